From an optimization exercise on the open Yosys and OpenROAD flow, aimed at small area, a short achievable clock period and few clock cycles; shortcuts taken in it are not production practice.
RTL that was checked went through simulation tests only; none was proved equivalent to the original.
Runs are listed by start time; runs that overlapped did not see each other's results, and the first one shown may already differ from the original design.
Some runs may be left out. An edit can pass the tests and still lose a function that they never use.
The RTL of run 1 was laid out without a check of its function.
Power figures rest on the tool's default switching activity, not on a simulated workload.

## config.mk

```make
export PLATFORM = sky130hd
export DESIGN_NAME = mips_cpu
export DESIGN_NICKNAME = mips_cpu
export VERILOG_FILES = /design/flow/design.v
export SDC_FILE = /design/flow/constraint.sdc
export NUM_CORES = 4
export LEC_CHECK = 0
export CAP_MARGIN = 20
export CELL_PAD_IN_SITES_DETAIL_PLACEMENT = 1
export CELL_PAD_IN_SITES_GLOBAL_PLACEMENT = 2
export CORE_MARGIN = 2
export CORE_UTILIZATION = 35
export PLACE_DENSITY = 0.55
export SLEW_MARGIN = 20
```

## design.v

```verilog
module Adder
  (
    input [31:0] PC_in,
    output [31:0] PC_out
  );
  assign PC_out = PC_in + 4;
endmodule
module Adder32
  (
    input [31:0] inp1,inp2,
    output [31:0] result
  );
	wire[31:0] shifted_inp2;
	assign shifted_inp2 = inp2 << 2;
  assign result = inp1 + shifted_inp2;
endmodule  
module Alu (
            input [31:0] first,
            input [31:0] second,
            input [3:0] control,
            output reg [31:0] out
            );
        always @ (*) begin
          case (control)
            4'b0000 : out <= first + second ;
            4'b0010 : out <= first - second ;
            4'b0100 : out <= first & second ;
            4'b0101 : out <= first | second ;
            4'b0110 : out <= ~(first | second) ;
            4'b0111 : out <= first ^ second ;
            4'b1000 : out <= first << second ;
            4'b1001 : out <= $signed($signed(first) >>> second) ;
            4'b1010 : out <= first >> second ;
				default : out <= 32'b0;
          endcase
        end
endmodule  
module Address_Mapping
  (
    input[31: 0] in,
    output[31:0] out
  );
  assign out = in - 32'b00000000000000000000010000000000;
endmodule
module Condition_Check
  (
    input[1:0] Branch_Type,
    input[31:0] Val1,
    input[31:0] Val2,
    output reg Br_taken
  );
  always @(*) begin
    case (Branch_Type)
      2'b01: Br_taken = (Val1 == Val2) ? 1'b1 : 1'b0;
      2'b10: Br_taken = (Val1 != Val2) ? 1'b1 : 1'b0;
      2'b11: Br_taken = 1'b1;
      default: Br_taken = 1'b0;
    endcase
  end
endmodule
module Control_Unit(
    input[5:0] Op_Code,
    output [3:0] Alu_Command, output mem_read,mem_write,
    output [1:0] branch_type,
    output wb_enable,is_immediate,
    output is_two_source
  );
  assign Alu_Command = (Op_Code == 6'b000000) ?  4'b0000 : 
                       (Op_Code == 6'b000001) ?  4'b0000 : 
                       (Op_Code == 6'b000011) ?  4'b0010 : 
                       (Op_Code == 6'b000101) ?  4'b0100 : 
                       (Op_Code == 6'b000110) ?  4'b0101 : 
                       (Op_Code == 6'b000111) ?  4'b0110 : 
                       (Op_Code == 6'b001000) ?  4'b0111 : 
                       (Op_Code == 6'b001001) ?  4'b1000 : 
                       (Op_Code == 6'b001010) ?  4'b1000 : 
                       (Op_Code == 6'b001011) ?  4'b1001 : 
                       (Op_Code == 6'b001100) ?  4'b1010 : 
                       (Op_Code == 6'b100000) ?  4'b0000 : 
                       (Op_Code == 6'b100001) ?  4'b0010 : 
                       (Op_Code == 6'b100100) ?  4'b0000 : 
                       (Op_Code == 6'b100101) ?  4'b0000 : 
                       (Op_Code == 6'b101000) ?  4'b0000 : 
                       (Op_Code == 6'b101001) ?  4'b0000 : 
                       (Op_Code == 6'b101010) ?  4'b0000 : 
                       4'b0000;
  assign wb_enable =   (Op_Code == 6'b000000) ?  1'b1 : 
                       (Op_Code == 6'b000001) ?  1'b1 : 
                       (Op_Code == 6'b000011) ?  1'b1 : 
                       (Op_Code == 6'b000101) ?  1'b1 : 
                       (Op_Code == 6'b000110) ?  1'b1 : 
                       (Op_Code == 6'b000111) ?  1'b1 : 
                       (Op_Code == 6'b001000) ?  1'b1 : 
                       (Op_Code == 6'b001001) ?  1'b1 : 
                       (Op_Code == 6'b001010) ?  1'b1 : 
                       (Op_Code == 6'b001011) ?  1'b1 : 
                       (Op_Code == 6'b001100) ?  1'b1 : 
                       (Op_Code == 6'b100000) ?  1'b1 : 
                       (Op_Code == 6'b100001) ?  1'b1 : 
                       (Op_Code == 6'b100100) ?  1'b1 : 
                       1'b0;
  assign is_immediate =  (Op_Code == 6'b100000) ?  1'b1 : 
                         (Op_Code == 6'b100001) ?  1'b1 : 
                         (Op_Code == 6'b100100) ?  1'b1 : 
                         (Op_Code == 6'b100101) ?  1'b1 : 
                         (Op_Code == 6'b101000) ?  1'b1 : 
                         (Op_Code == 6'b101001) ?  1'b1 : 
                         (Op_Code == 6'b101010) ?  1'b1 : 
                         1'b0;
  assign mem_read = (Op_Code == 6'b100100) ? 1'b1: 1'b0; 
  assign mem_write = (Op_Code == 6'b100101) ? 1'b1: 1'b0; 
  assign branch_type = (Op_Code == 6'b101000) ?  2'b01 : 
                       (Op_Code == 6'b101001) ?  2'b10 : 
                       (Op_Code == 6'b101010) ?  2'b11 : 
                       2'b00;
  assign is_two_source = (Op_Code == 6'b100101) ? 1'b1 :
                         (Op_Code == 6'b101001) ? 1'b1 :
                         (Op_Code == 6'b000001) ?  1'b1 : 
                         (Op_Code == 6'b000011) ?  1'b1 : 
                         (Op_Code == 6'b000101) ?  1'b1 : 
                         (Op_Code == 6'b000110) ?  1'b1 : 
                         (Op_Code == 6'b000111) ?  1'b1 : 
                         (Op_Code == 6'b001000) ?  1'b1 : 
                         (Op_Code == 6'b001001) ?  1'b1 : 
                         (Op_Code == 6'b001010) ?  1'b1 : 
                         (Op_Code == 6'b001011) ?  1'b1 : 
                         (Op_Code == 6'b001100) ?  1'b1 : 
                         1'b0;
  endmodule
module EX_Stage
  (
    input clk,
    input rst,
    input [3:0] EXE_CMD,
    input [31:0] val1,
    input [31:0] val2,
    input [31:0] val_src2,
    input [31:0] PC_in,
    input [1:0] Br_type,
    input WB_EN,
    input MEM_Write,
    input MEM_Read,
    input [4:0] dest,
    input [31:0] ALU_result_in_Mem,
    input [31:0] Write_Value,
    input[1:0] val1_sel,
    input[1:0] val2_sel,
    input[1:0] ST_val_sel,
    input is_two_source_in,
    output reg [31:0] PC,
    output [31:0] ALU_result,
    output [31:0] Br_Addr,
    output Br_taken,
    output [4:0] dest_out,
    output [31:0] val_src2_out,
    output WB_EN_out,
    output MEM_Write_out,
    output MEM_Read_out
  );
  wire[31:0] val1_alu;
  wire[31:0] val2_alu;
  assign WB_EN_out = WB_EN;
  assign MEM_Write_out = MEM_Write;
  assign MEM_Read_out = MEM_Read;
  assign dest_out = dest;
  Alu alu (.first(val1_alu), .second(val2_alu), .control(EXE_CMD), .out(ALU_result));
  Adder32 addr32(.inp1(PC_in), .inp2(val2), .result(Br_Addr));
  Condition_Check condition_check ( .Branch_Type(Br_type), .Val1(val1_alu), .Val2(val_src2_out), .Br_taken(Br_taken));
  Mux_3to1 mux1(.sel(val1_sel), .inp1(val1), .inp2(ALU_result_in_Mem), .inp3(Write_Value), .out(val1_alu));
  Mux_3to1 mux2(.sel(val2_sel), .inp1(val2), .inp2(ALU_result_in_Mem), .inp3(Write_Value), .out(val2_alu));
  Mux_3to1 mux3(.sel(ST_val_sel), .inp1(val_src2), .inp2(ALU_result_in_Mem), .inp3(Write_Value), .out(val_src2_out));
  always @(posedge clk, posedge rst)
    begin
      if(rst)
        begin
          PC <= 32'b0;
        end
      else
        begin
          PC <= PC_in;
        end
    end
endmodule
module EX_Stage_reg
  (
    input clk,
    input rst,
    input WB_en_in,
    input MEM_R_EN_in,
    input MEM_W_EN_in,
    input [31:0] PC_in,
    input [31:0] ALU_result_in,
    input [31:0] ST_val_in,
    input [4:0] Dest_in,
    output reg WB_en,
    output reg MEM_R_EN,
    output reg  MEM_W_EN,
    output reg [31:0] PC,
    output reg [31:0] ALU_result,
    output reg [31:0] ST_val,
    output reg [4:0] Dest
  );
  always @(posedge clk, posedge rst)
    begin
      if(rst)
        begin
        WB_en <= 1'b0;
        MEM_R_EN <= 1'b0;
        MEM_W_EN <= 1'b0;
        PC <= 32'b0;
        ALU_result <= 32'b0;
        ST_val <= 1'b0;
        Dest <= 5'b0;
      end
      else
        begin
          WB_en <= WB_en_in;
          MEM_R_EN <= MEM_R_EN_in;
          MEM_W_EN <= MEM_W_EN_in;
          PC <= PC_in;
          ALU_result <= ALU_result_in;
          ST_val <= ST_val_in;
          Dest <= Dest_in;
        end
    end
endmodule
module Forwarding_Unit (
                        input[4:0] src1_EXE,
                        input[4:0] src2_EXE,
                        input[4:0] ST_src_EXE,
                        input[4:0] dest_MEM,
                        input[4:0] dest_WB,
                        input WB_EN_MEM,
                        input WB_EN_WB,
                        input is_two_source,
                        output[1:0] val1_sel,
                        output[1:0] val2_sel,
                        output[1:0] ST_val_sel
                       );
    assign val1_sel = (WB_EN_MEM && src1_EXE == dest_MEM && dest_MEM != 5'b0) ? 2'b01 :
                      (WB_EN_WB && src1_EXE == dest_WB && dest_WB != 5'b0) ? 2'b10 :
                      2'b00;
    assign val2_sel = (is_two_source == 1'b1 && WB_EN_MEM && src2_EXE == dest_MEM && dest_MEM != 5'b0) ? 2'b01 :
                      (is_two_source == 1'b1 && WB_EN_WB && src2_EXE == dest_WB && dest_WB != 5'b0) ? 2'b10 :
                      2'b00;
    assign ST_val_sel = (is_two_source == 1'b1 && WB_EN_MEM && ST_src_EXE == dest_MEM && dest_MEM != 5'b0) ? 2'b01 :
                        (is_two_source == 1'b1 && WB_EN_WB && ST_src_EXE == dest_WB && dest_WB != 5'b0) ? 2'b10 :
                         2'b00;
endmodule
module HazardUnit_with_ForwardUnit (
                    input [4:0] Src1, Src2,
                    input [4:0] Exe_dst,
                    input is_two_source,
                    input Mem_R_EN,
                    output Hazard_detected_signal
                   );
    assign  Hazard_detected_signal =  (is_two_source == 1'b1 && Mem_R_EN == 1'b1 && (Src1 == Exe_dst || Src2 == Exe_dst)) ? 1'b1 :
                                      (is_two_source == 1'b0 && Mem_R_EN == 1'b1 && Src1 == Exe_dst) ? 1'b1 :
                                      1'b0;
endmodule  
module ID_Stage
  (
    input clk,
    input rst,
    input Freeze,
    input [31:0] PC_in,
    input [31:0]Instruction,
    input [31:0] write_val,
    input [4:0] Dest_in,
    input WB_enable_in,
    output WB_enable,
    output [1:0]Branch_type,
    output [3:0] Ex_cmd,
    output [31:0] Mux_1_res,
    output [4:0] Destination,
    output [31:0] Reg1,Reg2,
    output Mem_read,Mem_write,
    output [31:0] PC_out,
    output [4:0] src1,
    output [4:0] src2,
    output is_two_source
  );
  wire Is_imm;
  wire [5:0] Src1,Src2;
  wire [15:0] Immediate;
  wire [31:0] Reg2_tmp;
  wire [31:0] Extended;
  wire [8:0] Input_Controller_Signals;
  wire [8:0] Output_Controller_Signals;
  wire temp_WB_enable;
  wire temp_Mem_read;
  wire temp_Mem_write;
  wire [1:0] temp_Branch_type;
  wire [3:0] temp_Ex_cmd;
  assign PC_out = PC_in;
  assign Reg2_tmp = Reg2;
  assign Input_Controller_Signals = {temp_WB_enable, temp_Mem_read, temp_Mem_write, temp_Branch_type, temp_Ex_cmd};
  assign Ex_cmd = Output_Controller_Signals [3:0];
  assign Branch_type = Output_Controller_Signals [5:4];
  assign Mem_write = Output_Controller_Signals [6];
  assign Mem_read = Output_Controller_Signals [7];
  assign WB_enable = Output_Controller_Signals [8];
  assign src1 = Instruction[25:21];
  assign src2 = (Is_imm) ? 5'b0 : Instruction[20:16];
  Control_Unit control_unit(.Op_Code(Instruction[31:26]), .Alu_Command(temp_Ex_cmd),
                            .mem_read(temp_Mem_read), .mem_write(temp_Mem_write), .branch_type(temp_Branch_type), .wb_enable(temp_WB_enable), .is_immediate(Is_imm), .is_two_source(is_two_source));
  Sign_Extend sign_extend(.in(Instruction[15:0]), .out(Extended));
  Registers_File register_file(.clk(clk), .rst(rst), .src1(Instruction[25:21]),
                              .src2(Instruction[20:16]), .dest(Dest_in), . Write_Val(write_val),
                              .Write_EN(WB_enable_in), .reg1(Reg1), .reg2(Reg2));
  Mux32 mux1(.is_immediate(Is_imm), .inp1(Reg2_tmp), .inp2(Extended), .out(Mux_1_res));
  Mux5 mux2(.is_immediate(Is_imm), .inp1(Instruction[15:11]), .inp2(Instruction[20:16]), .out(Destination));
  Mux9 mux3(.sel(Freeze), .inp1(Input_Controller_Signals), .inp2(9'b0), .out(Output_Controller_Signals));
endmodule
module ID_Stage_reg
  (
    input clk,
    input rst,
    input[31:0] PC_in,
    input WB_enable,
    input [3:0] Ex_cmd,
    input [1:0] Branch_type,
    input MEM_Write,MEM_Read,
    input [31:0] Reg1,Reg2,
    input [31:0] Mux1_res,
    input [4:0] Destination,
    input flush,
    input [4:0] src1_in,
    input [4:0] src2_in,
    input is_two_source_in,
    output reg[31:0] PC_out,
    output reg write_back_enable,
    (* fsm_encoding = "none" *) output reg [3:0] ex_cmd,
    (* fsm_encoding = "none" *) output reg [1:0] branch_type,
    output reg mem_write,mem_Read,
    output reg [31:0] val1,reg2,
    output reg [31:0] val2,
    output reg [4:0] dst,
    output reg [4:0] src1,
    output reg [4:0] src2,
    output reg is_two_source
  );
  always @(posedge clk, posedge rst)
    begin
      if(rst)
        begin
          PC_out <= 32'b0;
          write_back_enable <= 1'b0;
          ex_cmd <= 4'b0;
          branch_type <= 2'b0;
          mem_write <= 1'b0;
          mem_Read <= 1'b0;
          val1 <= 32'b0;
          val2 <= 32'b0;
          reg2 <= 32'b0;
          dst  <= 5'b0;
          is_two_source <= 1'b0;
          src1 <= 5'b0;
          src2 <= 5'b0;
      end
		else if(flush)begin
			    PC_out <= 32'b0;
          write_back_enable <= 1'b0;
          ex_cmd <= 4'b0;
          branch_type <= 2'b0;
          mem_write <= 1'b0;
          mem_Read <= 1'b0;
          val1 <= 32'b0;
          val2 <= 32'b0;
          reg2 <= 32'b0;
          dst  <= 5'b0;
          is_two_source <= 1'b0;
          src1 <= 5'b0;
          src2 <= 5'b0;
			end
      else
        begin
          write_back_enable <= WB_enable;
          ex_cmd <= Ex_cmd;
          branch_type <= Branch_type;
          mem_write <= MEM_Write;
          mem_Read <= MEM_Read;
          val1 <= Reg1;
          val2 <= Mux1_res;
          reg2 <= Reg2;
          dst  <= Destination;
          PC_out <= PC_in;
          is_two_source <= is_two_source_in;
          src1 <= src1_in;
          src2 <= src2_in;
        end
    end
endmodule
module IF_Stage
  (
    input clk,
    input rst,
    input Freeze,
    input Br_taken,
    input[31:0] Branch_Address,
    output[31:0] PC,
    output[31:0] Instruction3,
    output[31:0] imem_addr,
    input[31:0] imem_data
  );
  wire[31:0] mux_out;
  wire [31:0] PC_out, Adder_out;
  Mux32 m(Br_taken, Adder_out, Branch_Address, mux_out);
  Adder Adder(PC_out, Adder_out);
  PC PC2(clk, rst, Freeze, mux_out, PC_out);
  assign imem_addr = PC_out;
  assign Instruction3 = imem_data;
  assign PC = Adder_out;
endmodule
module IF_Stage_reg
  (
    input clk,
    input rst,
    input Freeze,
    input[31:0] PC_in,
    input[31:0] Instruction_in,
    input flush,
    output reg[31:0] PC,
    output reg[31:0] Instruction
  );
  always @(posedge clk, posedge rst)
    begin
      if(rst)
			   begin
            PC <= 32'b0;
            Instruction <= 32'b0;
			   end
      else if (Freeze == 1'b0)
    		if(flush)
            begin
    			     PC <= 32'b0;
               Instruction <= 32'b0;
    			  end
      else
        begin
            PC <= PC_in;
            Instruction <= Instruction_in;
        end
    end
endmodule
module Mem_Stage
  (
    input clk,
    input rst,
    input[31:0] PC_in,
    input WB_en_in,
    input MEM_R_EN_in,
    input MEM_W_EN_in,
    input [31:0] ALU_result_in,
    input [31:0] ST_val_in,
    input [4:0] Dest_in,
    output WB_en,
    output reg [31:0] PC,
    output MEM_R_EN,
    output [31:0] ALU_result,
    output [31:0] MEM_read_value,
    output [4:0] Dest,
    output [31:0] dmem_addr,
    output [31:0] dmem_wdata,
    output dmem_we,
    output dmem_re,
    input [31:0] dmem_rdata
  );
    wire [31:0] adr;
    assign WB_en = WB_en_in;
    assign ALU_result = ALU_result_in;
    assign MEM_R_EN = MEM_R_EN_in;
    assign Dest = Dest_in;
    assign dmem_addr = adr;
    assign dmem_wdata = ST_val_in;
    assign dmem_we = MEM_W_EN_in;
    assign dmem_re = MEM_R_EN_in;
    assign MEM_read_value = MEM_R_EN_in ? dmem_rdata : 32'b0;
    Address_Mapping address_mapping (.in(ALU_result_in), .out(adr));
  always @(posedge clk, posedge rst)
    begin
      if(rst)
        begin
          PC <= 32'b0;
      end
      else
        begin
          PC <= PC_in;
        end
    end
endmodule
module Mem_Stage_reg
  (
    input clk,
    input rst,
    input[31:0] PC_in,
    input WB_en_in,
    input MEM_R_EN_in,
    input[31:0] ALU_result_in,
    input[31:0] Mem_read_value_in,
    input[4:0] Dest_in,
    output reg [31:0] PC,
    output reg WB_en,
    output reg MEM_R_EN,
    output reg[31:0] ALU_result,
    output reg[31:0] Mem_read_value,
    output reg[4:0] Dest
  );
  always @(posedge clk, posedge rst)
    begin
      if(rst)
        begin
          PC <= 32'b0;
          WB_en <= 1'b0;
          MEM_R_EN <= 1'b0;
          ALU_result <= 32'b0;
          Mem_read_value <= 32'b0;
          Dest <= 5'b0;
      end
      else
        begin
          PC <= PC_in;
          WB_en <= WB_en_in;
          MEM_R_EN <= MEM_R_EN_in;
          ALU_result <= ALU_result_in;
          Mem_read_value <= Mem_read_value_in;
          Dest <= Dest_in;
        end
    end
endmodule
module PC
  (
    input clk,
    input rst,
    input Freeze,
    input [31:0] PC_in,
    output reg [31:0] PC_out
  );
  always @(posedge clk, posedge rst)  begin
      if (rst)
        PC_out <= 32'b0;
      else if (Freeze == 1'b0)
        PC_out <= PC_in;
    end
endmodule
module Registers_File
  (
    input clk,
    input rst,
    input[4:0] src1,
    input[4:0] src2,
    input[4:0] dest,
    input[31:0] Write_Val,
    input Write_EN,
    output[31:0] reg1,
    output[31:0] reg2
   );
  reg[31:0] registers[31:0];
	integer i;
  always @(negedge clk, posedge rst) begin
	 if(rst)begin
		for(i = 0; i < 32; i = i + 1) begin
			registers[i] <= 32'b0;
		end
	 end
    else if (dest !=5'd0 && Write_EN) begin
      registers[dest] <= Write_Val;
    end
  end
    assign reg1 = registers[src1];
    assign reg2 = registers[src2];
endmodule
module WB_Stage
  (
    input clk,
    input rst,
    input WB_en_in,
    input MEM_R_EN,
    input[31:0] ALU_result,
    input[31:0] Mem_read_value,
    input[4:0] Dest_in,
    input[31:0] PC_in,
    output  WB_en,
    output[31:0]  Write_Value,
    output[4:0] Dest,
    output reg[31:0] PC
  );
  Mux32 mux4(MEM_R_EN, ALU_result, Mem_read_value, Write_Value);
  assign Dest = Dest_in;
  assign WB_en = WB_en_in;
  always @(posedge clk, posedge rst)
    begin
      if(rst)
        begin
          PC <= 32'b0;
        end
      else
        begin
          PC <= PC_in;
        end
    end
endmodule
module Mux32
  (
    input is_immediate,
    input [31:0] inp1,inp2,
    output [31:0] out
  );
  assign out = (is_immediate)?(inp2):(inp1);
endmodule
module Mux5
  (
    input is_immediate,
    input [4:0] inp1,inp2,
    output [4:0] out
  );
  assign out = (is_immediate)?(inp2):(inp1);
endmodule
module Mux9
  (
    input sel,
    input [9:0] inp1, inp2,
    output [9:0] out
  );
  assign out = (sel) ? (inp2) : (inp1);
endmodule
module Mux_3to1
  (
    input[1:0] sel,
    input[31:0] inp1, inp2, inp3,
    output[31:0] out
  );
  assign out = (sel == 2'b01) ? inp2 :
               (sel == 2'b10) ? inp3 :
               inp1;
endmodule
module Sign_Extend(
  input [15:0] in,
  output [31:0] out
);
  assign out = (in[15])?({16'b1111111111111111,in}):({16'b0000000000000000,in});
endmodule
module mips_cpu
  (
    input clk,
    input rst,
    output [31:0] imem_addr,
    input [31:0] imem_data,
    output [31:0] dmem_addr,
    output [31:0] dmem_wdata,
    output dmem_we,
    output dmem_re,
    input [31:0] dmem_rdata
  );
wire [31:0] PC;
wire [31:0] Instruction;
wire [31:0] PC1;
wire [31:0] Instruction1;
wire WB_enable;
wire [3:0] Ex_cmd;
wire [31:0] Mux_1_res;
wire [4:0] Destination;
wire [31:0] Reg1;
wire [31:0] Reg2;
wire Mem_read;
wire Mem_write;
wire [31:0] PC2;
wire [31:0] PC3;
wire write_back_enable_id_reg_out;
wire [3:0] ex_cmd_id_reg_out;
wire [1:0] branch_type_id_reg_out;
wire mem_write_id_reg_out;
wire mem_Read_id_reg_out;
wire [31:0] val1_id_reg_out;
wire [31:0] reg2_id_reg_out;
wire [31:0] val2_id_reg_out;
wire [4:0] dst_id_reg_out;
wire [31:0] PC4;
wire [31:0] ALU_result1;
wire [31:0] Br_Addr;
wire Br_taken;
wire [4:0] dest_out;
wire [31:0] val_src2_out;
wire WB_EN_out;
wire MEM_Write_out;
wire MEM_Read_out;
wire WB_EN_out2;
wire MEM_Write_out2;
wire MEM_Read_out2;
wire [31:0] PC5;
wire [31:0] ALU_result2;
wire [31:0] ST_val;
wire [4:0] Destination2;
wire WB_EN_out3;
wire [31:0] PC6;
wire MEM_Read_out3;
wire [31:0] ALU_result3;
wire [31:0] MEM_read_value;
wire [4:0] Destination3;
wire [31:0] PC7;
wire WB_EN_out4;
wire MEM_Read_out4;
wire [31:0] ALU_result4;
wire [31:0] MEM_read_value2;
wire [4:0] Destination4;
wire WB_EN_out5;
wire [31:0] write_val2;
wire [4:0] Destination5;
wire [31:0] PC8;
wire [1:0] Branch_type;
wire Hazard_detected_signal;
wire is_two_source;
wire[1:0] val1_sel;
wire[1:0] val2_sel;
wire[1:0] ST_val_sel;
wire is_two_source1;
wire is_two_source2;
wire [4:0] src1_1;
wire [4:0] src2_1;
wire [4:0] src1_2;
wire [4:0] src2_2;
IF_Stage u1(
    				.clk(clk),
    				.rst(rst),
            .Freeze(Hazard_detected_signal),
    				.Br_taken(Br_taken),
    				.Branch_Address(Br_Addr),
    				.PC(PC),
    				.Instruction3(Instruction),
            .imem_addr(imem_addr),
            .imem_data(imem_data)
  				);
IF_Stage_reg u2(
								.clk(clk),
								.rst(rst),
                .Freeze(Hazard_detected_signal),
								.PC_in(PC),
								.Instruction_in(Instruction),
                .flush(Br_taken),
								.PC(PC1),
								.Instruction(Instruction1)
								);
ID_Stage u3(
						.clk(clk),
						.rst(rst),
            .Freeze(Hazard_detected_signal),
						.PC_in(PC1),
						.Instruction(Instruction1),
						.write_val(write_val2),
						.Dest_in(Destination4),
						.WB_enable_in(WB_EN_out4),
						.WB_enable(WB_enable),
						.Branch_type(Branch_type),
						.Ex_cmd(Ex_cmd),
						.Mux_1_res(Mux_1_res),
						.Destination(Destination),
						.Reg1(Reg1),
						.Reg2(Reg2),
						.Mem_read(Mem_read),
						.Mem_write(Mem_write),
						.PC_out(PC2),
            .src1(src1_1),
            .src2(src2_1),
            .is_two_source(is_two_source)
						);
ID_Stage_reg u4(
                .clk(clk),
                .rst(rst),
                .PC_in(PC2),
                .WB_enable(WB_enable),
                .Ex_cmd(Ex_cmd),
                .Branch_type(Branch_type),
                .MEM_Write(Mem_write),
                .MEM_Read(Mem_read),
                .Reg1(Reg1),
	 							.Reg2(Reg2),
                .Mux1_res(Mux_1_res),
                .Destination(Destination),
                .flush(Br_taken),
                .src1_in(src1_1),
                .src2_in(src2_1),
                .is_two_source_in(is_two_source),
                .PC_out(PC3),
                .write_back_enable(write_back_enable_id_reg_out),
                .ex_cmd(ex_cmd_id_reg_out),
								.branch_type(branch_type_id_reg_out),
                .mem_write(mem_write_id_reg_out),
                .mem_Read(mem_Read_id_reg_out),
                .val1(val1_id_reg_out),
                .reg2(reg2_id_reg_out),
                .val2(val2_id_reg_out),
								.dst(dst_id_reg_out),
                .src1(src1_2),
                .src2(src2_2),
                .is_two_source(is_two_source2)
                );
EX_Stage u5(
		.clk(clk), .rst(rst),
    .EXE_CMD(ex_cmd_id_reg_out),
    .val1(val1_id_reg_out),
    .val2(val2_id_reg_out),
    .val_src2(reg2_id_reg_out),
    .PC_in(PC3),
    .Br_type(branch_type_id_reg_out),
    .WB_EN(write_back_enable_id_reg_out),
    .MEM_Write(mem_write_id_reg_out),
    .MEM_Read(mem_Read_id_reg_out),
    .dest(dst_id_reg_out),
    .ALU_result_in_Mem(ALU_result3),
    .Write_Value(write_val2),
    .val1_sel(val1_sel),
    .val2_sel(val2_sel),
    .ST_val_sel(ST_val_sel),
    .is_two_source_in(is_two_source2),
    .PC(PC4),
    .ALU_result(ALU_result1),
    .Br_Addr(Br_Addr),
    .Br_taken(Br_taken),
    .dest_out(dest_out),
    .val_src2_out(val_src2_out),
    .WB_EN_out(WB_EN_out),
    .MEM_Write_out(MEM_Write_out),
    .MEM_Read_out(MEM_Read_out)
);
EX_Stage_reg u6(
    .clk(clk),
    .rst(rst),
    .WB_en_in(WB_EN_out),
    .MEM_R_EN_in(MEM_Read_out),
    .MEM_W_EN_in(MEM_Write_out),
    .PC_in(PC4),
    .ALU_result_in(ALU_result1),
    .ST_val_in(val_src2_out),
    .Dest_in(dest_out),
    .WB_en(WB_EN_out2),
    .MEM_R_EN(MEM_Read_out2),
    .MEM_W_EN(MEM_Write_out2),
    .PC(PC5),
    .ALU_result(ALU_result2),
    .ST_val(ST_val),
    .Dest(Destination2)
  );
Mem_Stage u7
	  (
	    .clk(clk),
	    .rst(rst),
	    .PC_in(PC5),
	    .WB_en_in(WB_EN_out2),
	    .MEM_R_EN_in(MEM_Read_out2),
	    .MEM_W_EN_in(MEM_Write_out2),
	    .ALU_result_in(ALU_result2),
	    .ST_val_in(ST_val),
			.Dest_in(Destination2),
	    .WB_en(WB_EN_out3),
	    .PC(PC6),
	    .MEM_R_EN(MEM_Read_out3),
	    .ALU_result(ALU_result3),
	    .MEM_read_value(MEM_read_value),
			.Dest(Destination3),
      .dmem_addr(dmem_addr),
      .dmem_wdata(dmem_wdata),
      .dmem_we(dmem_we),
      .dmem_re(dmem_re),
      .dmem_rdata(dmem_rdata)
	  );
Mem_Stage_reg u8
		(
		  .clk(clk),
		  .rst(rst),
		  .PC_in(PC6),
		  .WB_en_in(WB_EN_out3),
		  .MEM_R_EN_in(MEM_Read_out3),
		  .ALU_result_in(ALU_result3),
		  .Mem_read_value_in(MEM_read_value),
		  .Dest_in(Destination3),
		  .PC(PC7),
		  .WB_en(WB_EN_out4),
		  .MEM_R_EN(MEM_Read_out4),
		  .ALU_result(ALU_result4),
		  .Mem_read_value(MEM_read_value2),
		  .Dest(Destination4)
		);
WB_Stage u9
		  (
		   .clk(clk),
		   .rst(rst),
		   .WB_en_in(WB_EN_out4),
		   .MEM_R_EN(MEM_Read_out4),
		   .ALU_result(ALU_result4),
		   .Mem_read_value(MEM_read_value2),
		   .Dest_in(Destination4),
		   .PC_in(PC7),
		   .WB_en(WB_EN_out5),
		   .Write_Value(write_val2),
		   .Dest(Destination5),
		   .PC(PC8)
		  );
HazardUnit_with_ForwardUnit hazard_with_forward(
                    .Src1(Instruction1[25:21]),
                    .Src2(Instruction1[20:16]),
                    .Exe_dst(dst_id_reg_out),
                    .is_two_source(is_two_source),
                    .Mem_R_EN(mem_Read_id_reg_out),
                    .Hazard_detected_signal(Hazard_detected_signal)
                   );
Forwarding_Unit forwarding_unit
      (
        .src1_EXE(src1_2),
        .src2_EXE(src2_2),
        .ST_src_EXE(dst_id_reg_out),
        .dest_MEM(Destination3),
        .dest_WB(Destination5),
        .WB_EN_MEM(WB_EN_out2),
        .WB_EN_WB(WB_EN_out5),
        .is_two_source(is_two_source2),
        .val1_sel(val1_sel),
        .val2_sel(val2_sel),
        .ST_val_sel(ST_val_sel)
      );
endmodule  
```

## run.sh

```bash
#!/bin/bash
# synth_recipe.tcl (not shown) runs the flow's synth.tcl, then flattens the netlist and writes it again
# the make line also repeats each setting of config.mk as NAME=value (left out here)
make -C /OpenROAD-flow-scripts/flow DESIGN_CONFIG=/design/flow/config.mk WORK_HOME=/design/flow/orfs CLKGATE_MAP_FILE= SYNTH_SCRIPT=/design/flow/synth_recipe.tcl finish
```

## constraint.sdc

```tcl
create_clock -name core_clock -period 10.0 [get_ports {clk}]
set_input_delay 2.0000 -clock core_clock [delete_from_list [all_inputs] [get_ports {clk}]]
set_output_delay 2.0000 -clock core_clock [all_outputs]
set_load 0.01 [all_outputs]
```

==> flow_summary.yaml, run 1 <==
place:
  port_buffers: 163
  routabilityCongestion: 0.955
  dpl.hpwl_mm: 301
critical_path:
  r2r_end: "u3.register_file.registers[8][19]"
  rrSetupSlack_ps: 1480
  r2r-start: "u8.Dest[4]"
  worstSetupPathType: "reg -> reg"
  start_kind: "flop"
  critPathRequiredTime_ps: 5570
  worstPathArrival_ps: 4090
  critPathMaxFanout: 40
  reg2reg_depth: 6
  endpoint_kind: "flop"
clock_network:
  h-tree-depth: 4
  cts_resized: 0
  postCtsHoldBufs: 0
  worstSkewPairLatency_ps: 840
  cts.sinks: 1416
  cts_root_buf: "clkbuf_16"
  post-cts-setup-buffers: 0
  clockBufferDepth: 3
  cts_tree: "done"
  clk_pin_slew_ps: 60
  cts_buffers: 171
timing:
  setup_tns_ps: 0
  setup_viol: 0
  rsz0062_at_grt: "false"
  tightest_slew_ps: 1400
  fin_skew_ps: 117
  hold_viol_final: 0
  holdWs_ps: 352
  slew_violations: 0
  max-slew-margin-rel: 0.0598
yosys:
  synth_top_area_frac: 0.332
  synth_edf_count: 0
  ys_types: 92
  synth-seq-cells: 1416
  syn_avg_cell_area_um2: 8.98
  synthArstFlopShare: 1.00
  synthTopCellsByArea: "dfrtn_1, dfrtp_1, a21oi_1"
  synth_area_um2: 77100
  yosys_warnings: 14
  synthCells: 8588
  ys_seq_area_frac: 0.459
  synth_top_area_cell: "dfrtn_1"
  synth_ff_type: "dfrtn_1"
drt:
  drc_errors: 0
  vias: 78500
  drt_iter0_markers: 11200
  ant_nets: 0
  wl_per_cell_um: 41.6
  routed_wl_mm: 477
  via_per_inst: 6.83
  first_pass_iters: 6
finish:
  drive_gt1_frac: 0.109
  regMostFlops: "u3.register_file.registers"
  fillCellCount: 24600
  area_growth_pct: 16.2
  nets: 8646
  mostFrequentLayoutCell: "dfrtn_1"
  layout_common_cells: "dfrtn_1, a21oi_1, nor2_1"
  largest_reg_flops: 1024
min_path:
  hold_depth: 0
  hold_path_end: "u3.register_file.registers[0][5]"
  hold_start: "u3.register_file.registers[0][5]"
  hp-class: "reg -> reg"
floorplan:
  die_y_um: 473
  core_area_um2: 219000
  num_rows: 172
  die_area_um2: 224000
  ios: 164
  initial_core_util: 0.352
  fp.dieW_um: 473
run:
  drv_cap: 0
run_status:
  status: "no timing/DRC/antenna violations"
pwr:
  peakVddDrop_uv: 175
  p_leak_nw: 37.6
  p_per_area_nw_per_um2: 293
grt:
  grt.total_usage: 0.416
  grt_pass1_wl_mm: 652
  antenna_found_initial: 35
  grt_max_degree: 136
  grt_pass1_vias: 76800
  gr-total-overflow: 0
-- cell usage after synthesis, types with 59 or more instances --
master,n
a21oi_1,920
a221oi_1,332
a22o_1,320
a22oi_1,330
and3_1,113
buf_1,61
clkbuf_1,711
dfrtn_1,1024
dfrtp_1,392
ha_1,127
inv_1,106
mux2i_1,168
nand2_1,753
nand3_1,151
nand4_1,201
nor2_1,965
nor3_1,124
o211ai_1,59
o21ai_0,587
o31ai_1,65
xnor2_1,126
xor2_1,67
-- report_power, final --
| part | leakage [nW] | switching (mW) | internal, mW |
|---|---|---|---|
| clock | 2.93 | 2.83 | 3.90 |
| sequential | 18.7 | 2.11 | 7.66 |
| combinational | 15.9 | 6.46 | 3.27 |
| total | 37.6 | 11.4 | 14.8 |
-- worst max-delay path by stage --
stage | startpoint | end | cells after the start
floorplan | rst | u3.register_file.registers[0][0] | 1
global placement | rst | u3.register_file.registers[27][17] | 4
detailed placement | rst | u3.register_file.registers[27][17] | 4
CTS | u8.Dest[4] | u3.register_file.registers[8][19] | 6
global route | u8.Dest[4] | u3.register_file.registers[8][19] | 6
finish | u8.Dest[4] | u3.register_file.registers[8][19] | 6
-- stage by stage --
stage | setup slack (ps) | power (mW) | cells | util | cell area (µm²)
after floorplan | -16090 | 14.4 | 8588 | - | 77100
after global placement | 1390 | 19.0 | 11100 | 0.380 | 83300
after detailed placement | 1360 | 19.2 | 11100 | 0.381 | 83500
after CTS | 1560 | 25.9 | 11500 | 0.408 | 89500
after global routing | 1320 | 27.2 | 11500 | 0.409 | 89600
final | 1480 | 26.2 | 11500 | 0.409 | 89600
-- cells by family after synthesis --
group,after synthesis,synth area share
muxes,219,0.0300
buffers and inverters,947,0.0475
AOI/OAI and AO/OA,3126,0.271
DFF,1416,0.459
adders and majority gates,129,0.0211
and+or+nand+nor,2558,0.149
xor gates and xnor gates,193,0.0219
-- final cells by class --
cell class | count | area [µm²] | share of cell area
clock buffer | 241 | 5000 | 0.0557
sequential | 1416 | 35400 | 0.395
tap | 2871 | 3590 | 0.0401
inverter | 110 | 417 | 0.00465
clock inverter | 78 | 957 | 0.0107
antenna | 19 | 47.5 | 0.000530
timing repair buffer | 527 | 4900 | 0.0547
multi-input combinational | 6225 | 39300 | 0.438
-- worst max-delay path, stage by stage (launching register included) --
cell and delay [ps]:
dfrtp_1 570, nand2b_1 290, nor3b_1 880, nand2_4 740, buf_4 520, nand2_1 110, o21ai_0 80
-- routing by layer --
| layer | wire [µm] | track usage | up-vias | part of all wire |
|---|---|---|---|---|
| li1 | - | - | 31500 | - |
| met1 | 200000 | 0.571 | 40500 | 0.42 |
| met2 | 197000 | 0.589 | 5115 | 0.41 |
| met3 | 50200 | 0.118 | 1319 | 0.11 |
| met4 | 29500 | 0.223 | 22 | 0.062 |
| met5 | 428 | 0.00930 | - | 0.00090 |
==> run 2: changes to the inputs <==
==> design.v (replaced) <==
module mips_cpu
  (
    input clk,
    input rst,
    output [31:0] imem_addr,
    input [31:0] imem_data,
    output [31:0] dmem_addr,
    output [31:0] dmem_wdata,
    output dmem_we,
    output dmem_re,
    input [31:0] dmem_rdata
  );
  reg [31:0] pc;
  reg        x_wb, x_ld, x_st, x_bc, x_bne, x_pred;
  reg        x_add, x_sub, x_and, x_or, x_nor, x_xor, x_sll, x_srl, x_sra;
  reg [4:0]  x_rd;
  reg [31:0] x_a, x_b, x_sd, x_alt;
  reg        m_wb, m_ld, m_st;
  reg [4:0]  m_rd;
  reg [31:0] m_res, m_sd;
  reg [31:0] rf [1:31];
  reg [31:1] rv;
  assign dmem_addr  = m_res;
  assign dmem_wdata = m_sd;
  assign dmem_we    = m_st;
  assign dmem_re    = m_ld;
  wire [31:0] m_val = m_ld ? dmem_rdata : m_res;
  integer k;
  always @(posedge clk) begin
    for (k = 1; k < 32; k = k + 1)
      if (m_wb && m_rd == k) rf[k] <= m_val;
  end
  always @(posedge clk or posedge rst) begin
    if (rst) rv <= 31'b0;
    else for (k = 1; k < 32; k = k + 1)
      if (m_wb && m_rd == k) rv[k] <= 1'b1;
  end
  wire [31:0] add_b   = x_b ^ {32{x_sub}};
  wire [31:0] sum     = x_a + add_b + {31'b0, x_sub};
  wire        big     = |x_b[31:5];
  wire [4:0]  sh      = x_b[4:0];
  wire [31:0] shl     = x_a << sh;
  wire [31:0] shr     = $signed({x_sra & x_a[31], x_a}) >>> sh;
  wire [31:0] fill    = {32{x_sra & x_a[31]}};
  wire [31:0] alu_out =
      ({32{x_add | x_sub}} & sum) |
      ({32{x_and}} & (x_a & x_b)) |
      ({32{x_or}}  & (x_a | x_b)) |
      ({32{x_nor}} & ~(x_a | x_b)) |
      ({32{x_xor}} & (x_a ^ x_b)) |
      ({32{x_sll & ~big}} & shl) |
      ({32{(x_srl | x_sra) & ~big}} & shr) |
      ({32{big}} & fill);
  wire eq      = (x_a == x_b);
  wire taken   = eq ^ x_bne;
  wire mispred = x_bc & (taken ^ x_pred);
  assign imem_addr = pc;
  wire [31:0] ir = imem_data;
  wire [5:0]  op = ir[31:26];
  wire [4:0]  rs = ir[25:21];
  wire [4:0]  rt = ir[20:16];
  wire [4:0]  rdr = ir[15:11];
  wire [15:0] imm = ir[15:0];
  wire o_add  = op == 6'd1;
  wire o_sub  = op == 6'd3;
  wire o_and  = op == 6'd5;
  wire o_or   = op == 6'd6;
  wire o_nor  = op == 6'd7;
  wire o_xor  = op == 6'd8;
  wire o_sll  = op == 6'd9 || op == 6'd10;
  wire o_sra  = op == 6'd11;
  wire o_srl  = op == 6'd12;
  wire o_addi = op == 6'd32;
  wire o_subi = op == 6'd33;
  wire o_ld   = op == 6'd36;
  wire o_st   = op == 6'd37;
  wire o_bez  = op == 6'd40;
  wire o_bne  = op == 6'd41;
  wire o_jmp  = op == 6'd42;
  wire is_r   = o_add | o_sub | o_and | o_or | o_nor | o_xor | o_sll | o_sra | o_srl;
  wire use_rt = is_r | o_bne | o_st;
  wire [4:0] dst = is_r ? rdr : rt;
  wire wb    = (is_r | o_addi | o_subi | o_ld) && dst != 5'd0;
  wire stall = x_ld && x_wb && (x_rd == rs || (use_rt && x_rd == rt));
  reg [31:0] rf_rs, rf_rt;
  integer j;
  always @(*) begin
    rf_rs = 32'b0;
    rf_rt = 32'b0;
    for (j = 1; j < 32; j = j + 1) begin
      rf_rs = rf_rs | ({32{rs == j && rv[j]}} & rf[j]);
      rf_rt = rf_rt | ({32{rt == j && rv[j]}} & rf[j]);
    end
  end
  wire hx_rs = x_wb && x_rd == rs;
  wire hx_rt = x_wb && x_rd == rt;
  wire hm_rs = m_wb && m_rd == rs;
  wire hm_rt = m_wb && m_rd == rt;
  wire [31:0] m_rs = hm_rs ? m_val : rf_rs;
  wire [31:0] m_rt = hm_rt ? m_val : rf_rt;
  wire [31:0] v_rs = hx_rs ? alu_out : m_rs;
  wire [31:0] v_rt = hx_rt ? alu_out : m_rt;
  wire [31:0] simm = {{16{imm[15]}}, imm};
  wire [31:0] ival = (o_ld | o_st) ? simm - 32'd1024 : simm;
  wire [31:0] bval = (is_r | o_bne) ? v_rt : o_bez ? 32'b0 : ival;
  wire [31:0] pc4  = pc + 32'd4;
  wire [31:0] tgt  = pc4 + {simm[29:0], 2'b00};
  wire        bc   = o_bez | o_bne;
  wire        pred = o_jmp | o_bne | (o_bez & imm[15]);
  always @(posedge clk or posedge rst) begin
    if (rst) begin
      pc <= 32'b0;
      x_wb <= 1'b0; x_ld <= 1'b0; x_st <= 1'b0; x_bc <= 1'b0;
      m_wb <= 1'b0; m_ld <= 1'b0; m_st <= 1'b0;
    end else begin
      m_wb <= x_wb; m_ld <= x_ld; m_st <= x_st;
      if (mispred) begin
        pc <= x_alt;
      end else if (!stall) begin
        pc <= pred ? tgt : pc4;
      end
      if (mispred || stall) begin
        x_wb <= 1'b0; x_ld <= 1'b0; x_st <= 1'b0; x_bc <= 1'b0;
      end else begin
        x_wb <= wb; x_ld <= o_ld; x_st <= o_st; x_bc <= bc;
      end
    end
  end
  always @(posedge clk) begin
    m_rd  <= x_rd;
    m_res <= alu_out;
    m_sd  <= x_sd;
    x_rd  <= dst;
    x_a   <= v_rs;
    x_b   <= bval;
    x_sd  <= v_rt;
    x_alt <= pred ? pc4 : tgt;
    x_bne <= o_bne;
    x_pred <= pred;
    x_add <= o_add | o_addi | o_ld | o_st;
    x_sub <= o_sub | o_subi;
    x_and <= o_and;
    x_or  <= o_or;
    x_nor <= o_nor;
    x_xor <= o_xor;
    x_sll <= o_sll;
    x_srl <= o_srl;
    x_sra <= o_sra;
  end
endmodule
==> run 2 against run 1 <==
Still clean on timing, DRC and antenna. Worst setup slack improved by 2900 ps. Die area decreased by 21%. Synthesized area decreased by 21%. Clock-buffer cell count decreased by 60. Wire length decreased by 28%. Highest routed layer unchanged.
==> flow_summary.yaml, run 2 <==
run_status:
  status: "no timing/DRC/antenna violations"
yosys:
  synthArstFlopShare: 0.0549
  synth_edf_count: 992
  synthCells: 4927
  synthTopCellsByArea: "edfxtp_1, dfxtp_1, a22oi_1"
  syn_avg_cell_area_um2: 12.3
  synth_top_area_frac: 0.492
  synthTopCellsByCount: "edfxtp_1, a22oi_1, clkbuf_1"
  ys_seq_area_frac: 0.591
  ys_types: 84
  synth.most_common_cell: "edfxtp_1"
  synth-seq-cells: 1275
  synth_area_um2: 60600
  yosys_warnings: 2
  synth_ff_type: "edfxtp_1"
  synth_top_area_cell: "edfxtp_1"
finish:
  area_growth_pct: 16.5
  layout_common_cells: "edfxtp_1, a22oi_1, a22o_1"
  regMostFlops: "rf"
  mostFrequentLayoutCell: "edfxtp_1"
  nets: 5230
  fillCellCount: 17900
  drive_gt1_frac: 0.135
  largest_reg_flops: 992
floorplan:
  initial_core_util: 0.353
  num_rows: 152
  ios: 164
  fp.dieW_um: 420
  die_area_um2: 176000
  die_y_um: 420
  core_area_um2: 172000
critical_path:
  worstSetupPathType: "in -> reg"
  start_kind: "primary input"
  critPathMaxFanout: 14
  critPathRequiredTime_ps: 10750
  r2r-start: "x_sub"
  worstPathArrival_ps: 6320
  reg2reg_depth: 12
  endpoint_kind: "flop"
  r2r_end: "x_b[28]"
  rrSetupSlack_ps: 4840
clock_network:
  cts_buffers: 148
  post-cts-setup-buffers: 0
  cts.sinks: 1275
  cts_resized: 0
  cts_tree: "done"
  h-tree-depth: 4
  worstSkewPairLatency_ps: 830
  clockBufferDepth: 3
  postCtsHoldBufs: 0
  cts_root_buf: "clkbuf_16"
  clk_pin_slew_ps: 50
place:
  port_buffers: 163
  dpl.hpwl_mm: 213
  routabilityCongestion: 0.909
drt:
  drt_iter0_markers: 8877
  ant_nets: 0
  wl_per_cell_um: 46.0
  first_pass_iters: 7
  drc_errors: 0
  routed_wl_mm: 344
  via_per_inst: 6.97
  vias: 52100
timing:
  hold_viol_final: 0
  holdWs_ps: 325
  max-slew-margin-rel: 0.119
  setup_tns_ps: 0
  fin_skew_ps: 36.6
  tightest_slew_ps: 1310
  rsz0062_at_grt: "false"
  slew_violations: 0
  fmax_mhz: 179
  post-route-period-util: 0.557
  setup_viol: 0
  finalCriticalPeriod_ps: 5570
grt:
  grt.total_usage: 0.382
  gr-total-overflow: 0
  grt_max_degree: 64
  antenna_found_initial: 6
  grt_pass1_vias: 51100
  grt_pass1_wl_mm: 458
min_path:
  hold_start: "x_sd[22]"
  hold_path_end: "m_sd[22]"
  hp-class: "reg -> reg"
  hold_depth: 0
run:
  drv_cap: 0
pwr:
  p_leak_nw: 25.0
  finalPower_mw: 14.8
  peakVddDrop_uv: 166
  p_per_area_nw_per_um2: 210
[run 2: changes by cell type in the layout (fill, tap and decap cells not counted), sizes merged, moves of 487 or more]
cell | previous run | this run
dfrtn | 1024 | 0
o21ai | 629 | 142
a21oi | 920 | 153
nand2 | 754 | 204
edfxtp | 0 | 992
nor2 | 965 | 264
[run 2: worst max path at each step]
stage | start | end | slack (ps) | cells past startpoint
2_1_floorplan | imem_data[0] | pc[30] | 5330 | 12
3_3_place_gp | imem_data[17] | x_b[16] | 3800 | 11
3_5_place_dp | imem_data[19] | x_b[15] | 3830 | 12
4_1_cts | imem_data[19] | x_b[15] | 4700 | 12
5_1_grt | imem_data[19] | x_b[13] | 4470 | 12
6_report | imem_data[19] | x_b[3] | 4430 | 12
[run 2: power breakdown]
| part | switching (mW) | total (mW) | internal (mW) | leakage, nW |
|---|---|---|---|---|
| combinational | 1.66 | 2.70 | 1.05 | 10.8 |
| sequential | 0.361 | 6.41 | 6.05 | 11.8 |
| clock | 2.42 | 5.70 | 3.29 | 2.46 |
[run 2: layout make-up]
class                   instances  area [µm²]  share of cell area
clock inverters                94        1050              0.0148
inverters                     119         448             0.00635
multi-input cells            3126       23200               0.328
clock buffers                 181        3990              0.0566
well taps                    2310        2890              0.0410
repair buffers                366        3190              0.0451
diodes                          6        15.0            0.000213
flip-flops and latches       1275       35800               0.507
[run 2: worst max-delay path, cell delays in order]
cell,delay [ps]
clkdlybuf4s50_1,710
nor2b_1,580
and3_2,590
buf_4,460
buf_4,500
a22oi_1,210
nand4_1,140
nor3_1,70
a21oi_1,390
nor2_1,80
a21oi_1,320
a22o_1,180
[run 2: cells by family (layout without fill, tap and decap cells)]
kind of cell	after synthesis	count (layout)	synth area share
xor+xnor	129	129	0.0186
compound gates	1606	1606	0.201
buf+inv	526	760	0.0329
simple gates	1086	1086	0.0890
fa+ha+maj	128	128	0.0267
mux	177	177	0.0404
other cells	0	6	0
flops	1275	1275	0.591
[run 2: layer usage]
| layer | track usage | vias to the layer above | wire length [µm] |
|---|---|---|---|
| met3 | 0.0907 | 970 | 35900 |
| met2 | 0.564 | 3963 | 147000 |
| met5 | 0.00306 | - | 133 |
| met1 | 0.520 | 27100 | 140000 |
| li1 | - | 20100 | - |
| met4 | 0.198 | 8 | 21100 |
[run 2: stage by stage]
stage	cell area [µm²]	std cells	worst slack, ps	util
2_1_floorplan	60600	4927	5330	-
3_3_place_gp	65400	7189	3800	0.381
3_5_place_dp	65500	7195	3830	0.381
4_1_cts	70600	7470	4700	0.411
5_1_grt	70600	7471	4470	0.411
6_report	70600	7477	4430	0.411
Testbench counts for the RTL of run 2, summed over its fixed seeds: cycles 51,695.
==> run 3: changes to the inputs <==
--- a/design.v
+++ b/design.v
@@ -1,2 +1,33 @@
+module ks_add #(parameter N = 32, parameter L = 6)
+  (
+    input  [N-1:0] a,
+    input  [N-1:0] b,
+    input          cin,
+    output [N-1:0] s,
+    output         cout
+  );
+  wire [N:0] g0 = {a & b, cin};
+  wire [N:0] p0 = {a ^ b, 1'b0};
+  wire [N:0] g [0:L];
+  wire [N:0] p [0:L];
+  assign g[0] = g0;
+  assign p[0] = p0;
+  genvar l, i;
+  generate
+    for (l = 0; l < L; l = l + 1) begin : lvl
+      for (i = 0; i <= N; i = i + 1) begin : bt
+        if (i >= (1 << l)) begin : op
+          assign g[l+1][i] = g[l][i] | (p[l][i] & g[l][i - (1 << l)]);
+          assign p[l+1][i] = p[l][i] & p[l][i - (1 << l)];
+        end else begin : pass
+          assign g[l+1][i] = g[l][i];
+          assign p[l+1][i] = p[l][i];
+        end
+      end
+    end
+  endgenerate
+  assign s    = p0[N:1] ^ g[L][N-1:0];
+  assign cout = g[L][N];
+endmodule
 module mips_cpu
   (
@@ -11,9 +42,10 @@
     input [31:0] dmem_rdata
   );
-  reg [31:0] pc;
+  reg [31:2] pc;
   reg        x_wb, x_ld, x_st, x_bc, x_bne, x_pred;
   reg        x_add, x_sub, x_and, x_or, x_nor, x_xor, x_sll, x_srl, x_sra;
   reg [4:0]  x_rd;
-  reg [31:0] x_a, x_b, x_sd, x_alt;
+  reg [31:0] x_a, x_b, x_sd;
+  reg [31:2] x_alt;
   reg        m_wb, m_ld, m_st;
   reg [4:0]  m_rd;
@@ -37,5 +69,7 @@
   end
   wire [31:0] add_b   = x_b ^ {32{x_sub}};
-  wire [31:0] sum     = x_a + add_b + {31'b0, x_sub};
+  wire [31:0] sum;
+  wire        sum_co;
+  ks_add #(.N(32), .L(6)) alu_add (.a(x_a), .b(add_b), .cin(x_sub), .s(sum), .cout(sum_co));
   wire        big     = |x_b[31:5];
   wire [4:0]  sh      = x_b[4:0];
@@ -55,5 +89,5 @@
   wire taken   = eq ^ x_bne;
   wire mispred = x_bc & (taken ^ x_pred);
-  assign imem_addr = pc;
+  assign imem_addr = {pc, 2'b00};
   wire [31:0] ir = imem_data;
   wire [5:0]  op = ir[31:26];
@@ -95,29 +129,38 @@
   wire hx_rs = x_wb && x_rd == rs;
   wire hx_rt = x_wb && x_rd == rt;
-  wire hm_rs = m_wb && m_rd == rs;
-  wire hm_rt = m_wb && m_rd == rt;
-  wire [31:0] m_rs = hm_rs ? m_val : rf_rs;
-  wire [31:0] m_rt = hm_rt ? m_val : rf_rt;
-  wire [31:0] v_rs = hx_rs ? alu_out : m_rs;
-  wire [31:0] v_rt = hx_rt ? alu_out : m_rt;
+  wire hm_rs = m_wb && m_rd == rs && !hx_rs;
+  wire hm_rt = m_wb && m_rd == rt && !hx_rt;
+  wire [31:0] v_rs = ({32{hx_rs}} & alu_out) | ({32{hm_rs}} & m_val) |
+                     ({32{!hx_rs && !hm_rs}} & rf_rs);
+  wire [31:0] v_rt = ({32{hx_rt}} & alu_out) | ({32{hm_rt}} & m_val) |
+                     ({32{!hx_rt && !hm_rt}} & rf_rt);
   wire [31:0] simm = {{16{imm[15]}}, imm};
   wire [31:0] ival = (o_ld | o_st) ? simm - 32'd1024 : simm;
-  wire [31:0] bval = (is_r | o_bne) ? v_rt : o_bez ? 32'b0 : ival;
-  wire [31:0] pc4  = pc + 32'd4;
-  wire [31:0] tgt  = pc4 + {simm[29:0], 2'b00};
+  wire        b_reg = is_r | o_bne;
+  wire        b_imm = !(is_r | o_bne | o_bez);
+  wire [31:0] bval = ({32{b_reg}} & v_rt) | ({32{b_imm}} & ival);
+  wire [31:2] pc4    = pc + 30'd1;
+  wire [16:0] lo;
+  ks_add #(.N(16), .L(5)) tgt_add (.a(pc[17:2]), .b(imm), .cin(1'b1), .s(lo[15:0]), .cout(lo[16]));
+  wire [31:18] hi    = pc[31:18];
+  wire [31:18] hi_p1 = hi + 14'd1;
+  wire [31:18] hi_m1 = hi - 14'd1;
+  wire [31:18] thi   = imm[15] ? (lo[16] ? hi : hi_m1) : (lo[16] ? hi_p1 : hi);
+  wire [31:2] tgt    = {thi, lo[15:0]};
   wire        bc   = o_bez | o_bne;
   wire        pred = o_jmp | o_bne | (o_bez & imm[15]);
   always @(posedge clk or posedge rst) begin
     if (rst) begin
-      pc <= 32'b0;
+      pc <= 30'b0;
       x_wb <= 1'b0; x_ld <= 1'b0; x_st <= 1'b0; x_bc <= 1'b0;
       m_wb <= 1'b0; m_ld <= 1'b0; m_st <= 1'b0;
     end else begin
       m_wb <= x_wb; m_ld <= x_ld; m_st <= x_st;
-      if (mispred) begin
+      if (pred && !stall && !mispred)
+        pc <= tgt;
+      else if (mispred)
         pc <= x_alt;
-      end else if (!stall) begin
-        pc <= pred ? tgt : pc4;
-      end
+      else if (!stall)
+        pc <= pc4;
       if (mispred || stall) begin
         x_wb <= 1'b0; x_ld <= 1'b0; x_st <= 1'b0; x_bc <= 1'b0;
--- a/config.mk
+++ b/config.mk
@@ -12,3 +12,4 @@
 export CORE_UTILIZATION = 35
 export PLACE_DENSITY = 0.55
+export SETUP_SLACK_MARGIN = 5
 export SLEW_MARGIN = 20
==> run 3 against run 2 <==
Worst hold slack gained 1.4 ps. Combinational power fell by 7%. Utilization shrank 0.28 points. Critical path depth unchanged.
==> flow_summary.yaml, run 3 <==
critical_path:
  critPathRequiredTime_ps: 10760
  worstSetupPathType: "in -> reg"
  rrSetupSlack_ps: 5060
  start_kind: "primary input"
  endpoint_kind: "flop"
  r2r_end: "pc[22]"
  setup.worst_path.start: "imem_data[19]"
  critPathMaxFanout: 16
  worstPathArrival_ps: 5890
  reg2reg_depth: 12
  endpoint: "x_b[26]"
  r2r-start: "x_b[1]"
place:
  dp.cells: 7215
  port_buffers: 161
  dp_slack_ps: 3710
  routabilityCongestion: 0.921
  dpl.hpwl_mm: 219
  dpl_cell_area_um2: 66000
finish:
  nets: 5220
  drive_gt1_frac: 0.142
  multi_input_area_um2: 23900
  largest_reg_flops: 992
  layout_common_cells: "edfxtp_1, a22oi_1, a221oi_1"
  regMostFlops: "rf"
  register_area_um2: 35700
  area_growth_pct: 15.8
  final_cell_count_no_fill: 7486
  fin_area_um2: 70900
  fin_util: 0.408
  mostFrequentLayoutCell: "edfxtp_1"
  fillCellCount: 18300
clock_network:
  clk_pin_slew_ps: 60
  cts.sinks: 1271
  worstSkewPairLatency_ps: 850
  cts_buffers: 145
  h-tree-depth: 4
  post-cts-setup-buffers: 0
  cts_tree: "done"
  postCtsHoldBufs: 0
  clockBufferDepth: 3
  cts_root_buf: "clkbuf_16"
grt:
  grt_pass1_wl_mm: 469
  grt_pass1_vias: 51400
  gr-total-overflow: 0
  grt_max_degree: 64
  antenna_found_initial: 19
  grt.total_usage: 0.386
drt:
  vias: 53500
  routed_wl_mm: 354
  wl_per_cell_um: 47.3
  ant_nets: 0
  drt_iter0_markers: 9726
  first_pass_iters: 9
  via_per_inst: 7.14
  drc_errors: 0
yosys:
  synth_top_area_frac: 0.486
  yosys_warnings: 4
  synthTopCellsByArea: "edfxtp_1, dfxtp_1, a221oi_1"
  synth_ff_type: "edfxtp_1"
  ys_types: 85
  ys_seq_area_frac: 0.583
  synthCells: 4959
  synthTopCellsByCount: "edfxtp_1, a22oi_1, a221oi_1"
  synth_top_area_cell: "edfxtp_1"
  synth.most_common_cell: "edfxtp_1"
  synth_area_um2: 61300
  syn_avg_cell_area_um2: 12.4
  synth_edf_count: 992
  synthArstFlopShare: 0.0535
  synth-seq-cells: 1271
timing:
  max-slew-margin-rel: 0.103
  rsz0062_at_grt: "true"
  hold_viol_final: 0
  finalCriticalPeriod_ps: 5130
  setup_ws_ps: 4870
  post-route-period-util: 0.513
  slew_violations: 0
  setup_viol: 0
  fmax_mhz: 195
  fin_skew_ps: 50.6
  setup_tns_ps: 0
  tightest_slew_ps: 1340
floorplan:
  die_y_um: 422
  num_rows: 153
  core_area_um2: 174000
  initial_core_util: 0.352
  ios: 164
  fp.dieW_um: 422
  die_area_um2: 178000
pwr:
  peakVddDrop_uv: 127
  p_clk_frac: 0.383
  internal_power_mw: 10.1
  p_sw_mw: 4.39
  pwr-share-seq: 0.443
  p_leak_nw: 25.0
  pwr-share-comb: 0.173
  sw_frac_of_total: 0.303
  p_per_area_nw_per_um2: 204
run_status:
  status: "no timing/DRC/antenna violations"
run:
  drv_cap: 0
min_path:
  hp-class: "reg -> reg"
## run 3: cell count changes after synthesis, sizes merged, moves of 15 or more
cell / change
a221oi: +86
mux2: +15
o211ai: +28
nor3: +20
nand3: -15
mux4: +16
a22oi: -158
a21o: -16
clkbuf: -40
buf: +62
nor2: -23
o21ai: +22
a22o: +71
## run 3: cells by family (layout without fill, tap and decap cells)
group	after synthesis	after routing	share of synthesized area
AOI/OAI and AO/OA	1601	1601	0.201
xor gates and xnor gates	131	131	0.0187
adders and majority gates	117	117	0.0239
buffers and inverters	546	741	0.0354
DFF	1271	1271	0.583
muxes	204	204	0.0479
other	1	8	0.0000612
and+or+nand+nor	1088	1088	0.0897
## run 3: worst min path at each step
stage | start | to | slack (ps) | depth (start not counted)
floorplan | x_sd[0] | m_sd[0] | 310 | 0
global placement | x_sd[28] | m_sd[28] | 310 | 0
detailed placement | x_sd[21] | m_sd[21] | 310 | 0
CTS | x_sd[20] | m_sd[20] | 330 | 0
global route | x_sd[6] | m_sd[6] | 340 | 0
finish | x_sd[20] | m_sd[20] | 330 | 0
## run 3: layer usage
| layer | GRT usage | share of wire |
|---|---|---|
| met1 | 0.534 | 0.41 |
| met2 | 0.556 | 0.42 |
| met3 | 0.106 | 0.12 |
| met4 | 0.183 | 0.056 |
| met5 | 0 | 0.00047 |
## run 3: metrics by stage
step	power, mW	hold slack [ps]
2_1_floorplan	7.77	310
3_3_place_gp	8.97	310
3_5_place_dp	8.97	315
4_1_cts	14.5	328
5_1_grt	14.9	340
6_report	14.5	326
## run 3: final cells by class
class	count	share of cell area
well taps	2325	0.0410
repair buffers	359	0.0438
flip-flops and latches	1271	0.504
multi-input cells	3143	0.337
inverters	117	0.00621
clock buffers	184	0.0551
diodes	6	0.000212
clock inverters	81	0.0129
## run 3: what timing repair did
action | in CTS | in global routing
pin swaps | 0 | 1
gates resized for setup | 23 | 22
setup endpoints to repair | 60 | 39
gates cloned | 0 | 0
## run 3: power groups by stage
stage          Combinational [mW]  Sequential (mW)  Clock, mW
4_1_cts                      2.47             6.41       5.59
3_5_place_dp                 2.45             6.52          0
5_1_grt                      2.68             6.44       5.79
3_3_place_gp                 2.44             6.53          0
6_report                     2.51             6.42       5.55
2_1_floorplan                1.44             6.33          0
## run 3: worst max-delay path: stages
cell and delay [ps]:
dlygate4sd2_1 550, nor2b_1 550, and3_2 600, buf_4 600
buf_4 380, a22o_1 180, a221oi_1 60, nand4_1 130
nor3_1 60, nor3_1 380, or3_1 230, a21o_1 120
Testbench counts for the RTL of run 3, summed over its fixed seeds: cycles 51,695.
==> run 4: changes to the inputs <==
--- a/design.v
+++ b/design.v
@@ -30,4 +30,35 @@
   assign cout = g[L][N];
 endmodule
+module sk_add #(parameter N = 32, parameter L = 6)
+  (
+    input  [N-1:0] a,
+    input  [N-1:0] b,
+    input          cin,
+    output [N-1:0] s,
+    output         cout
+  );
+  wire [N:0] g0 = {a & b, cin};
+  wire [N:0] p0 = {a ^ b, 1'b0};
+  wire [N:0] g [0:L];
+  wire [N:0] p [0:L];
+  assign g[0] = g0;
+  assign p[0] = p0;
+  genvar l, i;
+  generate
+    for (l = 0; l < L; l = l + 1) begin : lvl
+      for (i = 0; i <= N; i = i + 1) begin : bt
+        if ((i >> l) % 2 == 1) begin : op
+          assign g[l+1][i] = g[l][i] | (p[l][i] & g[l][((i >> l) << l) - 1]);
+          assign p[l+1][i] = p[l][i] & p[l][((i >> l) << l) - 1];
+        end else begin : pass
+          assign g[l+1][i] = g[l][i];
+          assign p[l+1][i] = p[l][i];
+        end
+      end
+    end
+  endgenerate
+  assign s    = p0[N:1] ^ g[L][N-1:0];
+  assign cout = g[L][N];
+endmodule
 module mips_cpu
   (
@@ -43,9 +74,10 @@
   );
   reg [31:2] pc;
-  reg        x_wb, x_ld, x_st, x_bc, x_bne, x_pred;
+  reg        x_wb, x_ld, x_st, x_bc, x_bne, x_pred, x_fsd;
   reg        x_add, x_sub, x_and, x_or, x_nor, x_xor, x_sll, x_srl, x_sra;
   reg [4:0]  x_rd;
-  reg [31:0] x_a, x_b, x_sd;
-  reg [31:2] x_alt;
+  reg [31:0] x_a, x_b;
+  reg [31:0] x_c;
+  wire [31:2] x_alt = x_c[31:2];
   reg        m_wb, m_ld, m_st;
   reg [4:0]  m_rd;
@@ -74,6 +106,12 @@
   wire        big     = |x_b[31:5];
   wire [4:0]  sh      = x_b[4:0];
-  wire [31:0] shl     = x_a << sh;
-  wire [31:0] shr     = $signed({x_sra & x_a[31], x_a}) >>> sh;
+  function [31:0] rev32(input [31:0] v);
+    integer n;
+    for (n = 0; n < 32; n = n + 1) rev32[n] = v[31 - n];
+  endfunction
+  wire [31:0] sh_in   = x_sll ? rev32(x_a) : x_a;
+  wire [31:0] sh_out  = $signed({x_sra & x_a[31], sh_in}) >>> sh;
+  wire [31:0] shl     = rev32(sh_out);
+  wire [31:0] shr     = sh_out;
   wire [31:0] fill    = {32{x_sra & x_a[31]}};
   wire [31:0] alu_out =
@@ -116,5 +154,6 @@
   wire [4:0] dst = is_r ? rdr : rt;
   wire wb    = (is_r | o_addi | o_subi | o_ld) && dst != 5'd0;
-  wire stall = x_ld && x_wb && (x_rd == rs || (use_rt && x_rd == rt));
+  wire ld_rt = x_ld && x_wb && x_rd == rt;
+  wire stall = x_ld && x_wb && (x_rd == rs || (use_rt && !o_st && x_rd == rt));
   reg [31:0] rf_rs, rf_rt;
   integer j;
@@ -173,11 +212,11 @@
     m_rd  <= x_rd;
     m_res <= alu_out;
-    m_sd  <= x_sd;
+    m_sd  <= x_fsd ? dmem_rdata : x_c;
     x_rd  <= dst;
     x_a   <= v_rs;
     x_b   <= bval;
-    x_sd  <= v_rt;
-    x_alt <= pred ? pc4 : tgt;
+    x_c   <= ({32{bc}} & {pred ? pc4 : tgt, 2'b00}) | ({32{!bc}} & v_rt);
     x_bne <= o_bne;
+    x_fsd <= o_st && ld_rt;
     x_pred <= pred;
     x_add <= o_add | o_addi | o_ld | o_st;
==> flow/run.sh (new file) <==
#!/bin/bash
# Layout flow: the standard flow (standard.sh, unchanged) with two
# settings passed through the environment:
#  - the port buffers that buffer_ports inserts are sky130_fd_sc_hd__buf_4
#    (its default pick is a slow delay cell);
#  - repair_timing aims at 6 ns of setup slack (SETUP_SLACK_MARGIN 6), so
#    the resizer keeps working until paths fit in about 4 ns.
# The SDC (clock period, IO delays, loads) is the standard flow's, untouched.
set -o pipefail
export BUFFER_PORTS_ARGS="-buffer_cell sky130_fd_sc_hd__buf_4"
export SETUP_SLACK_MARGIN=6
bash standard.sh > standard.log 2>&1
rc=$?
cp standard.sh standard_sh_copy.log
grep -h "setup_margin\|buffer_ports\|Perform port buffering" orfs/logs/*/*/*/*.log > settings_check.log 2>&1
exit $rc
==> standard.sh (new file) <==
#!/bin/bash
# synth_recipe.tcl (not shown) runs the flow's synth.tcl, then flattens the netlist and writes it again
# the make line also repeats each setting of config.mk as NAME=value (left out here)
make -C /OpenROAD-flow-scripts/flow DESIGN_CONFIG=/design/flow/config.mk WORK_HOME=/design/flow/orfs CLKGATE_MAP_FILE= SYNTH_SCRIPT=/design/flow/synth_recipe.tcl "${@:-finish}"
--- a/config.mk
+++ b/config.mk
@@ -10,6 +10,7 @@
 export CELL_PAD_IN_SITES_GLOBAL_PLACEMENT = 2
 export CORE_MARGIN = 2
-export CORE_UTILIZATION = 35
-export PLACE_DENSITY = 0.55
-export SETUP_SLACK_MARGIN = 5
+export CORE_UTILIZATION = 45
+export CTS_CLUSTER_DIAMETER = 70
+export CTS_CLUSTER_SIZE = 25
+export PLACE_DENSITY = 0.6
 export SLEW_MARGIN = 20
removed: run.sh
==> run 4 against run 3 <==
Still clean. Clock skew is 35 ps higher. Register-to-register slack improved by 850 ps. Sequential share of layout area down 0.75 points. Final cell count down 7.8%. Critical path type unchanged.
==> flow_summary.yaml, run 4 <==
critical_path:
  worstSetupPathType: "in -> reg"
  critPathRequiredTime_ps: 10720
  endpoint_kind: "flop"
  worstPathArrival_ps: 5130
  start_kind: "primary input"
  critPathMaxFanout: 32
  reg2reg_depth: 10
pwr:
  p_per_area_nw_per_um2: 186
  pwr-share-comb: 0.202
  p_sw_mw: 4.42
  pwr-share-seq: 0.474
  p_leak_nw: 25.3
  sw_frac_of_total: 0.336
  p_clk_frac: 0.324
  internal_power_mw: 8.73
  peakVddDrop_uv: 199
finish:
  largest_reg_flops: 992
  fin_area_um2: 70800
  regMostFlops: "rf"
  drive_gt1_frac: 0.220
  area_growth_pct: 17.8
  layout_common_cells: "edfxtp_1, a22oi_1, buf_4"
  mostFrequentLayoutCell: "edfxtp_1"
  fillCellCount: 13200
  fin_util: 0.533
  nets: 5218
clock_network:
  cts_tree: "done"
  clockBufferDepth: 3
  worstSkewPairLatency_ps: 810
  cts.sinks: 1242
  clk_pin_slew_ps: 100
  postCtsHoldBufs: 0
  cts_root_buf: "clkbuf_16"
  cts_buffers: 92
  h-tree-depth: 3
timing:
  slew_violations: 0
  post-route-period-util: 0.440
  fmax_mhz: 227
  hold_viol_final: 0
  finalCriticalPeriod_ps: 4400
  rsz0062_at_grt: "true"
  setup_viol: 0
  holdWs_ps: 358
  max-slew-margin-rel: 0.192
  tightest_slew_ps: 1210
  setup_tns_ps: 0
  fin_skew_ps: 85.5
place:
  routabilityCongestion: 0.996
  dpl.hpwl_mm: 208
  dpl_cell_area_um2: 63700
  port_buffers: 161
drt:
  vias: 55700
  drc_errors: 0
  first_pass_iters: 13
  wl_per_cell_um: 50.8
  ant_nets: 0
  via_per_inst: 8.06
  routed_wl_mm: 350
  drt_iter0_markers: 11400
yosys:
  synth.most_common_cell: "edfxtp_1"
  synth-seq-cells: 1242
  synth_top_area_cell: "edfxtp_1"
  ys_types: 88
  synth_edf_count: 992
  synth_ff_type: "edfxtp_1"
  synthTopCellsByCount: "edfxtp_1, a22oi_1, clkbuf_1"
  synthArstFlopShare: 0.0548
  synthTopCellsByArea: "edfxtp_1, dfxtp_1, a22oi_1"
  syn_avg_cell_area_um2: 12.2
  ys_seq_area_frac: 0.584
  synth_top_area_frac: 0.495
  synthCells: 4910
  synth_area_um2: 60100
  yosys_warnings: 4
grt:
  gr-total-overflow: 0
  grt_pass1_wl_mm: 456
  grt_pass1_vias: 51700
  antenna_found_initial: 28
  grt.total_usage: 0.493
  grt_max_degree: 58
floorplan:
  die_y_um: 370
  die_area_um2: 137000
  ios: 164
  core_area_um2: 133000
  num_rows: 134
  initial_core_util: 0.452
  fp.dieW_um: 370
run:
  drv_cap: 0
min_path:
  hp-class: "reg -> reg"
  hold_depth: 0
run_status:
  status: "no timing/DRC/antenna violations"
==> run 4: changes by cell type after synthesis, moves of 13 or more <==
cell      before  now
a221oi_1     323  282
a22o_1       312  284
a22oi_1      326  393
and3_1        91   77
buf_2         73    9
clkbuf_1     306  349
dfxtp_1      211  182
mux2_2        64   98
mux4_2        65   35
nand2_1      205  234
xnor2_1       45   59
xor2_1        86   73
==> run 4: layout make-up <==
type / instances / area [µm²] / area share
tap: 1768 / 2210 / 0.0312
sequential: 1242 / 35100 / 0.496
clock inverter: 72 / 1040 / 0.0147
antenna: 22 / 55.1 / 0.000777
multi-input combinational: 3137 / 25000 / 0.352
inverter: 119 / 460 / 0.00650
timing repair buffer: 444 / 4610 / 0.0650
clock buffer: 98 / 2380 / 0.0336
==> run 4: worst paths after layout <==
check                               from       to  slack (ps)
setup reg to reg                  x_b[0]  x_b[28]        5910
min in group asynchronous            rst   pc[28]        1180
hold reg to reg                     x_st     m_st         360
setup / recovery           imem_data[18]  x_c[29]        5600
max in group asynchronous            rst     m_ld        7520
hold / removal                      x_st     m_st         360
==> run 4: logic make-up after synthesis <==
| logic type | Yosys count | synth area share |
|---|---|---|
| multiplexers | 206 | 0.0452 |
| buffers and inverters | 533 | 0.0341 |
| AND/OR/NAND/NOR | 1080 | 0.0891 |
| AO/OA/AOI/OAI | 1600 | 0.204 |
| adder cells (fa/ha/maj) | 116 | 0.0241 |
| XOR/XNOR | 132 | 0.0192 |
| flip-flops | 1242 | 0.584 |
| other | 1 | 0.0000624 |
==> run 4: worst max-delay path, stage by stage <==
cell       delay (ps)
buf_6             150
nor2b_1           590
and3_2            320
buf_8             450
a22o_1            240
a221oi_1           60
nand4_1           150
nor3_2             80
or3_1             400
o21ai_0           160
a31oi_2            80
buf_4             200
a2bb2oi_1         110
==> run 4: power by group through the flow <==
stage / clock network, mW / logic [mW] / registers, mW
after floorplan: 0 / 1.41 / 6.13
after global placement: 0 / 2.34 / 6.31
after detailed placement: 0 / 2.36 / 6.31
after CTS: 4.24 / 2.49 / 6.20
after global routing: 4.41 / 2.78 / 6.24
final: 4.26 / 2.65 / 6.23
==> run 4: metal layers <==
metal	wire, µm	global-route usage	vias to the layer above
met2	142000	0.686	5873
met4	32300	0.352	22
met3	53700	0.194	1720
li1	-	-	20100
met5	230	0	-
met1	122000	0.622	27900
==> run 4: timing repair <==
item | in CTS | in global routing
buffers inserted | 42 | 54
pin swaps | 30 | 77
setup endpoints to repair | 143 | 103
resized for setup | 311 | 190
gates cloned | 14 | 8
==> run 4: metrics by stage <==
stage | std cells | total power [mW] | worst slack (ps)
floorplan | 4911 | 7.54 | 5610
global placement | 6592 | 8.66 | 4010
detailed placement | 6592 | 8.67 | 3970
CTS | 6818 | 12.9 | 5950
global route | 6883 | 13.4 | 5820
finish | 6902 | 13.1 | 5600
Testbench counts for the RTL of run 4, summed over its fixed seeds: cycles 51,450.
==> run 5: changes to the inputs <==
--- a/config.mk
+++ b/config.mk
@@ -10,7 +10,7 @@
 export CELL_PAD_IN_SITES_GLOBAL_PLACEMENT = 2
 export CORE_MARGIN = 2
-export CORE_UTILIZATION = 45
+export CORE_UTILIZATION = 38
 export CTS_CLUSTER_DIAMETER = 70
 export CTS_CLUSTER_SIZE = 25
-export PLACE_DENSITY = 0.6
+export PLACE_DENSITY = 0.55
 export SLEW_MARGIN = 20
==> run 5 against run 4 <==
Register-to-register slack gained 60 ps. Clock power grew 8.2%. Flip-flop and latch count is the same. Final area grew 1.8%. Critical path type unchanged. Sequential share of layout area shrank 0.85 points. Non-clock buffer count grew 43. Via count shrank 2.4%. First-iteration DRC count shrank 13%. Sequential power is essentially flat. Still clean. Final cell count grew 5.2%. Clock skew shrank 15 ps. Synthesized area is the same. Highest routed layer unchanged.
==> flow_summary.yaml, run 5 <==
yosys:
  ys_seq_area_frac: 0.584
  synth_ff_type: "edfxtp_1"
  syn_avg_cell_area_um2: 12.2
  synthTopCellsByArea: "edfxtp_1, dfxtp_1, a22oi_1"
  synthTopCellsByCount: "edfxtp_1, a22oi_1, clkbuf_1"
  ys_types: 88
  synth.most_common_cell: "edfxtp_1"
  synth_top_area_frac: 0.495
  synth_area_um2: 60100
  synthArstFlopShare: 0.0548
  synth-seq-cells: 1242
  synth_top_area_cell: "edfxtp_1"
  yosys_warnings: 4
  synth_edf_count: 992
  synthCells: 4910
critical_path:
  cp_top_family: "simple AND/OR/NAND/NOR gates"
  critPathMaxFanout: 11
  slowest_delay_ps: 360
  start_kind: "primary input"
  worstSetupPathType: "in -> reg"
  critPathRequiredTime_ps: 10650
  worst-path-buf-inv: 3
  cp_slowest_cell: "nor3_4"
  worstPathCellList: "buf_6 -> nor2b_1 -> and3_4 -> buf_12 -> buf_4 -> a22o_1 -> a221oi_1 -> nand3_1 -> nor3_4 -> nand2_2 -> o211ai_1 -> o21ai_2 -> mux2_4"
  endpoint_kind: "flop"
  worstPathArrival_ps: 4780
  setup.worst_path.start: "imem_data[20]"
  r2r-start: "x_sll"
timing:
  tightest_slew_ps: 1290
  hold_viol_final: 0
  post-route-period-util: 0.413
  setup_viol: 0
  fin_skew_ps: 70.5
  fmax_mhz: 242
  max-slew-margin-rel: 0.131
  holdWs_ps: 389
  slew_violations: 0
  setup_tns_ps: 0
  rsz0062_at_grt: "true"
  finalCriticalPeriod_ps: 4130
drt:
  wl_per_cell_um: 49.4
  drc_errors: 0
  drt_iter0_markers: 9949
  vias: 54300
  routed_wl_mm: 359
  first_pass_iters: 11
  ant_nets: 0
  via_per_inst: 7.48
floorplan:
  die_y_um: 402
  initial_core_util: 0.384
  fp.dieW_um: 402
  core_area_um2: 157000
  num_rows: 145
  ios: 164
  die_area_um2: 161000
clock_network:
  worstSkewPairLatency_ps: 800
  postCtsHoldBufs: 0
  clk_pin_slew_ps: 80
  clockBufferDepth: 3
  cts.sinks: 1242
  cts_buffers: 104
  cts_root_buf: "clkbuf_16"
  h-tree-depth: 3
  cts_tree: "done"
grt:
  grt_pass1_wl_mm: 467
  antenna_found_initial: 18
  grt.total_usage: 0.425
  gr-total-overflow: 0
  grt_pass1_vias: 50500
  grt_max_degree: 57
min_path:
  hold_start: "x_st"
  hp-class: "reg -> reg"
place:
  routabilityCongestion: 0.922
  port_buffers: 161
  dpl.hpwl_mm: 216
pwr:
  p_per_area_nw_per_um2: 188
  peakVddDrop_uv: 163
  p_leak_nw: 25.7
finish:
  drive_gt1_frac: 0.237
  largest_reg_flops: 992
  area_growth_pct: 19.9
  regMostFlops: "rf"
  nets: 5276
  mostFrequentLayoutCell: "edfxtp_1"
  fillCellCount: 16000
  layout_common_cells: "edfxtp_1, a22oi_1, buf_4"
run:
  drv_cap: 0
run_status:
  status: "no timing/DRC/antenna violations"
-- run 5: cell count changes in the layout (fill, tap and decap cells not counted), moves of 10 or more --
cell	previous run	this run
buf_12	32	44
buf_4	335	378
nand2_1	222	211
clkbuf_16	102	114
o21ai_0	133	123
inv_6	9	20
-- run 5: cell type report --
cell class                 instances  area (µm²)  share of cell area
antenna                           18        45.0            0.000625
clock buffer                     113        2710              0.0376
clock inverter                    83        1070              0.0148
inverter                         119         469             0.00651
multi-input combinational       3140       25300               0.350
sequential                      1242       35200               0.488
tap                             2058        2570              0.0357
timing repair buffer             487        4820              0.0669
-- run 5: worst paths after layout --
path | to | slack (ps) | cells past startpoint
max reg2reg | x_b[20] | 5970 | 12
min in group asynchronous | pc[21] | 1220 | 2
min | m_st | 390 | 0
max in group asynchronous | m_ld | 7470 | 3
min reg2reg | m_st | 390 | 0
max | x_c[21] | 5870 | 13
-- run 5: cell families (layout without fill, tap and decap cells) --
kind of cell               count (synthesis)  count (layout)  synth area share
AOI/OAI and AO/OA                       1600            1601             0.204
xor gates and xnor gates                 132             132            0.0192
adders and majority gates                116             116            0.0241
buffers and inverters                    533             802            0.0341
DFF                                     1242            1242             0.584
muxes                                    206             206            0.0452
other                                      1              20         0.0000624
and+or+nand+nor                         1080            1083            0.0891
-- run 5: what timing repair did --
item / CTS / global route
setup endpoints to repair: 151 / 96
resized for setup: 387 / 188
gates cloned: 4 / 10
pin swaps: 82 / 77
buffers inserted: 84 / 69
-- run 5: worst reg2reg max path: cells and delay by family, from the launching register on --
| family | cells | cell delay [ps] |
|---|---|---|
| buffers and inverters | 2 | 600 |
| muxes | 3 | 1270 |
| AOI/OAI and AO/OA | 6 | 1350 |
| DFF | 1 | 340 |
| and+or+nand+nor | 1 | 320 |
-- run 5: metal layers --
layer  wire length (µm)  GRT usage  share of wire
met1             141000      0.593           0.39
met2             146000      0.603           0.41
met3              46000      0.112           0.13
met4              24700      0.226          0.069
met5                 95    0.00119        0.00026
-- run 5: metrics by stage --
step           utilization  worst slack [ps]  power [mW]  instances  area, µm²
6_report             0.460              5870        13.6       7260      72100
5_1_grt              0.460              5840        13.9       7244      72100
4_1_cts              0.449              5870        13.4       7163      70400
3_5_place_dp         0.409              3700        8.73       6879      64100
3_3_place_gp         0.409              3830        8.73       6878      64100
2_1_floorplan            -              5610        7.54       4911      60600
-- run 5: power breakdown --
group          total (mW)  leakage, nW  switching, mW  internal, mW
clock                4.61         1.84           2.38          2.23
sequential           6.24         11.5          0.417          5.83
combinational        2.72         12.3           1.73         0.993
total                13.6         25.7           4.52          9.05
==> run 6: changes to the inputs <==
==> run.sh (new file) <==
#!/bin/bash
# synth_recipe.tcl (not shown) runs the flow's synth.tcl, then flattens the netlist and writes it again
# the make line also repeats each setting of config.mk as NAME=value (left out here)
make -C /OpenROAD-flow-scripts/flow DESIGN_CONFIG=/design/flow/config.mk WORK_HOME=/design/flow/orfs CLKGATE_MAP_FILE= SYNTH_SCRIPT=/design/flow/synth_recipe.tcl finish
--- a/config.mk
+++ b/config.mk
@@ -14,3 +14,4 @@
 export CTS_CLUSTER_SIZE = 25
 export PLACE_DENSITY = 0.55
+export SETUP_SLACK_MARGIN = 5
 export SLEW_MARGIN = 20
removed: flow/run.sh
removed: standard.sh
==> run 6 against run 5 <==
Largest power group unchanged. Synthesized cell count did not move. Clock power is 4.8% lower. Largest cell class unchanged. Sequential share of layout area is 2.4 points higher. Final area down 4.7%. First-iteration DRC count fell by 0.59%.
==> flow_summary.yaml, run 6 <==
clock_network:
  cts_buffers: 97
  h-tree-depth: 3
  postCtsHoldBufs: 0
  cts.sinks: 1242
  cts_tree: "done"
  cts_root_buf: "clkbuf_16"
  clk_pin_slew_ps: 80
  worstSkewPairLatency_ps: 780
  clockBufferDepth: 3
yosys:
  synth_xor_area_frac: 0.0192
  synth_top_area_cell: "edfxtp_1"
  synthTopCellsByCount: "edfxtp_1, a22oi_1, clkbuf_1"
  yosys.area_share.simple: 0.0891
  synth_top_family_by_area: "compound AO/OA/AOI/OAI gates"
  synth_edf_count: 992
  synth-seq-cells: 1242
  synthTopCellsByArea: "edfxtp_1, dfxtp_1, a22oi_1"
  yosys_warnings: 4
  synthAdderAreaFrac: 0.0241
  syn_avg_cell_area_um2: 12.2
  synth.most_common_cell: "edfxtp_1"
  synthCells: 4910
  synth_mux_area_frac: 0.0452
  synth_top_area_frac: 0.495
  ys_seq_area_frac: 0.584
  synth_ff_type: "edfxtp_1"
  synthArstFlopShare: 0.0548
  ys_types: 88
  synth_area_um2: 60100
  synth_compound_area_frac: 0.204
floorplan:
  initial_core_util: 0.384
  ios: 164
  num_rows: 145
  die_area_um2: 161000
  die_y_um: 402
  core_area_um2: 157000
  fp.dieW_um: 402
timing:
  tightest_slew_ps: 1220
  fin_skew_ps: 59.4
  setup_ws_ps: 4910
  setup_tns_ps: 0
  fmax_mhz: 197
  slew_violations: 0
  rsz0062_at_grt: "true"
  finalCriticalPeriod_ps: 5090
  hold_viol_final: 0
  post-route-period-util: 0.509
  max-slew-margin-rel: 0.178
  setup_viol: 0
drt:
  via_per_inst: 7.51
  routed_wl_mm: 352
  first_pass_iters: 9
  drc_errors: 0
  wl_per_cell_um: 49.7
  ant_nets: 0
  vias: 53200
  drt_iter0_markers: 9890
finish:
  multi_input_area_um2: 23900
  fillCellCount: 16200
  final_cell_count_no_fill: 7086
  largest_reg_flops: 992
  nets: 5118
  drive_gt1_frac: 0.145
  fin_area_um2: 68700
  register_area_um2: 35100
  area_growth_pct: 14.2
  regMostFlops: "rf"
  layout_common_cells: "edfxtp_1, a22oi_1, a22o_1"
  mostFrequentLayoutCell: "edfxtp_1"
place:
  port_buffers: 161
  routabilityCongestion: 0.931
  dp_slack_ps: 3360
  dpl_cell_area_um2: 64300
  dp.cells: 6878
  dpl.hpwl_mm: 219
critical_path:
  critPathMaxFanout: 19
  worstPathCellList: "dlygate4sd2_1 -> and3b_1 -> and3_2 -> buf_4 -> a22o_1 -> a221oi_1 -> nand4_1 -> nor3_2 -> a211oi_1 -> a21oi_1 -> o21ai_0"
  slowest_delay_ps: 680
  worstPathArrival_ps: 5740
  critPathRequiredTime_ps: 10650
  cp_slowest_cell: "and3_2"
  worstSetupPathType: "in -> reg"
  start_kind: "primary input"
  endpoint_kind: "flop"
grt:
  grt.total_usage: 0.423
  grt_pass1_wl_mm: 464
  grt_pass1_vias: 49900
  gr-total-overflow: 0
  grt_max_degree: 58
  antenna_found_initial: 23
min_path:
  hp-class: "reg -> reg"
pwr:
  p_leak_nw: 24.0
  p_per_area_nw_per_um2: 192
  peakVddDrop_uv: 168
run_status:
  status: "no timing/DRC/antenna violations"
run:
  drv_cap: 0
-- run 6: final timing paths --
kind	start	endpoint	slack [ps]	cells after the start
setup / recovery	imem_data[18]	x_b[1]	4910	11
hold / removal	x_ld	m_ld	390	0
setup reg to reg	x_a[15]	pc[23]	5070	13
hold reg to reg	x_ld	m_ld	390	0
max in group asynchronous	rst	rv[9]	7150	3
min in group asynchronous	rst	pc[31]	1610	2
-- run 6: logic make-up (layout without fill, tap and decap cells) --
group	Yosys count	count (layout)
compound gates	1600	1601
xor+xnor	132	132
fa+ha+maj	116	116
buf+inv	533	639
flops	1242	1242
mux	206	206
other cells	1	12
simple gates	1080	1080
-- run 6: critical path, delay by kind of cell --
family,cells,cell delay [ps]
and+or+nand+nor,4,1280
AOI/OAI and AO/OA,5,1160
buffers and inverters,2,1230
-- run 6: what timing repair did --
action,4_1_cts,5_1_grt
gates cloned,1,0
buffers inserted,2,12
endpoints found under the setup margin,111,66
pin swaps,2,4
gates resized for setup,104,56
-- run 6: layer usage --
layer / part of all wire / vias to the layer above / GRT usage
met2: 0.41 / 4636 / 0.601
met3: 0.13 / 1084 / 0.115
met1: 0.40 / 27600 / 0.591
li1: - / 19900 / -
met5: 0.00045 / - / 0
met4: 0.062 / 12 / 0.211
-- run 6: final cells by class --
| cell class | instances | share of cell area |
|---|---|---|
| timing repair buffer | 339 | 0.0447 |
| antenna | 10 | 0.000364 |
| clock buffer | 101 | 0.0362 |
| inverter | 119 | 0.00658 |
| clock inverter | 80 | 0.0158 |
| sequential | 1242 | 0.512 |
| tap | 2058 | 0.0375 |
| multi-input combinational | 3137 | 0.347 |
-- run 6: where the power goes --
part           switching (mW)  total, mW  internal (mW)
clock network            2.34       4.39           2.05
registers               0.427       6.25           5.82
logic                    1.63       2.56          0.924
-- run 6: stage by stage --
stage                      util  hold WS [ps]  power [mW]
after detailed placement  0.410           385        8.76
after floorplan               -           331        7.50
after global placement    0.410           387        8.76
after global routing      0.438           405        13.5
final                     0.438           388        13.2
after CTS                 0.436           382        13.1

[afterwards: timing with drivers on the ports]
The flow's constraints put no driver on any port. The routed layouts listed below were extracted and timed again, unchanged, in two steps.
Step 1, drivers: a clkbuf_16 drives clk and a buf_2 each remaining input, both assumed.
Step 2 moves the port delays by t, midway between the first and last clock arrival at a register: inputs arrive t later, outputs are due t later. That takes back most of the time a late clock gives input paths.
Three values: ideal ports, drivers, drivers and shift; two values: the first two.
run | t (ns) | setup slack, ns | cell pins on the clock port's net
run 2 | 0.899 | 4.426 / 4.482 / 3.583 | 1
run 3 | 0.913 | 4.868 / 4.934 / 4.021 | 1
run 4 | 0.865 | 5.597 / 5.650 / 4.785 | 1
run 5 | 0.853 | 5.867 / 5.912 / 5.058 | 1
run 6 | 0.844 | 4.912 / 4.988 / 4.144 | 1
After both steps setup and hold are still met in every run listed. For run 3, which loses most, drivers alone change the setup slack by +0.066 ns; drivers and shift together by -0.847 ns.
